What follows belongs to an exercise in optimizing a design on an open flow for small area; a production flow would make more cautious choices. The RTL was checked by simulation tests, not by an equivalence proof against the original design. Runs are listed by start time; runs that overlapped did not see each other's results, and the first one shown may already differ from the original design. Some runs may be left out. An edit can pass the tests and still lose a function that they never use. Power and IR drop assume default switching activity.

[flow/run.sh]
#!/bin/bash
# synth_recipe.tcl (not shown) runs the flow's synth.tcl, then flattens the netlist and writes it again
# the make line also repeats each setting of config.mk as NAME=value (left out here)
make -C /OpenROAD-flow-scripts/flow DESIGN_CONFIG=/design/flow/config.mk WORK_HOME=/design/flow/orfs CLKGATE_MAP_FILE= SYNTH_SCRIPT=/design/flow/synth_recipe.tcl finish
[flow/config.mk]
export PLATFORM = sky130hd
export DESIGN_NAME = mem_elwro_sram
export DESIGN_NICKNAME = mem_elwro_sram
export VERILOG_FILES = /design/flow/design.v
export SDC_FILE = /design/flow/constraint.sdc
export NUM_CORES = 4
export LEC_CHECK = 0
export CAP_MARGIN = 30
export CORE_MARGIN = 2
export CORE_UTILIZATION = 40
export SLEW_MARGIN = 45
[flow/constraint.sdc]
create_clock -name core_clock -period 10.0 [get_ports {clk}]
set_input_delay 2.0000 -clock core_clock [delete_from_list [all_inputs] [get_ports {clk}]]
set_output_delay 2.0000 -clock core_clock [all_outputs]
set_load 0.01 [all_outputs]
[flow/design.v]
module memcfg(
	input clk,
	input rst,
	input reset,
	output reset_hold,
	input s,
	input [0:7] cfg_page,
	input [0:7] cfg_frame,
	input [0:7] page,
	output reg cfgok,
	output [0:7] frame,
	output pvalid
);
	parameter MODULE_ADDR_WIDTH = 2;
	parameter FRAME_ADDR_WIDTH = 3;
	reg [0:7] addr;
	always @ (*) begin
		case ({reset, s})
			2'b00: addr = page;			 
			2'b01: addr = cfg_page;	 
			2'b10: addr = clr_cnt;	 
			2'b11: addr = clr_cnt;	 
		endcase
	end
	reg map_wr;
	reg [0:7] rd_addr;
	reg [0:7] map [0:255];
	integer i;
	always @ (posedge clk) begin
		if (rst) begin
			for (i=0 ; i<256 ; i=i+1) begin
				if (i == 1) map[i] <= 8'd1;
				else map[i] <= 8'd0;
			end
			rd_addr <= 8'd0;
		end else begin
			if (map_wr) map[addr] <= cfg_frame & frame_clear;
			rd_addr <= addr;
		end
	end
	assign frame = map[rd_addr];
	localparam mmask = 2**MODULE_ADDR_WIDTH - 1;
	localparam fmask = 2**FRAME_ADDR_WIDTH - 1;
	localparam [3:0] frame_addr_mask = fmask[3:0];
	localparam [3:0] module_addr_mask = mmask[3:0];
	localparam [7:0] invalidity_mask = ~{module_addr_mask, frame_addr_mask};
	assign pvalid = (addr < 2) || (frame != 0);
	wire frame_addr_valid = (cfg_frame & invalidity_mask) == 8'd0;
	wire cfg_cmd_valid = s && (cfg_page > 1) && frame_addr_valid;
	localparam CIDLE	= 3'd0;
	localparam CCFG		= 3'd1;
	localparam COK		= 3'd2;
	localparam RESET	= 3'd3;
	localparam CLEAR	= 3'd4;
	reg [2:0] cstate;
	reg [7:0] clr_cnt;
	reg [7:0] frame_clear;
	assign reset_hold = (cstate == CLEAR) | (cstate == RESET);
	always @ (posedge clk) begin
		if (rst) begin
			cstate <= CIDLE;
			map_wr <= 0;
			cfgok <= 0;
			clr_cnt <= 8'd0;
			frame_clear <= 8'd0;
		end else if (reset & ~reset_hold) cstate <= RESET;
		else case (cstate)
			CIDLE: begin
				frame_clear <= 8'hff;
				if (cfg_cmd_valid) begin
					map_wr <= 1;
					cstate <= CCFG;
				end
			end
			CCFG: begin
				map_wr <= 0;
				cfgok <= 1;
				cstate <= COK;
			end
			COK: begin
				if (~s) begin
					cfgok <= 0;
					cstate <= CIDLE;
				end
			end
			RESET: begin
				clr_cnt <= 2;
				map_wr <= 1;
				frame_clear <= 8'd0;
				cstate <= CLEAR;
			end
			CLEAR: begin
				if (clr_cnt == 8'hff) begin
					cstate <= CIDLE;
					map_wr <= 0;
				end else begin
					clr_cnt <= clr_cnt + 1'b1;
				end
			end
		endcase
	end
endmodule
module mem_elwro_sram(
	input clk,
	input rst,
	input reset,
	output reset_hold,
	output ram_ce, ram_oe, ram_we,
	output [17:0] ram_a,
	input [15:0] ram_d_in,
	output [15:0] ram_d_out,
	input [0:3] nb,
	input [0:15] ad,
	output [0:15] ddt,
	input [0:15] rdt,
	input w, r, s,
	output ok
);
	wire [0:7] cfg_page = { rdt[12:15], rdt[0:3] };
	wire [0:7] cfg_frame = { ad[11:14], 1'b0, ad[8:10] };
	wire [0:7] page = { nb, ad[0:3] };
	wire [0:7] frame;
	wire cfgok;
	wire pvalid;
	memcfg #(
		.MODULE_ADDR_WIDTH(2),
		.FRAME_ADDR_WIDTH(3)
	) MEMCFG(
		.clk(clk),
		.rst(rst),
		.reset(reset),
		.reset_hold(reset_hold),
		.s(s & ad[15]),
		.cfg_page(cfg_page),
		.cfg_frame(cfg_frame),
		.page(page),
		.frame(frame),
		.cfgok(cfgok),
		.pvalid(pvalid)
	);
	localparam IDLE	= 2'd0;
	localparam MAP	= 2'd1;
	localparam OK1	= 2'd2;
	localparam OK2	= 2'd3;
	reg [0:2] state;
	wire rw = r | w;
	always @ (posedge clk) begin
		if (rst) state <= IDLE;
		else case (state)
			IDLE:
				if (rw) state <= MAP;
			MAP:
				if (pvalid) state <= OK1;
				else state <= IDLE;
			OK1:
				state <= OK2;
			OK2:
				if (~rw) state <= IDLE;
		endcase
	end
	wire we = w & (state == OK1);
	wire rwok = rw & ((state == OK1) || (state == OK2));
	assign ok = rwok | cfgok;
	assign ddt = r ? ram_d_in : 16'h0000;
	assign ram_ce = 1;
	assign ram_we = we;
	assign ram_oe = 1;  
	assign ram_a[17:0] = { frame[2:7], ad[4:15] };
	assign ram_d_out = rdt;
endmodule
==> qor.yml, run 1 <==
global_route:
  grt_antenna_before_repair: 11
  grt_use_total: 0.241
  first_global_vias: 50100
  grt_max_degree: 126
  grt_pass1_wl_mm: 358
  overflow: 0
synthesis:
  synth-edff-count: 1792
  synth_warnings: 2
  synth_top_area_cell: "edfxtp_1"
  synth_area_leaders: "edfxtp_1 68%, nor2_1 9.4%, mux4_2 7.8%"
  synthesis.area_sq_um: 79700
  netlist_instances: 6119
  postSynth.topFlopCell: "edfxtp_1"
  post_synth_num_cell_types: 70
  synth_top_area_share: 0.675
  ys_seq_area_frac: 0.681
  ys_ff_latch: 1816
  syn_area_per_cell_sq_um: 13.0
  async_flop_share: 0
timing:
  fin_tns_setup_ns: 0
  hold_violations: 0
  slew_headroom: 0.342
  drv_slew: 0
  setup_viol: 0
  holdWs_ns: 0.508
  rsz0062_at_grt: "false"
  fin_crit_sh: 0.751
  skew_ns: 0.0482
  period_needed_ns: 7.51
  worst_pin_slew_ns: 0.979
  max_freq_mhz: 133
  setup_slack_ns: 2.49
placement:
  hpwl_mm: 158
  io_buffers: 85
  gp_congestion: 0.907
  place_area_sq_um: 83100
  dp_slack_ns: 3.40
clock_tree:
  clockBufferDepth: 3
  cts_tree: "yes"
  cts_sinks: 1816
  cts_made_buffers: 190
  cts_hold_buf: 0
  h-tree-depth: 4
  path_clk_slew_ns: 0.07
  clock_latency_ns: 0.85
  cts_setup_buffers: 0
  cts_root_buf: "clkbuf_16"
  post_cts_resized: 0
route:
  drcViolationCount: 0
  drt_iter0_markers: 7336
  ant_nets: 0
  finalWirelength_mm: 248
  wl_per_cell_microns: 28.0
  first_pass_iters: 6
  viasPerCell: 5.88
  route.vias.total: 52000
critical_path:
  cp-start-kind: "register"
  crit_path_end_kind: "output port"
  crit_fanout: 74
  cp.required_ns: 8.00
  critPathArrivalTime_ns: 5.51
  worstSetupPathType: "reg -> out"
finish:
  fin_area_sq_um: 89500
  area_growth_pct: 12.3
  nNetsFinal: 6095
  drive_gt1_frac: 0.122
  postLayoutCoreUtil: 0.453
die:
  die_h_microns: 450
  die_area_sq_um: 203000
  initial_utilization: 0.403
  core_area_sq_um: 198000
  num_io_pins: 113
  die_w_microns: 450
  num_rows: 163
job:
  maxCapViolCount: 0
worst_hold_path:
  min_path_type: "reg -> reg"
power:
  pwr_density_cell_nw_per_um2: 197
  irDropWorstVdd_v: 0.000163
  power.leakage_nw: 28.7
outcome:
  status: "no timing/DRC/antenna violations"
==> metrics by stage <==
step           total power (W)  std cells
2_1_floorplan          0.00977       6120
3_3_place_gp            0.0105       8477
3_5_place_dp            0.0105       8482
4_1_cts                 0.0177       8838
5_1_grt                 0.0181       8840
6_report                0.0177       8849
==> flip-flops by register name, summed over array words and instances, names as in the netlist, named ones only <==
signal / flops
MEMCFG.map: 1792
MEMCFG.clr_cnt: 8
MEMCFG.cstate: 3
MEMCFG.cfgok: 1
MEMCFG.frame_clear: 1
MEMCFG.map_wr: 1
state: 1
==> final cells by class <==
type                            instances  area (sq um)
Antenna cell                            9          22.5
Clock inverter                        127          1370
Sequential cell                      1816         54300
Inverter                                9          33.8
Timing Repair Buffer                  197          2000
Multi-Input combinational cell       3822         23500
Fill cell                           17600        108000
Clock buffer                          229          5010
Tap cell                             2640          3300
==> worst max-delay path, cell delays in order, from the launching register on <==
cell             delay, ns
dfxtp_4               0.67
buf_4                 0.39
buf_12                0.38
mux4_2                0.31
nand2_1               0.09
nand3_1               0.20
o21ai_0               0.11
a2111oi_1             0.67
buf_4                 0.23
a31oi_1               0.05
a2bb2o_1              0.31
nor2_1                0.45
clkdlybuf4s50_1       0.65
==> worst paths after layout <==
kind | start | end | slack, ns | depth (start not counted)
setup reg to reg | register | register | 4.56 | 11
setup / recovery | register | ram_a[17] | 2.49 | 12
hold reg to reg | MEMCFG.cfgok$_SDFFE_PP0P_ | MEMCFG.cfgok$_SDFFE_PP0P_ | 0.51 | 2
hold / removal | MEMCFG.cfgok$_SDFFE_PP0P_ | MEMCFG.cfgok$_SDFFE_PP0P_ | 0.51 | 2
==> layer usage <==
metal | up-vias | GRT usage | wire, microns
met3 | 470 | 0.0509 | 27000
met2 | 3156 | 0.374 | 114000
li1 | 22000 | - | -
met5 | - | 0 | 30
met1 | 26300 | 0.331 | 95300
met4 | 6 | 0.100 | 11200
==> cells by family (layout without fill, tap and decap cells) <==
family | after synthesis | after routing | synth area share
AND/OR/NAND/NOR | 2924 | 2924 | 0.153
flip-flops | 1816 | 1816 | 0.681
buffers and inverters | 482 | 562 | 0.0285
other | 2 | 12 | 0.0000942
adder cells (fa/ha/maj) | 1 | 1 | 0.000157
XOR/XNOR | 4 | 4 | 0.000440
multiplexers | 410 | 410 | 0.0966
AO/OA/AOI/OAI | 480 | 480 | 0.0401
==> cell usage in the layout (no fill, tap or decap), drive strengths merged, types with 10 or more instances in the layout <==
| cell | synthesis | final |
|---|---|---|
| a211oi | 65 | 65 |
| a21oi | 113 | 113 |
| a221oi | 11 | 11 |
| a22oi | 34 | 34 |
| a31oi | 24 | 24 |
| and2 | 21 | 21 |
| buf | 154 | 114 |
| bufinv | 0 | 22 |
| clkbuf | 319 | 230 |
| clkdlybuf4s50 | 0 | 82 |
| clkinv | 1 | 91 |
| dfxtp | 24 | 24 |
| edfxtp | 1792 | 1792 |
| inv | 8 | 14 |
| mux2i | 119 | 119 |
| mux4 | 284 | 284 |
| nand2 | 370 | 370 |
| nand2b | 274 | 274 |
| nand3 | 28 | 28 |
| nand4 | 10 | 10 |
| nor2 | 1991 | 1991 |
| nor2b | 16 | 16 |
| nor3 | 161 | 161 |
| nor4 | 17 | 17 |
| o21ai | 78 | 78 |
| o221ai | 34 | 34 |
| o22ai | 35 | 35 |
| o311ai | 12 | 12 |
| o31ai | 12 | 12 |
| or3 | 11 | 11 |
==> Yosys cell counts, types with 7 or more instances <==
cell type	n
nand2_1	370
mux2_2	7
and2_1	21
and3_1	7
clkbuf_1	319
o221ai_1	34
nor2_1	1991
o21a_1	8
o31ai_1	12
nor2b_1	16
mux2i_1	119
buf_4	56
a21oi_1	113
a22oi_1	34
o22ai_1	35
or3_1	11
nor3b_1	9
buf_6	17
o21ai_0	78
a211oi_1	65
nor3_1	160
nor4_1	16
mux4_2	276
o211ai_1	9
nand2b_1	274
mux4_1	8
edfxtp_1	1792
a2111oi_0	9
o311ai_0	12
inv_1	8
nand3_1	28
dfxtp_1	24
buf_2	73
nand4_1	10
a221oi_1	10
a31oi_1	24
==> where the power goes <==
| part | total [W] | switching [W] | leakage (nW) | internal, W |
|---|---|---|---|---|
| clock | 0.00729 | 0.00313 | 3.11 | 0.00416 |
| sequential | 0.00870 | 0.000109 | 18.7 | 0.00859 |
| combinational | 0.00168 | 0.00123 | 6.93 | 0.000453 |
| total | 0.0177 | 0.00446 | 28.7 | 0.0132 |
==> run 2: changes to the inputs <==
--- a/flow/design.v
+++ b/flow/design.v
@@ -10,7 +10,5 @@
 	output reg cfgok,
-	output [0:7] frame,
+	output [4:0] frame,
 	output pvalid
 );
-	parameter MODULE_ADDR_WIDTH = 2;
-	parameter FRAME_ADDR_WIDTH = 3;
 	reg [0:7] addr;
@@ -24,27 +22,73 @@
 	end
+	wire [5:0] grp = addr[0:5];
+	wire [1:0] sub = addr[6:7];
 	reg map_wr;
-	reg [0:7] rd_addr;
-	reg [0:7] map [0:255];
-	integer i;
+	reg [20:0] map [0:63];
+	wire [20:0] code = map[grp];
+	integer g;
+	wire ce = code[20];
+	wire [3:0] m = code[3:0];
+	wire [4:0] f0 = code[4:0];
+	wire [4:0] f1 = code[9:5];
+	wire [4:0] f2 = code[14:10];
+	wire [4:0] f3 = code[19:15];
+	wire [3:0] hi = ce ? m : 4'd0;
+	wire [4:0] d0 = ~ce ? f0 : m[0] ? 5'd0 : m[1] ? f1 : m[2] ? f2 : f3;
+	wire [4:0] d1 = hi[1] ? 5'd0 : f1;
+	wire [4:0] d2 = hi[2] ? 5'd0 : f2;
+	wire [4:0] d3 = hi[3] ? 5'd0 : f3;
+	reg [4:0] rd_d;
+	always @ (*) begin
+		case (sub)
+			2'd0: rd_d = d0;
+			2'd1: rd_d = d1;
+			2'd2: rd_d = d2;
+			2'd3: rd_d = d3;
+		endcase
+	end
+	wire rd_nz = hi[sub] | (|rd_d);
+	reg frame_clear;
+	wire [4:0] wd = {cfg_frame[2:3], cfg_frame[5:7]} & {5{frame_clear}};
+	wire wnz = frame_clear & (|cfg_frame);
+	wire whi = wnz & ~(|wd);
+	wire [3:0] nhi = {sub == 2'd3 ? whi : hi[3], sub == 2'd2 ? whi : hi[2], sub == 2'd1 ? whi : hi[1], sub == 2'd0 ? whi : hi[0]};
+	wire [4:0] n0 = sub == 2'd0 ? wd : d0;
+	wire [4:0] n1 = sub == 2'd1 ? wd : d1;
+	wire [4:0] n2 = sub == 2'd2 ? wd : d2;
+	wire [4:0] n3 = sub == 2'd3 ? wd : d3;
+	wire ne = |nhi;
+	wire [4:0] n0m = nhi[0] ? 5'd0 : n0;
+	wire [20:0] ncode = ~ne ? {1'b0, n3, n2, n1, n0} : {
+		1'b1,
+		nhi[3] & ~nhi[2] & ~nhi[1] ? n0m : n3,
+		nhi[2] & ~nhi[1] ? n0m : n2,
+		nhi[1] ? n0m : n1,
+		1'b0, nhi
+	};
+	wire [20:0] wcode = rst ? 21'd0 : ncode;
+	wire [20:0] wcode0 = rst ? 21'h000020 : ncode;
+	wire wr = map_wr & ~rst;
+	always @ (posedge clk) begin
+		for (g=0 ; g<64 ; g=g+1)
+			if (rst | (wr & (grp == g)))
+				map[g] <= (g == 0) ? wcode0 : wcode;
+	end
+	reg [4:0] fd;
+	reg fnz;
 	always @ (posedge clk) begin
 		if (rst) begin
-			for (i=0 ; i<256 ; i=i+1) begin
-				if (i == 1) map[i] <= 8'd1;
-				else map[i] <= 8'd0;
-			end
-			rd_addr <= 8'd0;
+			fd <= 5'd0;
+			fnz <= 1'b0;
+		end else if (map_wr) begin
+			fd <= wd;
+			fnz <= wnz;
 		end else begin
-			if (map_wr) map[addr] <= cfg_frame & frame_clear;
-			rd_addr <= addr;
+			fd <= rd_d;
+			fnz <= rd_nz;
 		end
 	end
-	assign frame = map[rd_addr];
-	localparam mmask = 2**MODULE_ADDR_WIDTH - 1;
-	localparam fmask = 2**FRAME_ADDR_WIDTH - 1;
-	localparam [3:0] frame_addr_mask = fmask[3:0];
-	localparam [3:0] module_addr_mask = mmask[3:0];
-	localparam [7:0] invalidity_mask = ~{module_addr_mask, frame_addr_mask};
-	assign pvalid = (addr < 2) || (frame != 0);
-	wire frame_addr_valid = (cfg_frame & invalidity_mask) == 8'd0;
-	wire cfg_cmd_valid = s && (cfg_page > 1) && frame_addr_valid;
+	assign frame = fd;
+	assign pvalid = (addr[0:6] == 7'd0) || fnz;
+	wire frame_addr_valid = ~cfg_frame[0] & ~cfg_frame[1];
+	wire cfg_cmd_valid = s && (cfg_page[0:6] != 7'd0) && frame_addr_valid;
 	localparam CIDLE	= 3'd0;
@@ -56,3 +100,2 @@
 	reg [7:0] clr_cnt;
-	reg [7:0] frame_clear;
 	assign reset_hold = (cstate == CLEAR) | (cstate == RESET);
@@ -64,3 +107,3 @@
 			clr_cnt <= 8'd0;
-			frame_clear <= 8'd0;
+			frame_clear <= 1'b0;
 		end else if (reset & ~reset_hold) cstate <= RESET;
@@ -68,3 +111,3 @@
 			CIDLE: begin
-				frame_clear <= 8'hff;
+				frame_clear <= 1'b1;
 				if (cfg_cmd_valid) begin
@@ -88,3 +131,3 @@
 				map_wr <= 1;
-				frame_clear <= 8'd0;
+				frame_clear <= 1'b0;
 				cstate <= CLEAR;
@@ -121,9 +164,6 @@
 	wire [0:7] page = { nb, ad[0:3] };
-	wire [0:7] frame;
+	wire [4:0] frame;	 
 	wire cfgok;
 	wire pvalid;
-	memcfg #(
-		.MODULE_ADDR_WIDTH(2),
-		.FRAME_ADDR_WIDTH(3)
-	) MEMCFG(
+	memcfg MEMCFG(
 		.clk(clk),
@@ -144,3 +184,3 @@
 	localparam OK2	= 2'd3;
-	reg [0:2] state;
+	reg [1:0] state;
 	wire rw = r | w;
@@ -161,3 +201,3 @@
 	wire we = w & (state == OK1);
-	wire rwok = rw & ((state == OK1) || (state == OK2));
+	wire rwok = rw & state[1];
 	assign ok = rwok | cfgok;
@@ -167,3 +207,3 @@
 	assign ram_oe = 1;  
-	assign ram_a[17:0] = { frame[2:7], ad[4:15] };
+	assign ram_a[17:0] = { frame[4:3], 1'b0, frame[2:0], ad[4:15] };
 	assign ram_d_out = rdt;
==> qor.yml, run 2 <==
outcome:
  status: "no timing/DRC/antenna violations"
critical_path:
  slowest_delay_ns: 0.74
  cp_top_family: "compound AO/OA/AOI/OAI gates"
  path_cells: "clkdlybuf4s50_1 > nand2_4 > o311ai_4 > buf_4 > nor4_2 > buf_4 > buf_4 > and2_1 > buf_4 > a22oi_1 > nand4_1 > or4_1 > o22ai_1 > o211ai_1 > a21oi_1 > nand2_1 > a31oi_1 > nor2_4 > buf_16 > buf_8"
  crit_path_end_kind: "register"
  cp-start-kind: "input pin"
  critPathSlowestCell: "or4_1"
  cp.required_ns: 10.51
  crit_fanout: 30
  worstSetupPathType: "in -> reg"
  critPathArrivalTime_ns: 8.74
  path_buf_inv: 7
  critPathMostFrequentCell: "buf_4"
synthesis:
  post_synth_num_cell_types: 78
  yosysMostFrequentCell: "edfxtp_1"
  synth_warnings: 3
  synthesis.area_sq_um: 53800
  syn_area_per_cell_sq_um: 15.3
  synthTopCellsByCount: "1344 x edfxtp_1, 478 x nand3_1, 294 x a22oi_1"
  netlist_instances: 3508
  synth_area_leaders: "edfxtp_1 75%, nand3_1 4.5%, a22oi_1 4.1%"
  async_flop_share: 0
  ys_seq_area_frac: 0.759
  ys_ff_latch: 1366
  synth-edff-count: 1344
  synth_top_area_share: 0.751
  synth_top_area_cell: "edfxtp_1"
  postSynth.topFlopCell: "edfxtp_1"
worst_hold_path:
  min_path_type: "reg -> reg"
timing:
  setup_viol: 0
  worst_pin_slew_ns: 0.879
  hold_violations: 0
  fin_crit_sh: 0.823
  period_needed_ns: 8.23
  slew_headroom: 0.414
  max_freq_mhz: 122
  fin_tns_setup_ns: 0
  skew_ns: 0.0299
  rsz0062_at_grt: "false"
  drv_slew: 0
route:
  route.vias.total: 38700
  finalWirelength_mm: 231
  wl_per_cell_microns: 41.6
  drcViolationCount: 0
  drt_iter0_markers: 7670
  first_pass_iters: 6
  viasPerCell: 6.96
  ant_nets: 0
finish:
  drive_gt1_frac: 0.152
  largestRegisters: "MEMCFG.map x1344, MEMCFG.clr_cnt x8, MEMCFG.fd x5"
  multi_input_area_sq_um: 12200
  nNetsFinal: 3738
  nFillCells: 11600
  final_common_cell: "edfxtp_1"
  ff_latch_area_sq_um: 40800
  mostFrequentLayoutCells: "1344 x edfxtp_1, 478 x nand3_1, 294 x a22oi_1"
  largest_register_ffs: 1344
  postLayoutCoreUtil: 0.466
  largest_register: "MEMCFG.map"
  area_growth_pct: 15.7
clock_tree:
  clockBufferDepth: 3
  cts_tree: "yes"
  cts_setup_buffers: 0
  h-tree-depth: 4
  cts_sinks: 1366
  cts_root_buf: "clkbuf_16"
  cts_hold_buf: 0
  path_clk_slew_ns: 0.06
  post_cts_resized: 0
  clock_latency_ns: 0.79
  cts_made_buffers: 136
power:
  pwr_density_cell_nw_per_um2: 235
  power.leakage_nw: 22.1
  irDropWorstVdd_v: 0.000230
global_route:
  grt_max_degree: 81
  overflow: 0
  grt_antenna_before_repair: 10
  first_global_vias: 35200
  grt_use_total: 0.332
  grt_pass1_wl_mm: 308
placement:
  hpwl_mm: 138
  gp_congestion: 0.981
  io_buffers: 85
die:
  initial_utilization: 0.403
  die_h_microns: 371
  die_w_microns: 371
  num_io_pins: 113
  die_area_sq_um: 137000
  num_rows: 134
  core_area_sq_um: 133000
job:
  maxCapViolCount: 0
run 2: changes by cell type after synthesis, moves of 64 or more:
cell	previous run	this run
a21o_1	1	65
a22oi_1	34	294
and3_1	7	155
clkbuf_1	319	160
edfxtp_1	1792	1344
mux2i_1	119	7
mux4_2	276	0
nand2_1	370	79
nand2b_1	274	18
nand3_1	28	478
nand4_1	10	189
nor2_1	1991	109
nor3_1	160	22
run 2: cell families after synthesis:
logic type / Yosys count / synth area share
flip-flops: 1366 / 0.759
AND/OR/NAND/NOR: 1202 / 0.123
AO/OA/AOI/OAI: 628 / 0.0889
buffers and inverters: 289 / 0.0254
multiplexers: 14 / 0.00277
XOR/XNOR: 6 / 0.000978
other: 2 / 0.000140
adder cells (fa/ha/maj): 1 / 0.000233
run 2: power breakdown:
| part | switching [W] | internal [W] |
|---|---|---|
| Combinational | 0.00140 | 0.000366 |
| Clock | 0.00225 | 0.00277 |
| Sequential | 0.000271 | 0.00753 |
run 2: cell type report:
class / instances / area share
antenna: 6 / 0.000241
clock buffer: 166 / 0.0582
clock inverter: 77 / 0.00978
inverter: 5 / 0.000302
multi-input combinational: 1854 / 0.196
sequential: 1366 / 0.656
tap: 1768 / 0.0356
timing repair buffer: 316 / 0.0442
run 2: metal layers:
layer | track usage | part of all wire | routed length, microns
met1 | 0.437 | 0.35 | 80400
met2 | 0.467 | 0.41 | 95800
met3 | 0.121 | 0.16 | 37600
met4 | 0.203 | 0.074 | 17200
met5 | 0 | 0.00039 | 89
run 2: worst paths after layout:
path                                   from                     endpoint  slack, ns  cells after the start
max                                  ad[15]  MEMCFG.map[2][15]$_DFFE_PP_       1.77                     20
min                                register                     register       0.51                      2
max reg2reg  MEMCFG.clr_cnt[6]$_SDFFE_PP0P_  MEMCFG.map[59][4]$_DFFE_PP_       3.49                     17
min reg2reg                        register                     register       0.51                      2
run 2: through the flow:
| step | std cells | worst slack [ns] | power, W | instance area [sq um] | hold slack (ns) |
|---|---|---|---|---|---|
| floorplan | 3509 | 1.45 | 0.00861 | 53800 | 0.457 |
| detailed placement | 5307 | 1.27 | 0.00960 | 57900 | 0.507 |
| CTS | 5550 | 2.05 | 0.0145 | 62100 | 0.516 |
| global placement | 5296 | 1.16 | 0.00953 | 57600 | 0.485 |
| global route | 5552 | 1.67 | 0.0149 | 62200 | 0.555 |
| finish | 5558 | 1.77 | 0.0146 | 62200 | 0.511 |
run 2: worst reg2reg max path: cells and delay by family (launching register included):
family                 cells  cell delay (ns)
AND/OR/NAND/NOR           10             2.80
buffers and inverters      4             1.16
flip-flops                 1             0.42
AO/OA/AOI/OAI              3             1.78
==> run 3: changes to the inputs <==
--- a/flow/design.v
+++ b/flow/design.v
@@ -25,5 +25,33 @@
 	reg map_wr;
-	reg [20:0] map [0:63];
-	wire [20:0] code = map[grp];
-	integer g;
+	wire [20:0] wcode, wcode0;	 
+	wire [63:0] sel;
+	genvar gi, bi;
+	generate for (gi=0 ; gi<64 ; gi=gi+1) begin: dec
+		assign sel[gi] = rst | (grp == gi);
+	end endgenerate
+	wire wr = map_wr | rst;
+	wire [63:0] ld = sel & {64{wr}};
+	wire [63:0] hd = ~ld;
+	wire [20:0] q [0:63];
+	generate for (gi=0 ; gi<64 ; gi=gi+1) begin: row
+		wire [20:0] d = (gi == 0) ? wcode0 : wcode;
+		for (bi=0 ; bi<21 ; bi=bi+1) begin: b
+			map_bit u(.clk(clk), .h(hd[gi]), .l(ld[gi]), .d(d[bi]), .q(q[gi][bi]));
+		end
+	end endgenerate
+	wire [21:0] rdn [0:20];
+	generate for (bi=0 ; bi<21 ; bi=bi+1) begin: rd
+		for (gi=0 ; gi<21 ; gi=gi+1) begin: t
+			map_aoi222 u(
+				.a1(sel[3*gi]), .a2(q[3*gi][bi]),
+				.b1(sel[3*gi+1]), .b2(q[3*gi+1][bi]),
+				.c1(sel[3*gi+2]), .c2(q[3*gi+2][bi]),
+				.y(rdn[bi][gi]));
+		end
+		assign rdn[bi][21] = ~(sel[63] & q[63][bi]);
+	end endgenerate
+	wire [20:0] code;
+	generate for (bi=0 ; bi<21 ; bi=bi+1) begin: rdo
+		assign code[bi] = ~&rdn[bi];
+	end endgenerate
 	wire ce = code[20];
@@ -67,10 +95,4 @@
 	};
-	wire [20:0] wcode = rst ? 21'd0 : ncode;
-	wire [20:0] wcode0 = rst ? 21'h000020 : ncode;
-	wire wr = map_wr & ~rst;
-	always @ (posedge clk) begin
-		for (g=0 ; g<64 ; g=g+1)
-			if (rst | (wr & (grp == g)))
-				map[g] <= (g == 0) ? wcode0 : wcode;
-	end
+	assign wcode = rst ? 21'd0 : ncode;
+	assign wcode0 = rst ? 21'h000020 : ncode;
 	reg [4:0] fd;
@@ -144,2 +166,18 @@
 	end
+endmodule
+module map_bit(
+	input clk,
+	input h,
+	input l,
+	input d,
+	output reg q
+);
+	always @ (posedge clk)
+		q <= (q & h) | (d & l);
+endmodule
+module map_aoi222(
+	input a1, a2, b1, b2, c1, c2,
+	output y
+);
+	assign y = ~((a1 & a2) | (b1 & b2) | (c1 & c2));
 endmodule
--- a/flow/config.mk
+++ b/flow/config.mk
@@ -11 +11,3 @@
 export SLEW_MARGIN = 45
+export SYNTH_HIERARCHICAL = 1
+export SYNTH_MINIMUM_KEEP_SIZE = 0
==> qor.yml, run 3 <==
die:
  core_area_sq_um: 120000
  die_h_microns: 352
  initial_utilization: 0.404
  die_area_sq_um: 124000
  die_w_microns: 352
  num_io_pins: 113
  num_rows: 127
synthesis:
  synth_compound_area_frac: 0.367
  ys_ff_latch: 1366
  synth-edff-count: 0
  post_synth_num_cell_types: 68
  netlist_instances: 4092
  synth_area_leaders: "dfxtp_1 56%, a22o_1 24%, a222oi_1 9.1%"
  synth_warnings: 9
  synth_top_area_share: 0.565
  syn_area_per_cell_sq_um: 11.8
  synth_fa_ha_area_frac: 0.000258
  async_flop_share: 0
  synthesis.area_sq_um: 48400
  synthTopCellsByCount: "1366 x dfxtp_1, 1344 x a22o_1, 441 x a222oi_1"
  postSynth.topFlopCell: "dfxtp_1"
  synthXorXnorAreaFrac: 0.000904
  synth_top_area_cell: "dfxtp_1"
  synth-simple-area-share: 0.0500
  synthMuxAreaShare: 0.00230
  synth_top_family_by_area: "compound AO/OA/AOI/OAI gates"
  ys_seq_area_frac: 0.565
  yosysMostFrequentCell: "dfxtp_1"
global_route:
  grt_pass1_wl_mm: 276
  grt_antenna_before_repair: 3
  overflow: 0
  first_global_vias: 39500
  grt_use_total: 0.290
  grt_max_degree: 56
power:
  pwr_density_cell_nw_per_um2: 238
  power.leakage_nw: 22.6
  irDropWorstVdd_v: 0.000127
clock_tree:
  clock_latency_ns: 0.77
  cts_setup_buffers: 0
  h-tree-depth: 4
  cts_made_buffers: 139
  cts_root_buf: "clkbuf_16"
  cts_sinks: 1366
  path_clk_slew_ns: 0.06
  clockBufferDepth: 3
  post_cts_resized: 0
  cts_tree: "yes"
  cts_hold_buf: 0
timing:
  max_freq_mhz: 117
  fin_tns_setup_ns: 0
  holdWs_ns: 0.480
  hold_violations: 0
  period_needed_ns: 8.57
  worst_pin_slew_ns: 0.921
  rsz0062_at_grt: "false"
  fin_crit_sh: 0.857
  setup_viol: 0
  skew_ns: 0.0343
  slew_headroom: 0.386
  drv_slew: 0
route:
  first_pass_iters: 9
  drt_iter0_markers: 6487
  route.vias.total: 42300
  wl_per_cell_microns: 30.5
  ant_nets: 0
  drcViolationCount: 0
  finalWirelength_mm: 189
  viasPerCell: 6.81
placement:
  place_area_sq_um: 53400
  gp_congestion: 0.948
  hpwl_mm: 119
  io_buffers: 85
critical_path:
  startpoint: "ad[15]"
  cp.required_ns: 10.70
  path_cells: "clkdlybuf4s50_1 > and2_1 > mux2i_1 > o21ai_0 > nand2_1 > nor2_1 > nand2_1 > nand2_1 > buf_4 > a222oi_1 > nand4_1 > nor4_1 > nand2_1 > a221oi_2 > buf_4 > o31ai_1 > nor3b_1 > buf_4 > a21oi_1 > nor2_4 > buf_12 > a22o_1"
  rrSetupSlack_ns: 3.62
  slowest_delay_ns: 0.76
  critPathCapture: "MEMCFG.row[55].b[3].u.q$_DFF_P_"
  critPathSlowestCell: "nor4_1"
  worstReg2RegStart: "MEMCFG.clr_cnt[7]$_SDFFE_PP0P_"
  crit_fanout: 30
  crit_path_end_kind: "register"
  cp-start-kind: "input pin"
  reg2reg_to: "MEMCFG.row[10].b[12].u.q$_DFF_P_"
  critPathArrivalTime_ns: 9.27
  worstSetupPathType: "in -> reg"
  r2r_cells: 19
  critPathMostFrequentCell: "nand2_1"
finish:
  largest_register: "MEMCFG.row.b.u.q"
  fin_area_sq_um: 58100
  drive_gt1_frac: 0.123
  largest_register_ffs: 1344
  largestRegisters: "MEMCFG.row.b.u.q x1344, MEMCFG.clr_cnt x8, MEMCFG.fd x5"
  postLayoutCoreUtil: 0.484
  area_growth_pct: 19.9
  nNetsFinal: 4542
  mostFrequentLayoutCells: "1365 x dfxtp_1, 1344 x a22o_1, 441 x a222oi_1"
  final_common_cell: "dfxtp_1"
outcome:
  status: "no timing/DRC/antenna violations"
worst_hold_path:
  min_path_type: "reg -> reg"
job:
  maxCapViolCount: 0
## run 3: stage by stage
| step | std cells | power, W | setup WS, ns |
|---|---|---|---|
| after floorplan | 4094 | 0.00753 | 0.0541 |
| after global placement | 5936 | 0.00845 | 0.769 |
| after detailed placement | 5951 | 0.00849 | 0.810 |
| after CTS | 6202 | 0.0138 | 1.62 |
| after global routing | 6205 | 0.0142 | 1.17 |
| final | 6207 | 0.0138 | 1.43 |
## run 3: final cells by class
cell class	count	area [sq um]
antenna	2	5.00
clock buffer	217	4260
clock inverter	34	403
fill	10900	61900
inverter	74	278
multi-input combinational	2569	20600
sequential	1366	27400
tap	1612	2020
timing repair buffer	333	3120
## run 3: worst min path at each step
stage / startpoint / to / slack, ns / depth (start not counted)
after floorplan: MEMCFG.cfgok$_SDFFE_PP0P_ / MEMCFG.cfgok$_SDFFE_PP0P_ / 0.45 / 2
after global placement: MEMCFG.row[39].b[11].u.q$_DFF_P_ / MEMCFG.row[39].b[11].u.q$_DFF_P_ / 0.46 / 1
after detailed placement: MEMCFG.row[48].b[20].u.q$_DFF_P_ / MEMCFG.row[48].b[20].u.q$_DFF_P_ / 0.47 / 1
after CTS: MEMCFG.cfgok$_SDFFE_PP0P_ / MEMCFG.cfgok$_SDFFE_PP0P_ / 0.48 / 2
after global routing: MEMCFG.row[55].b[5].u.q$_DFF_P_ / MEMCFG.row[55].b[5].u.q$_DFF_P_ / 0.49 / 1
final: MEMCFG.cfgok$_SDFFE_PP0P_ / MEMCFG.cfgok$_SDFFE_PP0P_ / 0.48 / 2
## run 3: metal layers
layer  global-route usage  share of wire  vias up
met1                0.408           0.43    21400
li1                     -              -    18300
met5                    0       0.000090        -
met2                0.426           0.43     2260
met3               0.0640          0.097      367
met4                0.126          0.042        4
## run 3: Yosys stat by module, one instance, submodules excluded
module	cells inside	copies in the design	area [sq um]
map_aoi222	1	441	10.0
mem_elwro_sram	64	1	460
memcfg	899	1	4890
map_bit	2	1344	28.8
## run 3: logic make-up (layout without fill, tap and decap cells)
kind of cell,after synthesis,count (layout)
and+or+nand+nor,516,516
xor gates and xnor gates,5,5
DFF,1366,1366
other,2,6
AOI/OAI and AO/OA,2032,2032
muxes,11,11
buffers and inverters,159,658
adders and majority gates,1,1
## run 3: power by group
group / total (W) / switching (W) / internal (W)
Clock: 0.00534 / 0.00223 / 0.00311
Combinational: 0.00215 / 0.00132 / 0.000822
Sequential: 0.00631 / 0.000314 / 0.00600
Total: 0.0138 / 0.00387 / 0.00993
## run 3: worst max-delay path, delay by kind of cell
kind,cells,cell delay [ns]
AND/OR/NAND/NOR,10,3.85
AO/OA/AOI/OAI,6,1.45
buffers and inverters,5,1.51
multiplexers,1,0.43
==> run 4: changes to the inputs <==
--- a/flow/design.v
+++ b/flow/design.v
@@ -26,13 +26,25 @@
 	wire [20:0] wcode, wcode0;	 
-	wire [63:0] sel;
+	wire [7:0] pa, pb;
 	genvar gi, bi;
-	generate for (gi=0 ; gi<64 ; gi=gi+1) begin: dec
-		assign sel[gi] = rst | (grp == gi);
+	generate for (gi=0 ; gi<8 ; gi=gi+1) begin: pre
+		assign pa[gi] = rst | (grp[5:3] == gi);
+		assign pb[gi] = rst | (grp[2:0] == gi);
 	end endgenerate
 	wire wr = map_wr | rst;
-	wire [63:0] ld = sel & {64{wr}};
-	wire [63:0] hd = ~ld;
+	wire [20:0] nwcode = ~wcode;
+	wire [20:0] wq [0:3];
+	generate for (gi=0 ; gi<4 ; gi=gi+1) begin: wdrv
+		for (bi=0 ; bi<21 ; bi=bi+1) begin: b
+			map_inv u(.a(nwcode[bi]), .y(wq[gi][bi]));
+		end
+	end endgenerate
+	wire [63:0] sel, hd, ld;
 	wire [20:0] q [0:63];
 	generate for (gi=0 ; gi<64 ; gi=gi+1) begin: row
-		wire [20:0] d = (gi == 0) ? wcode0 : wcode;
+		wire nsel;
+		map_nand2 u_ns(.a(pa[gi/8]), .b(pb[gi%8]), .y(nsel));
+		map_inv u_s(.a(nsel), .y(sel[gi]));
+		map_nand2 u_h(.a(sel[gi]), .b(wr), .y(hd[gi]));
+		map_inv u_l(.a(hd[gi]), .y(ld[gi]));
+		wire [20:0] d = (gi == 0) ? wcode0 : wq[gi/16];
 		for (bi=0 ; bi<21 ; bi=bi+1) begin: b
@@ -182,2 +194,14 @@
 	assign y = ~((a1 & a2) | (b1 & b2) | (c1 & c2));
+endmodule
+module map_inv(
+	input a,
+	output y
+);
+	assign y = ~a;
+endmodule
+module map_nand2(
+	input a, b,
+	output y
+);
+	assign y = ~(a & b);
 endmodule
==> flow/flow/run.sh (new file) <==
#!/bin/bash
# The standard layout (standard.sh, with its own synthesis), with two changes:
# - the clock tree uses small clusters of sinks per clkbuf_8 and no dummy loads,
# - the port buffers are buf_1 cells.
# make's full output goes to make.log; each ORFS step keeps its own log under orfs/logs/.
set -euo pipefail
bash standard.sh \
  "CTS_ARGS=-sink_clustering_enable -repair_clock_nets -dont_use_dummy_load -sink_clustering_size 12 -sink_clustering_max_diameter 40 -buf_list sky130_fd_sc_hd__clkbuf_8" \
  "BUFFER_PORTS_ARGS=-buffer_cell sky130_fd_sc_hd__buf_1" \
  finish > make.log 2>&1
==> flow/standard.sh (new file) <==
#!/bin/bash
# synth_recipe.tcl (not shown) runs the flow's synth.tcl, then flattens the netlist and writes it again
# the make line also repeats each setting of config.mk as NAME=value (left out here)
make -C /OpenROAD-flow-scripts/flow DESIGN_CONFIG=/design/flow/config.mk WORK_HOME=/design/flow/orfs CLKGATE_MAP_FILE= SYNTH_SCRIPT=/design/flow/synth_recipe.tcl "${@:-finish}"
removed: flow/run.sh
==> qor.yml, run 4 <==
global_route:
  grt_use_total: 0.285
  first_global_vias: 38600
  overflow: 0
  grt_max_degree: 56
  grt_antenna_before_repair: 4
  grt_pass1_wl_mm: 268
clock_tree:
  cts_root_buf: "clkbuf_8"
  post_cts_resized: 0
  cts_setup_buffers: 0
  cts_hold_buf: 0
  clock_latency_ns: 0.93
  cts_tree: "yes"
  clockBufferDepth: 3
  path_clk_slew_ns: 0.07
  cts_made_buffers: 163
  cts_sinks: 1366
  h-tree-depth: 4
finish:
  multi_input_area_sq_um: 20100
  ff_latch_area_sq_um: 27300
  drive_gt1_frac: 0.0998
  final_common_cell: "dfxtp_1"
  postLayoutCoreUtil: 0.451
  mostFrequentLayoutCells: "1366 x dfxtp_1, 1346 x a22o_1, 441 x a222oi_1"
  largestRegisters: "MEMCFG.row.b.u.q x1344, MEMCFG.clr_cnt x8, MEMCFG.fd x5"
  area_growth_pct: 11.7
  largest_register_ffs: 1344
  largest_register: "MEMCFG.row.b.u.q"
  nFillCells: 11300
  nNetsFinal: 4540
synthesis:
  ys_ff_latch: 1366
  synth-simple-area-share: 0.0476
  ys_seq_area_frac: 0.564
  async_flop_share: 0
  synthesis.area_sq_um: 48500
  synthMuxAreaShare: 0.00403
  synth_top_area_share: 0.564
  synthXorXnorAreaFrac: 0.00108
  synth_top_area_cell: "dfxtp_1"
  synth_area_leaders: "dfxtp_1 56%, a22o_1 24%, a222oi_1 9.1%"
  yosysMostFrequentCell: "dfxtp_1"
  postSynth.topFlopCell: "dfxtp_1"
  synth_top_family_by_area: "compound AO/OA/AOI/OAI gates"
  netlist_instances: 4117
  post_synth_num_cell_types: 70
  synth-edff-count: 0
  synth_fa_ha_area_frac: 0.000464
  synth_warnings: 9
  synthTopCellsByCount: "1366 x dfxtp_1, 1346 x a22o_1, 441 x a222oi_1"
  synth_compound_area_frac: 0.358
  syn_area_per_cell_sq_um: 11.8
timing:
  drv_slew: 0
  slew_headroom: 0.425
  setup_slack_ns: 1.46
  fin_crit_sh: 0.854
  period_needed_ns: 8.54
  holdWs_ns: 0.481
  setup_viol: 0
  hold_violations: 0
  worst_pin_slew_ns: 0.855
  fin_tns_setup_ns: 0
  rsz0062_at_grt: "false"
  max_freq_mhz: 117
  skew_ns: 0.112
critical_path:
  crit_path_end_kind: "register"
  cp.required_ns: 10.81
  critPathArrivalTime_ns: 9.35
  cp-start-kind: "input pin"
  critPathSlowestCell: "or4_4"
  slowest_delay_ns: 0.64
  path_buf_inv: 4
  critPathMostFrequentCell: "nand2_1"
  cp_top_family: "compound AO/OA/AOI/OAI gates"
  worstSetupPathType: "in -> reg"
  path_cells: "buf_1 > and2_1 > mux2i_1 > nor2_1 > a21oi_1 > o21ai_4 > nand2_1 > clkinv_1 > a222oi_1 > nand4_1 > or4_4 > a2111oi_4 > nand2_1 > a211oi_2 > o31a_2 > nor3_2 > or3_1 > inv_1 > buf_12 > a22o_1"
  crit_fanout: 22
die:
  num_rows: 127
  die_h_microns: 352
  core_area_sq_um: 120000
  die_w_microns: 352
  die_area_sq_um: 124000
  initial_utilization: 0.404
  num_io_pins: 113
placement:
  gp_congestion: 0.956
  io_buffers: 85
  hpwl_mm: 120
  dp_slack_ns: 0.945
outcome:
  status: "no timing/DRC/antenna violations"
power:
  power.leakage_nw: 21.7
  irDropWorstVdd_v: 0.000167
  pwr_density_cell_nw_per_um2: 228
route:
  finalWirelength_mm: 186
  drcViolationCount: 0
  ant_nets: 0
  first_pass_iters: 19
  drt_iter0_markers: 6355
  route.vias.total: 41400
  viasPerCell: 6.80
  wl_per_cell_microns: 30.5
worst_hold_path:
  min_path_type: "reg -> reg"
job:
  maxCapViolCount: 0
## run 4: layout make-up
cell class,count,share of cell area
repair buffers,258,0.0301
clock buffers,163,0.0414
multi-input cells,2468,0.371
diodes,5,0.000231
flip-flops and latches,1366,0.505
well taps,1612,0.0372
inverters,224,0.0155
## run 4: worst reg2reg max path, cell delays in order, from the launching register on
cell and delay [ns]:
dfxtp_1 0.34, a21oi_1 0.62, o21ai_4 0.37, nand2_1 0.17, clkinv_1 0.59, a222oi_1 0.62
nand4_1 0.45, or4_4 0.64, a2111oi_4 0.63, nand2_1 0.26, a211oi_2 0.38, o31a_2 0.27
nor3_2 0.07, or3_1 0.46, inv_1 0.39, buf_12 0.21, a22o_1 0.14
## run 4: report_power, final
| group | switching [W] | internal, W |
|---|---|---|
| sequential | 0.000393 | 0.00615 |
| clock | 0.00190 | 0.00144 |
| combinational | 0.00155 | 0.000904 |
## run 4: worst paths after layout
path / start / end / slack, ns / cells after the start
hold / removal: MEMCFG.row[62].b[4].u.q$_DFF_P_ / MEMCFG.row[62].b[4].u.q$_DFF_P_ / 0.48 / 1
setup reg to reg: MEMCFG.clr_cnt[3]$_SDFFE_PP0P_ / MEMCFG.row[18].b[15].u.q$_DFF_P_ / 3.36 / 16
hold reg to reg: MEMCFG.row[62].b[4].u.q$_DFF_P_ / MEMCFG.row[62].b[4].u.q$_DFF_P_ / 0.48 / 1
setup / recovery: ad[15] / MEMCFG.row[18].b[15].u.q$_DFF_P_ / 1.46 / 20
## run 4: kinds of logic after synthesis
logic type / Yosys count
DFF: 1366
xor gates and xnor gates: 6
buffers and inverters: 285
and+or+nand+nor: 483
other: 2
AOI/OAI and AO/OA: 1954
adders and majority gates: 2
muxes: 19
## run 4: per-stage QoR
stage / instance area [sq um] / std cells / power, W
6_report: 54200 / 6096 / 0.0123
5_1_grt: 54200 / 6093 / 0.0127
4_1_cts: 54100 / 6087 / 0.0123
3_5_place_dp: 51900 / 5924 / 0.00900
3_3_place_gp: 51700 / 5918 / 0.00896
2_1_floorplan: 48500 / 4119 / 0.00795
## run 4: per-module statistics from Yosys (local to each module, per instance)
| module | cells | flops+latches | cell area (sq um) | copies in the design |
|---|---|---|---|---|
| memcfg | 584 | 20 | 3660 | 1 |
| mem_elwro_sram | 64 | 2 | 460 | 1 |
| map_bit | 2 | 1 | 28.8 | 1344 |
| map_aoi222 | 1 | 0 | 10.0 | 441 |
| map_inv | 1 | 0 | 3.75 | 212 |
| map_nand2 | 1 | 0 | 3.75 | 128 |
## run 4: metal layers
layer / vias to the layer above / part of all wire / global-route usage
met5: - / 0 / 0
met4: 0 / 0.057 / 0.157
met3: 409 / 0.098 / 0.0618
met2: 2267 / 0.42 / 0.405
met1: 20800 / 0.42 / 0.398
li1: 18000 / - / -
==> run 5: changes to the inputs <==
==> flow/run.sh (new file) <==
#!/bin/bash
# synth_recipe.tcl (not shown) runs the flow's synth.tcl, then flattens the netlist and writes it again
# the make line also repeats each setting of config.mk as NAME=value (left out here)
make -C /OpenROAD-flow-scripts/flow DESIGN_CONFIG=/design/flow/config.mk WORK_HOME=/design/flow/orfs CLKGATE_MAP_FILE= SYNTH_SCRIPT=/design/flow/synth_recipe.tcl finish
--- a/flow/config.mk
+++ b/flow/config.mk
@@ -10,2 +10,5 @@
 export CORE_UTILIZATION = 40
+export CTS_BUF_LIST = sky130_fd_sc_hd__clkbuf_16
+export CTS_CLUSTER_DIAMETER = 50
+export CTS_CLUSTER_SIZE = 20
 export SLEW_MARGIN = 45
removed: flow/flow/run.sh
removed: flow/standard.sh
==> qor.yml, run 5 <==
finish:
  antenna_cells: 0
  final_common_cell: "dfxtp_1"
  fin_area_sq_um: 56900
  postLayoutCoreUtil: 0.473
  drive_gt1_frac: 0.109
  largestRegisters: "MEMCFG.row.b.u.q x1344, MEMCFG.clr_cnt x8, MEMCFG.fd x5"
  area_growth_pct: 17.3
  largest_register: "MEMCFG.row.b.u.q"
  mostFrequentLayoutCells: "1366 x dfxtp_1, 1346 x a22o_1, 441 x a222oi_1"
  nNetsFinal: 4517
  largest_register_ffs: 1344
critical_path:
  cp_top_family: "simple AND/OR/NAND/NOR gates"
  worstSetupPathType: "in -> reg"
  crit_fanout: 16
  critPathSlowestCell: "a222oi_1"
  rrSetupSlack_ns: 3.18
  startpoint: "ad[15]"
  path_buf_inv: 6
  crit_path_end_kind: "register"
  cp.required_ns: 10.63
  slowest_delay_ns: 0.64
  cp-start-kind: "input pin"
  path_cells: "clkdlybuf4s50_1 > and2_1 > mux2i_1 > nor2_1 > a21oi_1 > inv_1 > a31o_2 > nand2_1 > inv_1 > buf_4 > a222oi_1 > nand4_1 > nor4_1 > nand2_1 > a31oi_1 > nand2_1 > nor2_1 > buf_4 > mux2i_1 > nand2b_1 > inv_1 > a22o_1"
  worstReg2RegStart: "MEMCFG.clr_cnt[7]$_SDFFE_PP0P_"
  critPathArrivalTime_ns: 9.78
placement:
  place_area_sq_um: 52600
  io_buffers: 85
  hpwl_mm: 122
  gp_congestion: 0.996
power:
  pwr_density_cell_nw_per_um2: 247
  power.leakage_nw: 23.0
  irDropWorstVdd_v: 0.000178
  totalPowerFinal_w: 0.0141
clock_tree:
  post_cts_resized: 0
  cts_sinks: 1366
  cts_tree: "yes"
  cts_setup_buffers: 0
  cts_root_buf: "clkbuf_16"
  cts_hold_buf: 0
  path_clk_slew_ns: 0.08
  clockBufferDepth: 3
  h-tree-depth: 3
  cts_made_buffers: 120
  clock_latency_ns: 0.78
route:
  ant_nets: 0
  drcViolationCount: 0
  drt_iter0_markers: 6649
  wl_per_cell_microns: 30.2
  viasPerCell: 6.72
  first_pass_iters: 9
  finalWirelength_mm: 186
  route.vias.total: 41500
synthesis:
  post_synth_num_cell_types: 70
  ys_ff_latch: 1366
  synth_warnings: 9
  ys_seq_area_frac: 0.564
  synth_top_area_cell: "dfxtp_1"
  synthesis.area_sq_um: 48500
  postSynth.topFlopCell: "dfxtp_1"
  synthTopCellsByCount: "1366 x dfxtp_1, 1346 x a22o_1, 441 x a222oi_1"
  synth_top_area_share: 0.564
  yosysMostFrequentCell: "dfxtp_1"
  async_flop_share: 0
  syn_area_per_cell_sq_um: 11.8
  synth-edff-count: 0
  synth_area_leaders: "dfxtp_1 56%, a22o_1 24%, a222oi_1 9.1%"
  netlist_instances: 4117
global_route:
  grt_pass1_wl_mm: 271
  grt_antenna_before_repair: 3
  grt_max_degree: 56
  grt_use_total: 0.286
  overflow: 0
  first_global_vias: 38800
timing:
  worst_pin_slew_ns: 0.976
  rsz0062_at_grt: "false"
  hold_violations: 0
  slew_headroom: 0.344
  fin_tns_setup_ns: 0
  drv_slew: 0
  max_freq_mhz: 109
  fin_crit_sh: 0.914
  period_needed_ns: 9.14
  setup_viol: 0
  skew_ns: 0.0562
die:
  num_rows: 127
  die_w_microns: 352
  initial_utilization: 0.404
  die_area_sq_um: 124000
  num_io_pins: 113
  core_area_sq_um: 120000
  die_h_microns: 352
worst_hold_path:
  hp-start: "MEMCFG.row[61].b[7].u.q$_DFF_P_"
  min_path_type: "reg -> reg"
outcome:
  status: "no timing/DRC/antenna violations"
job:
  maxCapViolCount: 0
## run 5: cell counts after synthesis
Identical to the previous run, type by type.
## run 5: area by class of cell
| cell class | instances | area (sq um) |
|---|---|---|
| Clock buffer | 121 | 3030 |
| Clock inverter | 107 | 1220 |
| Fill cell | 11100 | 63300 |
| Inverter | 224 | 841 |
| Multi-Input combinational cell | 2468 | 20100 |
| Sequential cell | 1366 | 27300 |
| Tap cell | 1612 | 2020 |
| Timing Repair Buffer | 278 | 2350 |
## run 5: Yosys stat by module (local to each module, per instance)
module          cell area, sq um  times used  cells inside
mem_elwro_sram               460           1            64
map_bit                     28.8        1344             2
map_nand2                   3.75         128             1
map_aoi222                  10.0         441             1
map_inv                     3.75         212             1
memcfg                      3660           1           584
## run 5: per-stage QoR
step / hold WS, ns / instances / setup slack, ns
floorplan: 0.455 / 4119 / 3.14
global placement: 0.465 / 5945 / 0.500
detailed placement: 0.469 / 5946 / 0.472
CTS: 0.487 / 6174 / 1.26
global route: 0.494 / 6176 / 0.732
finish: 0.484 / 6176 / 0.855
## run 5: path summary, 6_finish.rpt
check                                endpoint  depth (start not counted)
min reg2reg   MEMCFG.row[61].b[7].u.q$_DFF_P_                          1
max reg2reg  MEMCFG.row[47].b[16].u.q$_DFF_P_                         18
min           MEMCFG.row[61].b[7].u.q$_DFF_P_                          1
max          MEMCFG.row[47].b[16].u.q$_DFF_P_                         22
## run 5: cells by family (layout without fill, tap and decap cells)
family,after synthesis,in the layout,synth area share
AOI/OAI and AO/OA,1954,1954,0.358
DFF,1366,1366,0.564
and+or+nand+nor,483,483,0.0476
buffers and inverters,285,730,0.0251
muxes,19,19,0.00403
xor gates and xnor gates,6,6,0.00108
adders and majority gates,2,2,0.000464
other,2,4,0.000155
## run 5: layer usage
| layer | global-route usage | wire [microns] |
|---|---|---|
| met5 | 0 | 12 |
| met4 | 0.141 | 10100 |
| met3 | 0.0549 | 17400 |
| met2 | 0.419 | 79400 |
| met1 | 0.402 | 79500 |
## run 5: power breakdown
| group | leakage [nW] | total (W) | internal [W] | switching [W] |
|---|---|---|---|---|
| combinational | 9.82 | 0.00250 | 0.000947 | 0.00156 |
| sequential | 11.2 | 0.00655 | 0.00615 | 0.000399 |
| clock | 2.03 | 0.00500 | 0.00257 | 0.00244 |
| total | 23.0 | 0.0141 | 0.00966 | 0.00439 |
==> run 6: changes to the inputs <==
==> flow/flow/run.sh (new file) <==
#!/bin/bash
# The standard layout (standard.sh, with its own synthesis), with two changes:
# - the clock tree uses small clusters of sinks per clkbuf_8 and no dummy loads,
# - the port buffers are buf_1 cells.
# make's full output goes to make.log; each ORFS step keeps its own log under orfs/logs/.
set -euo pipefail
bash standard.sh \
  "CTS_ARGS=-sink_clustering_enable -repair_clock_nets -dont_use_dummy_load -sink_clustering_size 12 -sink_clustering_max_diameter 40 -buf_list sky130_fd_sc_hd__clkbuf_8" \
  "BUFFER_PORTS_ARGS=-buffer_cell sky130_fd_sc_hd__buf_1" \
  finish > make.log 2>&1
==> flow/standard.sh (new file) <==
#!/bin/bash
# synth_recipe.tcl (not shown) runs the flow's synth.tcl, then flattens the netlist and writes it again
# the make line also repeats each setting of config.mk as NAME=value (left out here)
make -C /OpenROAD-flow-scripts/flow DESIGN_CONFIG=/design/flow/config.mk WORK_HOME=/design/flow/orfs CLKGATE_MAP_FILE= SYNTH_SCRIPT=/design/flow/synth_recipe.tcl "${@:-finish}"
--- a/flow/config.mk
+++ b/flow/config.mk
@@ -9,6 +9,4 @@
 export CORE_MARGIN = 2
-export CORE_UTILIZATION = 40
-export CTS_BUF_LIST = sky130_fd_sc_hd__clkbuf_16
-export CTS_CLUSTER_DIAMETER = 50
-export CTS_CLUSTER_SIZE = 20
+export CORE_UTILIZATION = 60
+export PLACE_DENSITY = 0.8
 export SLEW_MARGIN = 45
removed: flow/run.sh
==> qor.yml, run 6 <==
synthesis:
  async_flop_share: 0
  synthesis.area_sq_um: 48500
  synth_top_area_share: 0.564
  syn_area_per_cell_sq_um: 11.8
  post_synth_num_cell_types: 70
  synth_area_leaders: "dfxtp_1 56%, a22o_1 24%, a222oi_1 9.1%"
  synth-edff-count: 0
  ys_seq_area_frac: 0.564
  postSynth.topFlopCell: "dfxtp_1"
  ys_ff_latch: 1366
  yosysMostFrequentCell: "dfxtp_1"
  synthTopCellsByCount: "1366 x dfxtp_1, 1346 x a22o_1, 441 x a222oi_1"
  netlist_instances: 4117
  synth_warnings: 9
  synth_top_area_cell: "dfxtp_1"
clock_tree:
  clockBufferDepth: 3
  path_clk_slew_ns: 0.07
  cts_tree: "yes"
  cts_made_buffers: 152
  cts_setup_buffers: 0
  h-tree-depth: 4
  clock_latency_ns: 0.88
  cts_sinks: 1366
  post_cts_resized: 0
  cts_root_buf: "clkbuf_8"
  cts_hold_buf: 0
placement:
  hpwl_mm: 111
  io_buffers: 85
  placed_cells: 5340
  gp_congestion: 1.01
timing:
  max_freq_mhz: 108
  setup_viol: 0
  worst_pin_slew_ns: 0.901
  holdWs_ns: 0.483
  period_needed_ns: 9.22
  drv_slew: 0
  fin_crit_sh: 0.922
  fin_tns_setup_ns: 0
  slew_headroom: 0.394
  rsz0062_at_grt: "false"
  hold_violations: 0
  skew_ns: 0.128
worst_hold_path:
  min_path_type: "reg -> reg"
finish:
  final_common_cell: "dfxtp_1"
  mostFrequentLayoutCells: "1366 x dfxtp_1, 1346 x a22o_1, 441 x a222oi_1"
  largest_register: "MEMCFG.row.b.u.q"
  largestRegisters: "MEMCFG.row.b.u.q x1344, MEMCFG.clr_cnt x8, MEMCFG.fd x5"
  area_growth_pct: 9.49
  largest_register_ffs: 1344
  instances_no_fill: 5508
  drive_gt1_frac: 0.0860
  nNetsFinal: 4505
route:
  drcViolationCount: 0
  ant_nets: 0
  first_pass_iters: 10
  finalWirelength_mm: 173
  route.vias.total: 42200
  viasPerCell: 7.65
  drt_iter0_markers: 7099
  wl_per_cell_microns: 31.4
power:
  power.leakage_nw: 21.6
  pwr_density_cell_nw_per_um2: 229
  irDropWorstVdd_v: 0.000158
die:
  num_io_pins: 113
  die_w_microns: 288
  die_area_sq_um: 83100
  die_h_microns: 288
  initial_utilization: 0.604
  core_area_sq_um: 80300
  num_rows: 104
global_route:
  grtUsageMet2: 0.571
  grt_max_degree: 56
  grt_use_total: 0.398
  grt_pass1_wl_mm: 250
  grt_antenna_before_repair: 8
  grtUsageMet1: 0.531
  grt_busiest_layer: "met2"
  met3_usage: 0.112
  first_global_vias: 38400
  overflow: 0
critical_path:
  cp-start-kind: "input pin"
  cp.required_ns: 10.66
  critPathArrivalTime_ns: 9.88
  crit_fanout: 22
  worstSetupPathType: "in -> reg"
  crit_path_end_kind: "register"
outcome:
  status: "no timing/DRC/antenna violations"
job:
  maxCapViolCount: 0
## run 6: final timing paths
check | startpoint | cells past startpoint | endpoint | slack, ns
worst min register to register | MEMCFG.row[35].b[2].u.q$_DFF_P_ | 1 | MEMCFG.row[35].b[2].u.q$_DFF_P_ | 0.48
worst max register to register | MEMCFG.clr_cnt[4]$_SDFFE_PP0P_ | 18 | MEMCFG.row[15].b[16].u.q$_DFF_P_ | 2.27
worst max-delay path | s | 22 | MEMCFG.row[15].b[16].u.q$_DFF_P_ | 0.78
worst min-delay path | MEMCFG.row[35].b[2].u.q$_DFF_P_ | 1 | MEMCFG.row[35].b[2].u.q$_DFF_P_ | 0.48
## run 6: per-module statistics from Yosys (local to each module, per instance)
module / times used / area [sq um] / flops+latches / cells inside
map_aoi222: 441 / 10.0 / 0 / 1
map_inv: 212 / 3.75 / 0 / 1
memcfg: 1 / 3660 / 20 / 584
map_nand2: 128 / 3.75 / 0 / 1
map_bit: 1344 / 28.8 / 1 / 2
mem_elwro_sram: 1 / 460 / 2 / 64
## run 6: cell families (layout without fill, tap and decap cells)
family                   count (synthesis)  in the layout  synth area share
flip-flops                            1366           1366             0.564
multiplexers                            19             19           0.00403
buffers and inverters                  285            610            0.0251
XOR/XNOR                                 6              6           0.00108
adder cells (fa/ha/maj)                  2              2          0.000464
AO/OA/AOI/OAI                         1954           1954             0.358
other                                    2              8          0.000155
AND/OR/NAND/NOR                        483            483            0.0476
## run 6: metal layers
metal | wire length (microns) | share of wire | up-vias
met5 | 39 | 0.00023 | -
met4 | 11800 | 0.068 | 6
met3 | 23400 | 0.14 | 575
met2 | 71900 | 0.42 | 3063
met1 | 65800 | 0.38 | 20700
li1 | - | - | 17900
## run 6: cell type report
cell class                 instances  area, sq um
sequential                      1366        27300
clock buffer                     152         2090
fill                            6167        27200
tap                             1060         1330
timing repair buffer             234         1410
inverter                         224          841
multi-input combinational       2468        20100
antenna                            4         10.0
## run 6: worst max-delay path: stages
cell	delay [ns]
buf_1	0.09
and2_1	0.18
buf_4	0.19
mux2i_1	0.16
o21ai_0	0.62
nor2_1	0.11
nand2_1	0.11
nand2_1	0.53
nand2_1	0.22
clkinv_1	0.59
a222oi_1	0.73
nand3_1	0.36
nor4_1	0.75
nand2_1	0.41
a31oi_1	0.58
nand2_1	0.17
nor2_1	0.14
buf_4	0.19
mux2i_1	0.26
nand2b_1	0.30
clkinv_1	0.74
a22o_1	0.45
## run 6: report_power, final
group	total (W)	internal [W]	switching, W
combinational	0.00241	0.000890	0.00152
clock	0.00318	0.00135	0.00183
sequential	0.00656	0.00615	0.000403
## run 6: stage by stage
stage	setup slack, ns	power, W	utilization	area [sq um]
2_1_floorplan	3.14	0.00795	-	48500
3_3_place_gp	1.05	0.00885	0.633	50800
3_5_place_dp	1.04	0.00891	0.634	50900
4_1_cts	1.83	0.0120	0.660	53000
5_1_grt	0.748	0.0124	0.661	53100
6_report	0.775	0.0121	0.661	53100
==> run 7: changes to the inputs <==
--- a/flow/flow/run.sh
+++ b/flow/flow/run.sh
@@ -7,3 +7,3 @@
 bash standard.sh \
-  "CTS_ARGS=-sink_clustering_enable -repair_clock_nets -dont_use_dummy_load -sink_clustering_size 12 -sink_clustering_max_diameter 40 -buf_list sky130_fd_sc_hd__clkbuf_8" \
+  "CTS_ARGS=-sink_clustering_enable -repair_clock_nets -dont_use_dummy_load -sink_clustering_size 16 -sink_clustering_max_diameter 50 -buf_list sky130_fd_sc_hd__clkbuf_8" \
   "BUFFER_PORTS_ARGS=-buffer_cell sky130_fd_sc_hd__buf_1" \
==> qor.yml, run 7 <==
outcome:
  status: "no timing/DRC/antenna violations"
clock_tree:
  clock_latency_ns: 0.85
  h-tree-depth: 3
  cts_sinks: 1366
  cts_made_buffers: 115
  post_cts_resized: 0
  cts_setup_buffers: 0
  cts_root_buf: "clkbuf_8"
  cts_tree: "yes"
  clockBufferDepth: 3
  cts_hold_buf: 0
  path_clk_slew_ns: 0.08
synthesis:
  ys_seq_area_frac: 0.564
  synth_top_area_cell: "dfxtp_1"
  synth-edff-count: 0
  synth_area_leaders: "dfxtp_1 56%, a22o_1 24%, a222oi_1 9.1%"
  synthTopCellsByCount: "1366 x dfxtp_1, 1346 x a22o_1, 441 x a222oi_1"
  syn_area_per_cell_sq_um: 11.8
  synth_warnings: 9
  async_flop_share: 0
  ys_ff_latch: 1366
  synth_top_area_share: 0.564
  yosysMostFrequentCell: "dfxtp_1"
  postSynth.topFlopCell: "dfxtp_1"
  post_synth_num_cell_types: 70
  synthesis.area_sq_um: 48500
  netlist_instances: 4117
die:
  initial_utilization: 0.604
  die_h_microns: 288
  num_io_pins: 113
  die_area_sq_um: 83100
  num_rows: 104
  core_area_sq_um: 80300
  die_w_microns: 288
placement:
  io_buffers: 85
  hpwl_mm: 111
  dp_slack_ns: 1.04
  gp_congestion: 1.01
  place_area_sq_um: 50900
critical_path:
  cp.required_ns: 10.65
  crit_fanout: 22
  crit_path_end_kind: "register"
  critPathSlowestCell: "a222oi_1"
  path_cells: "buf_1 > and2_1 > buf_4 > mux2i_1 > o21ai_0 > nor2_1 > nand2_1 > nand2_1 > nand2_1 > clkinv_1 > a222oi_1 > nand3_1 > nor4_1 > nand2_2 > a31oi_1 > nand2_1 > nor2_1 > buf_4 > mux2i_1 > nand2b_1 > clkinv_1 > a22o_1"
  critPathMostFrequentCell: "nand2_1"
  slowest_delay_ns: 0.82
  critPathArrivalTime_ns: 9.88
  cp-start-kind: "input pin"
  worstSetupPathType: "in -> reg"
timing:
  worst_pin_slew_ns: 0.952
  slew_headroom: 0.360
  setup_viol: 0
  rsz0062_at_grt: "false"
  skew_ns: 0.111
  hold_violations: 0
  fin_tns_setup_ns: 0
  period_needed_ns: 9.23
  fin_crit_sh: 0.923
  drv_slew: 0
  setup_slack_ns: 0.773
  max_freq_mhz: 108
job:
  maxCapViolCount: 0
finish:
  drive_gt1_frac: 0.0776
  largest_register: "MEMCFG.row.b.u.q"
  mostFrequentLayoutCells: "1366 x dfxtp_1, 1346 x a22o_1, 441 x a222oi_1"
  fin_area_sq_um: 52600
  area_growth_pct: 8.44
  largestRegisters: "MEMCFG.row.b.u.q x1344, MEMCFG.clr_cnt x8, MEMCFG.fd x5"
  final_common_cell: "dfxtp_1"
  largest_register_ffs: 1344
  nNetsFinal: 4466
global_route:
  grt_pass1_wl_mm: 249
  grt_use_total: 0.395
  grt_max_degree: 56
  grt_antenna_before_repair: 7
  first_global_vias: 38000
  overflow: 0
power:
  power.leakage_nw: 21.3
  irDropWorstVdd_v: 0.000173
  totalPowerFinal_w: 0.0117
  pwr_density_cell_nw_per_um2: 223
route:
  finalWirelength_mm: 172
  drcViolationCount: 0
  first_pass_iters: 9
  viasPerCell: 7.63
  route.vias.total: 41700
  wl_per_cell_microns: 31.5
  ant_nets: 0
  drt_iter0_markers: 7461
worst_hold_path:
  min_path_type: "reg -> reg"
-- run 7: report_power, final --
group	leakage, nW	total, W	switching, W	internal, W
Sequential	11.2	0.00655	0.000403	0.00615
Combinational	9.35	0.00241	0.00152	0.000890
Clock	0.827	0.00275	0.00173	0.00102
Total	21.3	0.0117	0.00365	0.00806
-- run 7: worst paths after layout --
kind | from | endpoint | slack [ns] | cells after the start
worst min-delay path | MEMCFG.row[10].b[12].u.q$_DFF_P_ | MEMCFG.row[10].b[12].u.q$_DFF_P_ | 0.48 | 1
worst max register to register | MEMCFG.clr_cnt[4]$_SDFFE_PP0P_ | MEMCFG.row[15].b[16].u.q$_DFF_P_ | 2.38 | 18
worst max-delay path | s | MEMCFG.row[15].b[16].u.q$_DFF_P_ | 0.77 | 22
worst min register to register | MEMCFG.row[10].b[12].u.q$_DFF_P_ | MEMCFG.row[10].b[12].u.q$_DFF_P_ | 0.48 | 1
-- run 7: logic make-up (layout without fill, tap and decap cells) --
kind of cell / Yosys count / in the layout / synth area share
flip-flops: 1366 / 1366 / 0.564
buffers and inverters: 285 / 571 / 0.0251
other: 2 / 9 / 0.000155
adder cells (fa/ha/maj): 2 / 2 / 0.000464
AND/OR/NAND/NOR: 483 / 483 / 0.0476
AO/OA/AOI/OAI: 1954 / 1954 / 0.358
XOR/XNOR: 6 / 6 / 0.00108
multiplexers: 19 / 19 / 0.00403
-- run 7: per-layer routing --
layer	vias up	GRT usage	wire [microns]
li1	17800	-	-
met1	20400	0.533	65400
met2	3018	0.568	72200
met3	548	0.106	22900
met4	8	0.233	11600
met5	-	0	47
-- run 7: per-module statistics from Yosys, one instance, submodules excluded --
| module | flops+latches | copies in the design | area [sq um] |
|---|---|---|---|
| map_bit | 1 | 1344 | 28.8 |
| map_nand2 | 0 | 128 | 3.75 |
| memcfg | 20 | 1 | 3660 |
| mem_elwro_sram | 2 | 1 | 460 |
| map_aoi222 | 0 | 441 | 10.0 |
| map_inv | 0 | 212 | 3.75 |
-- run 7: metrics by stage --
| step | cells | utilization | hold slack, ns |
|---|---|---|---|
| 2_1_floorplan | 4119 | - | 0.455 |
| 3_3_place_gp | 5336 | 0.633 | 0.465 |
| 3_5_place_dp | 5340 | 0.634 | 0.469 |
| 4_1_cts | 5455 | 0.653 | 0.487 |
| 5_1_grt | 5467 | 0.655 | 0.495 |
| 6_report | 5470 | 0.655 | 0.485 |
-- run 7: cell type report --
cell class,count,area (sq um)
multi-input combinational,2468,20100
fill,6241,27700
sequential,1366,27300
tap,1060,1330
inverter,224,841
antenna,5,12.5
clock buffer,115,1580
timing repair buffer,232,1400
-- run 7: critical path, delay by kind of cell --
| family | cells | cell delay (ns) |
|---|---|---|
| simple gates | 11 | 3.10 |
| mux | 2 | 0.41 |
| compound gates | 4 | 2.52 |
| buf+inv | 5 | 1.81 |
==> run 8: changes to the inputs <==
--- a/flow/config.mk
+++ b/flow/config.mk
@@ -7,3 +7,3 @@
 export LEC_CHECK = 0
-export CAP_MARGIN = 30
+export CAP_MARGIN = 20
 export CORE_MARGIN = 2
@@ -11,3 +11,3 @@
 export PLACE_DENSITY = 0.8
-export SLEW_MARGIN = 45
+export SLEW_MARGIN = 20
 export SYNTH_HIERARCHICAL = 1
==> qor.yml, run 8 <==
synthesis:
  async_flop_share: 0
  synthMuxAreaShare: 0.00403
  ys_ff_latch: 1366
  synth_top_area_cell: "dfxtp_1"
  yosysMostFrequentCell: "dfxtp_1"
  postSynth.topFlopCell: "dfxtp_1"
  post_synth_num_cell_types: 70
  synth_area_leaders: "dfxtp_1 56%, a22o_1 24%, a222oi_1 9.1%"
  netlist_instances: 4117
  synth_top_family_by_area: "compound AO/OA/AOI/OAI gates"
  ys_seq_area_frac: 0.564
  synth_top_area_share: 0.564
  synth_fa_ha_area_frac: 0.000464
  synth_compound_area_frac: 0.358
  synth-edff-count: 0
  synthTopCellsByCount: "1366 x dfxtp_1, 1346 x a22o_1, 441 x a222oi_1"
  synthesis.area_sq_um: 48500
  syn_area_per_cell_sq_um: 11.8
  synthXorXnorAreaFrac: 0.00108
  synth-simple-area-share: 0.0476
  synth_warnings: 9
finish:
  area_growth_pct: 7.97
  fin_area_sq_um: 52400
  largest_register: "MEMCFG.row.b.u.q"
  final_common_cell: "dfxtp_1"
  drive_gt1_frac: 0.0629
  nNetsFinal: 4451
  instances_no_fill: 5455
  largest_register_ffs: 1344
  mostFrequentLayoutCells: "1366 x dfxtp_1, 1346 x a22o_1, 441 x a222oi_1"
  largestRegisters: "MEMCFG.row.b.u.q x1344, MEMCFG.clr_cnt x8, MEMCFG.fd x5"
power:
  irDropWorstVdd_v: 0.000148
  pwr-share-clk: 0.232
  power_frac_comb: 0.206
  power.leakage_nw: 21.4
  power_frac_seq: 0.562
  power.share.switching: 0.313
  pwr_density_cell_nw_per_um2: 223
  p_sw_w: 0.00365
  internal_power_w: 0.00802
critical_path:
  cp-start-kind: "input pin"
  crit_fanout: 16
  slowest_delay_ns: 0.88
  worstSetupPathType: "in -> reg"
  critPathArrivalTime_ns: 9.45
  rrSetupSlack_ns: 2.82
  path_buf_inv: 7
  r2r_cells: 19
  critPathMostFrequentCell: "buf_4"
  path_cells: "buf_1 > and2_1 > buf_4 > mux2i_1 > nor2_1 > a21oi_1 > o31ai_1 > buf_4 > nand2_1 > inv_1 > buf_4 > a222oi_1 > nand4_1 > nor4_1 > nand2_1 > a31oi_1 > nand2_1 > nor2_1 > buf_4 > a311oi_1 > or3_1 > inv_1 > a22o_1"
  critPathSlowestCell: "a222oi_1"
  reg2reg_to: "MEMCFG.row[24].b[15].u.q$_DFF_P_"
  crit_path_end_kind: "register"
  cp.required_ns: 10.67
  cp_top_family: "simple AND/OR/NAND/NOR gates"
  worstReg2RegStart: "MEMCFG.clr_cnt[4]$_SDFFE_PP0P_"
route:
  route.vias.total: 41700
  finalWirelength_mm: 173
  drt_iter0_markers: 7385
  wl_per_cell_microns: 31.6
  ant_nets: 0
  first_pass_iters: 19
  drcViolationCount: 0
  viasPerCell: 7.65
global_route:
  overflow: 0
  grt_antenna_before_repair: 10
  first_global_vias: 38000
  grt_max_degree: 56
  grt_pass1_wl_mm: 250
  grt_use_total: 0.397
worst_hold_path:
  min_path_type: "reg -> reg"
  min_to: "MEMCFG.row[61].b[7].u.q$_DFF_P_"
  hp-start: "MEMCFG.row[61].b[7].u.q$_DFF_P_"
  hold_path_depth: 1
placement:
  gp_congestion: 1.01
  placed_cells: 5336
  place_area_sq_um: 50800
  hpwl_mm: 111
  io_buffers: 85
timing:
  setup_viol: 0
  skew_ns: 0.136
  fin_tns_setup_ns: 0
  max_freq_mhz: 114
  worst_pin_slew_ns: 1.39
  period_needed_ns: 8.78
  hold_violations: 0
  rsz0062_at_grt: "false"
  fin_crit_sh: 0.878
  slew_headroom: 0.0688
  drv_slew: 0
  holdWs_ns: 0.485
clock_tree:
  cts_hold_buf: 0
  cts_setup_buffers: 0
  cts_root_buf: "clkbuf_8"
  cts_sinks: 1366
  cts_made_buffers: 111
  post_cts_resized: 0
  path_clk_slew_ns: 0.08
  h-tree-depth: 3
  cts_tree: "yes"
  clock_latency_ns: 0.84
  clockBufferDepth: 3
die:
  die_area_sq_um: 83100
  die_h_microns: 288
  die_w_microns: 288
  core_area_sq_um: 80300
  num_rows: 104
  num_io_pins: 113
  initial_utilization: 0.604
job:
  maxCapViolCount: 0
outcome:
  status: "no timing/DRC/antenna violations"
[run 8: logic make-up (layout without fill, tap and decap cells)]
kind of cell | after synthesis | in the layout
AOI/OAI and AO/OA | 1954 | 1954
xor gates and xnor gates | 6 | 6
adders and majority gates | 2 | 2
buffers and inverters | 285 | 556
DFF | 1366 | 1366
muxes | 19 | 19
other | 2 | 9
and+or+nand+nor | 483 | 483
[run 8: power by group through the flow]
| stage | Sequential [W] | Clock, W | Combinational [W] |
|---|---|---|---|
| floorplan | 0.00653 | 0 | 0.00141 |
| global placement | 0.00663 | 0 | 0.00222 |
| CTS | 0.00653 | 0.00269 | 0.00226 |
| global route | 0.00662 | 0.00288 | 0.00246 |
| finish | 0.00655 | 0.00271 | 0.00241 |
| detailed placement | 0.00665 | 0 | 0.00225 |
[run 8: how the worst max path moves through the flow]
stage / endpoint / cells after the start / from
floorplan: MEMCFG.row[16].b[15].u.q$_DFF_P_ / 19 / s
global placement: MEMCFG.row[10].b[16].u.q$_DFF_P_ / 23 / ad[15]
detailed placement: MEMCFG.row[3].b[16].u.q$_DFF_P_ / 23 / s
CTS: MEMCFG.row[20].b[15].u.q$_DFF_P_ / 23 / s
global route: MEMCFG.row[19].b[15].u.q$_DFF_P_ / 23 / ad[15]
finish: MEMCFG.row[24].b[15].u.q$_DFF_P_ / 23 / ad[15]
[run 8: Yosys stat by module, one instance, submodules excluded]
| module | times used | area, sq um | cells inside | flops+latches |
|---|---|---|---|---|
| map_aoi222 | 441 | 10.0 | 1 | 0 |
| map_bit | 1344 | 28.8 | 2 | 1 |
| map_inv | 212 | 3.75 | 1 | 0 |
| map_nand2 | 128 | 3.75 | 1 | 0 |
| mem_elwro_sram | 1 | 460 | 64 | 2 |
| memcfg | 1 | 3660 | 584 | 20 |
[run 8: area by class of cell]
type / count / area, sq um
fill: 6238 / 27900
timing repair buffer: 221 / 1330
sequential: 1366 / 27300
tap: 1060 / 1330
clock buffer: 111 / 1530
antenna: 5 / 12.5
multi-input combinational: 2468 / 20000
inverter: 224 / 841
[run 8: through the flow]
step                      worst slack, ns   util  power [W]
after floorplan                      3.14      -    0.00795
after global placement               1.05  0.633    0.00885
after detailed placement             1.11  0.633    0.00890
after CTS                            1.87  0.652     0.0115
after global routing                 1.18  0.652     0.0120
final                                1.22  0.652     0.0117
[run 8: worst reg2reg max path, stage by stage, from the launching register on]
cell      delay (ns)
dfxtp_1         0.35
a21oi_1         0.55
nor2_1          0.12
nand2_1         0.10
nand2_1         0.54
nand2_1         0.22
inv_1           0.21
buf_4           0.26
a222oi_1        0.49
nand4_1         0.57
nor4_1          0.91
nand2_2         0.30
a31oi_1         0.61
nand2_1         0.17
nor2_1          0.13
buf_4           0.19
a311oi_1        0.08
or3_1           0.44
inv_1           0.60
a22o_1          0.23
[run 8: routing by layer]
metal	up-vias	wire length (microns)	GRT usage
met1	20500	65900	0.534
met5	-	88	0
li1	17700	-	-
met2	2928	71300	0.562
met3	556	23000	0.117
met4	14	12300	0.243
==> run 9: changes to the inputs <==
--- a/flow/flow/run.sh
+++ b/flow/flow/run.sh
@@ -1,3 +1,5 @@
 #!/bin/bash
-# The standard layout (standard.sh, with its own synthesis), with two changes:
+# The standard layout (standard.sh, with its own synthesis), with three changes:
+# - before global placement, flow/drivers.tcl gives the high-fanout inverters
+#   and nand2 gates (the map's row and column drivers) a stronger cell,
 # - the clock tree uses small clusters of sinks per clkbuf_8 and no dummy loads,
@@ -7,2 +9,3 @@
 bash standard.sh \
+  "PRE_GLOBAL_PLACE_TCL=$PWD/flow/drivers.tcl" \
   "CTS_ARGS=-sink_clustering_enable -repair_clock_nets -dont_use_dummy_load -sink_clustering_size 16 -sink_clustering_max_diameter 50 -buf_list sky130_fd_sc_hd__clkbuf_8" \
==> flow/flow/drivers.tcl (new file) <==
# Before global placement: an inverter that drives many pins (the map's row
# and column drivers) becomes inv_2, which has the same area as inv_1; a nand2
# that does becomes nand2_2.
set db [ord::get_db]
set inv2 [$db findMaster sky130_fd_sc_hd__inv_2]
set nand22 [$db findMaster sky130_fd_sc_hd__nand2_2]
set n_inv 0; set n_nand 0
foreach inst [[ord::get_db_block] getInsts] {
  set m [[$inst getMaster] getName]
  if {$m ne "sky130_fd_sc_hd__inv_1" && $m ne "sky130_fd_sc_hd__clkinv_1" && $m ne "sky130_fd_sc_hd__nand2_1"} continue
  set fo 0
  foreach it [$inst getITerms] {
    if {[$it isOutputSignal] && [$it getNet] ne "NULL"} { set fo [expr {[llength [[$it getNet] getITerms]] - 1}] }
  }
  if {$fo < 12} continue
  if {$m eq "sky130_fd_sc_hd__nand2_1"} { $inst swapMaster $nand22; incr n_nand } else { $inst swapMaster $inv2; incr n_inv }
}
puts "drivers.tcl: $n_inv inverters to inv_2, $n_nand nand2 to nand2_2"
==> qor.yml, run 9 <==
global_route:
  grt_use_total: 0.392
  overflow: 0
  first_global_vias: 37600
  grt_pass1_wl_mm: 246
  grt_max_degree: 56
  grt_antenna_before_repair: 4
route:
  first_pass_iters: 9
  ant_nets: 0
  wl_per_cell_microns: 31.8
  dr_wl_met2_mm: 71.1
  route.vias.total: 41200
  route.layer.met1.wl_mm: 66.2
  drcViolationCount: 0
  dr_wl_met3_mm: 21.5
  finalWirelength_mm: 170
  highest_layer: "met5"
  viasPerCell: 7.72
  drt_iter0_markers: 7347
synthesis:
  synth_top_area_share: 0.564
  syn_area_per_cell_sq_um: 11.8
  async_flop_share: 0
  postSynth.topFlopCell: "dfxtp_1"
  synth_warnings: 9
  synth-edff-count: 0
  netlist_instances: 4117
  synthesis.area_sq_um: 48500
  ys_seq_area_frac: 0.564
  post_synth_num_cell_types: 70
  ys_ff_latch: 1366
  synth_area_leaders: "dfxtp_1 56%, a22o_1 24%, a222oi_1 9.1%"
  synth_top_area_cell: "dfxtp_1"
  synthTopCellsByCount: "1366 x dfxtp_1, 1346 x a22o_1, 441 x a222oi_1"
  yosysMostFrequentCell: "dfxtp_1"
finish:
  final_common_cell: "dfxtp_1"
  ff_latch_area_sq_um: 27300
  nFillCells: 6319
  largestRegisters: "MEMCFG.row.b.u.q x1344, MEMCFG.clr_cnt x8, MEMCFG.fd x5"
  mostFrequentLayoutCells: "1366 x dfxtp_1, 1346 x a22o_1, 441 x a222oi_1"
  instances_no_fill: 5343
  largest_register_ffs: 1344
  multi_input_area_sq_um: 20100
  postLayoutCoreUtil: 0.644
  largest_register: "MEMCFG.row.b.u.q"
  nNetsFinal: 4342
  area_growth_pct: 6.62
  drive_gt1_frac: 0.103
placement:
  gp_congestion: 1.02
  placed_cells: 5225
  hpwl_mm: 106
  io_buffers: 85
clock_tree:
  cts_root_buf: "clkbuf_8"
  post_cts_resized: 0
  h-tree-depth: 3
  cts_hold_buf: 0
  cts_sinks: 1366
  clockBufferDepth: 3
  cts_setup_buffers: 0
  path_clk_slew_ns: 0.04
  clock_latency_ns: 0.86
  cts_tree: "yes"
  cts_made_buffers: 115
critical_path:
  cp.required_ns: 10.67
  worstSetupPathType: "in -> reg"
  worstReg2RegStart: "MEMCFG.clr_cnt[4]$_SDFFE_PP0P_"
  crit_fanout: 22
  rrSetupSlack_ns: 3.27
  r2r_cells: 17
  cp-start-kind: "input pin"
  crit_path_end_kind: "register"
  critPathArrivalTime_ns: 9.10
  reg2reg_to: "MEMCFG.row[17].b[15].u.q$_DFF_P_"
timing:
  period_needed_ns: 8.42
  max_freq_mhz: 119
  setup_viol: 0
  hold_violations: 0
  rsz0062_at_grt: "false"
  holdWs_ns: 0.482
  worst_pin_slew_ns: 1.20
  skew_ns: 0.133
  fin_tns_setup_ns: 0
  fin_crit_sh: 0.842
  slew_headroom: 0.198
  drv_slew: 0
worst_hold_path:
  min_path_type: "reg -> reg"
  hp-start: "MEMCFG.row[49].b[13].u.q$_DFF_P_"
  min_to: "MEMCFG.row[49].b[13].u.q$_DFF_P_"
  hold_path_depth: 1
die:
  num_io_pins: 113
  die_w_microns: 288
  core_area_sq_um: 80300
  die_h_microns: 288
  num_rows: 104
  initial_utilization: 0.604
  die_area_sq_um: 83100
power:
  pwr_density_cell_nw_per_um2: 226
  irDropWorstVdd_v: 0.000142
  power.leakage_nw: 20.5
job:
  maxCapViolCount: 0
outcome:
  status: "no timing/DRC/antenna violations"
==> run 9: worst max path at each step <==
stage / from / endpoint / slack [ns] / cells after the start
floorplan: s / MEMCFG.row[16].b[15].u.q$_DFF_P_ / 3.14 / 19
global placement: s / MEMCFG.row[47].b[15].u.q$_DFF_P_ / 1.24 / 21
detailed placement: s / MEMCFG.row[23].b[15].u.q$_DFF_P_ / 1.20 / 21
CTS: s / MEMCFG.row[17].b[15].u.q$_DFF_P_ / 1.93 / 21
global route: ad[15] / MEMCFG.row[17].b[15].u.q$_DFF_P_ / 1.53 / 21
finish: s / MEMCFG.row[17].b[15].u.q$_DFF_P_ / 1.58 / 21
==> run 9: modules after synthesis (local to each module, per instance) <==
| module | cell area [sq um] | copies in the design | flops+latches |
|---|---|---|---|
| memcfg | 3660 | 1 | 20 |
| map_aoi222 | 10.0 | 441 | 0 |
| mem_elwro_sram | 460 | 1 | 2 |
| map_inv | 3.75 | 212 | 0 |
| map_bit | 28.8 | 1344 | 1 |
| map_nand2 | 3.75 | 128 | 0 |
==> run 9: final cells by class <==
| type | count | area share |
|---|---|---|
| Antenna cell | 2 | 0.0000968 |
| Clock buffer | 115 | 0.0306 |
| Inverter | 224 | 0.0163 |
| Multi-Input combinational cell | 2468 | 0.389 |
| Sequential cell | 1366 | 0.529 |
| Tap cell | 1060 | 0.0257 |
| Timing Repair Buffer | 108 | 0.00949 |
==> run 9: per-stage QoR <==
stage / cell area, sq um / power (W) / setup WS, ns
floorplan: 48500 / 0.00795 / 3.14
global placement: 50100 / 0.00881 / 1.24
detailed placement: 50100 / 0.00887 / 1.20
CTS: 51700 / 0.0115 / 1.93
global route: 51700 / 0.0120 / 1.53
finish: 51700 / 0.0117 / 1.58
==> run 9: critical path: stages <==
cell	delay (ns)
buf_1	0.08
and2_1	0.17
buf_4	0.19
mux2i_1	0.19
o21ai_0	0.53
nor2_1	0.11
nand2_1	0.09
nand2_1	0.54
nand2_1	0.30
inv_2	0.22
a222oi_1	1.08
nand4_1	0.25
or4_4	0.60
a2111oi_4	0.65
nand2_1	0.27
a211oi_2	0.37
o31a_2	0.25
nor3_2	0.05
or3_1	0.52
inv_2	0.36
a22o_1	0.19
==> run 9: cell families after synthesis <==
kind of cell               Yosys count  synth area share
AOI/OAI and AO/OA                 1954             0.358
xor gates and xnor gates             6           0.00108
adders and majority gates            2          0.000464
buffers and inverters              285            0.0251
DFF                               1366             0.564
muxes                               19           0.00403
other                                2          0.000155
and+or+nand+nor                    483            0.0476
==> run 9: report_power, final <==
group / leakage (nW) / internal [W] / switching, W
sequential: 11.2 / 0.00615 / 0.000393
combinational: 8.50 / 0.000851 / 0.00152
clock: 0.827 / 0.00102 / 0.00175
==> run 9: routing by layer <==
metal  up-vias  GRT usage
met2      2866      0.561
met5         -          0
li1      17500          -
met4         4      0.226
met3       470      0.105
met1     20400      0.533

## static timing again, ports no longer ideal
The results above use ideal ports. As a check the final layouts listed here were re-extracted and re-timed, cells and wires unchanged. Step 1: set_driving_cell puts a clkbuf_16 on clk and a buf_2 on each other input, an assumption about the parent block. Step 2 adds t to the input delays and takes it off the output delays; t is the mean of the earliest and latest rising clock arrival at the registers after step 1. Input paths then give back, and output paths get back, about the clock's delay inside the block. a / b / c = ideal / step 1 / step 2; a / b = the first two.
| run | shift t [ns] | setup WS [ns] | hold WS [ns] | clock arrival spread, ns | worst data-port slew with drivers (ns) |
|---|---|---|---|---|---|
| run 1 | 0.912 | 2.486 / 2.397 / 3.309 | 0.508 / 0.508 / 0.508 | 0.053 / 0.054 | 0.06 |
| run 2 | 0.850 | 1.771 / 1.813 / 0.963 | 0.511 / 0.511 / 0.511 | 0.030 / 0.030 | 0.07 |
| run 3 | 0.831 | 1.433 / 1.482 / 0.651 | 0.480 / 0.480 / 0.480 | 0.034 / 0.034 | 0.07 |
| run 4 | 0.941 | 1.458 / 1.504 / 0.563 | 0.481 / 0.481 / 0.481 | 0.113 / 0.112 | 0.07 |
| run 5 | 0.827 | 0.855 / 0.905 / 0.078 | 0.484 / 0.484 / 0.484 | 0.056 / 0.057 | 0.07 |
| run 6 | 0.877 | 0.775 / 0.821 / -0.057 | 0.483 / 0.483 / 0.483 | 0.129 / 0.129 | 0.06 |
| run 7 | 0.853 | 0.773 / 0.813 / -0.040 | 0.485 / 0.485 / 0.485 | 0.112 / 0.112 | 0.08 |
| run 8 | 0.834 | 1.221 / 1.258 / 0.424 | 0.485 / 0.485 / 0.485 | 0.137 / 0.136 | 0.09 |
| run 9 | 0.865 | 1.577 / 1.624 / 0.759 | 0.482 / 0.482 / 0.482 | 0.132 / 0.132 | 0.06 |
Met with ideal ports but missed after step 2: setup timing in run 6 and run 7. For run 4, which loses most, drivers alone change the setup slack by +0.046 ns; drivers and shift together by -0.895 ns.
